Source: an optimization exercise on an open RTL-to-GDS flow (aim: small area, a short achievable clock period and few clock cycles). Production flows keep margins and buffers that such runs may drop.
Function was checked by simulation only, so behaviour that the tests miss may differ from the original.
Runs are listed by start time; runs that overlapped did not see each other's results, and the first one shown may already differ from the original design.
Some runs may be left out. An edit can pass the tests and still lose a function that they never use.
No activity file was given, so power comes from the tool's default toggle rates.

**design/flow/run.sh**
```bash
#!/bin/bash
# synth_recipe.tcl (not shown) runs the flow's synth.tcl, then flattens the netlist and writes it again
# the make line also repeats each setting of config.mk as NAME=value (left out here)
make -C /OpenROAD-flow-scripts/flow DESIGN_CONFIG=/design/flow/config.mk WORK_HOME=/design/flow/orfs CLKGATE_MAP_FILE= SYNTH_SCRIPT=/design/flow/synth_recipe.tcl finish
```
**design/flow/constraint.sdc**
```tcl
create_clock -name core_clock -period 15.0 [get_ports {clk}]
set_input_delay 3.0000 -clock core_clock [delete_from_list [all_inputs] [get_ports {clk}]]
set_output_delay 3.0000 -clock core_clock [all_outputs]
set_load 0.01 [all_outputs]
```
**design/flow/design.v**
```verilog
`timescale 1ns / 1ps
module div_int(
	 input clk,
	 input rst,
	 input start,
    input [63:0] dnd,
    input [31:0] der,
    output [31:0] quo,
    output [31:0] rem,
    output err,
    output done
    );
reg [127:0] PA;
reg [127:0] res;
reg [5:0] cnt;
reg [63:0] B;
reg errf;
reg signND, signER;
reg run;
reg donef;
assign quo = res[31:0];
assign rem = res[95:64];
assign err = errf;
assign done = donef;
always @(posedge clk) begin
	if (rst) begin
		cnt = 6'b0;
		run = 1'b0;
		donef = 1'b0;
	end
	else begin
	donef = 1'b0;
	if (start) begin
		B[31:0] = der;
		B[63:32] = {der[31],der[31],der[31],der[31],der[31],der[31],der[31],der[31],der[31],der[31],der[31],der[31],der[31],der[31],der[31],der[31],
								der[31],der[31],der[31],der[31],der[31],der[31],der[31],der[31],der[31],der[31],der[31],der[31],der[31],der[31],der[31],der[31]};
		PA = {64'b0, dnd};
		if (B[63] == 1) begin
			signER = 1;
			B = {~B[63], ~B[62], ~B[61], ~B[60], ~B[59], ~B[58], ~B[57], ~B[56], ~B[55], ~B[54], ~B[53], ~B[52], ~B[51], ~B[50], ~B[49], ~B[48],
					 ~B[47], ~B[46], ~B[45], ~B[44], ~B[43], ~B[42], ~B[41], ~B[40], ~B[39], ~B[38], ~B[37], ~B[36], ~B[35], ~B[34], ~B[33], ~B[32],
					 ~B[31], ~B[30], ~B[29], ~B[28], ~B[27], ~B[26], ~B[25], ~B[24], ~B[23], ~B[22], ~B[21], ~B[20], ~B[19], ~B[18], ~B[17], ~B[16],
					 ~B[15], ~B[14], ~B[13], ~B[12], ~B[11], ~B[10], ~B[9], ~B[8], ~B[7], ~B[6], ~B[5], ~B[4], ~B[3], ~B[2], ~B[1], ~B[0]} + 1;
		end
		else begin
			signER = 0;
		end
		if (PA[63] == 1) begin
			signND = 1;
			PA = {~PA[63], ~PA[62], ~PA[61], ~PA[60], ~PA[59], ~PA[58], ~PA[57], ~PA[56], ~PA[55], ~PA[54], ~PA[53], ~PA[52], ~PA[51], ~PA[50], ~PA[49], ~PA[48],
						~PA[47], ~PA[46], ~PA[45], ~PA[44], ~PA[43], ~PA[42], ~PA[41], ~PA[40], ~PA[39], ~PA[38], ~PA[37], ~PA[36], ~PA[35], ~PA[34], ~PA[33], ~PA[32],
						~PA[31], ~PA[30], ~PA[29], ~PA[28], ~PA[27], ~PA[26], ~PA[25], ~PA[24], ~PA[23], ~PA[22], ~PA[21], ~PA[20], ~PA[19], ~PA[18], ~PA[17], ~PA[16],
						~PA[15], ~PA[14], ~PA[13], ~PA[12], ~PA[11], ~PA[10], ~PA[9], ~PA[8], ~PA[7], ~PA[6], ~PA[5], ~PA[4], ~PA[3], ~PA[2], ~PA[1], ~PA[0]} + 1;
		end
		else begin
			signND = 0;
		end
		errf = 0;
		if (B == 0) begin
			errf = 1;
		end
		cnt = 6'b0;
		run = 1'b1;
	end
	if (run) begin
	PA = PA << 1;
	if (PA[127] == 1) begin
		PA[127:64] = PA[127:64] + B;
	end
	else begin
		PA[127:64] = PA[127:64] - B;
	end
	if (PA[127] == 1) begin
		PA[0] = 0;
	end
	else begin
		PA[0] = 1;
	end
	cnt = cnt + 1;
	if (cnt == 0) begin
		if (PA[127] == 1) begin
			PA[127:64] = PA[127:64] + B;
		end
		res = PA;
		if (signER == 1) begin
			if (signND == 1) begin
				res[127:64] = -res[127:64];
			end
			else begin
				res[63:0] = -res[63:0];
			end
		end
		else begin
			if (signND == 1) begin
				res[63:0] = -res[63:0];
				res[127:64] = -res[127:64];
			end
			else begin
			end
		end
		run = 1'b0;
		donef = 1'b1;
	end
	end
	end
end
endmodule
`timescale 1ns / 1ps
module div_int_u(
	 input clk,
	 input rst,
	 input start,
    input [63:0] dnd,
    input [31:0] der,
    output [31:0] quo,
    output [31:0] rem,
    output err,
    output done
    );
reg [127:0] PA;
reg [127:0] res;
reg [5:0] cnt;
reg [63:0] B;
reg errf;
reg run;
reg donef;
assign quo = res[31:0];
assign rem = res[95:64];
assign err = errf;
assign done = donef;
always @(posedge clk) begin
	if (rst) begin
		cnt = 6'b0;
		run = 1'b0;
		donef = 1'b0;
	end
	else begin
	donef = 1'b0;
	if (start) begin
		B = {32'b0, der};
		PA = {64'b0, dnd};
		errf = 0;
		if (B == 0) begin
			errf = 1;
		end
		cnt = 6'b0;
		run = 1'b1;
	end
	if (run) begin
	PA = PA << 1;
	if (PA[127] == 1) begin
		PA[127:64] = PA[127:64] + B;
	end
	else begin
		PA[127:64] = PA[127:64] - B;
	end
	if (PA[127] == 1) begin
		PA[0] = 0;
	end
	else begin
		PA[0] = 1;
	end
	cnt = cnt + 1;
	if (cnt == 0) begin
		if (PA[127] == 1) begin
			PA[127:64] = PA[127:64] + B;
		end
		res = PA;
		run = 1'b0;
		donef = 1'b1;
	end
	end
	end
end
endmodule
`timescale 1ns / 1ps
module mul_int(
		input clk,
		input rst,
		input start,
		input wire [31:0]a,
		input wire [31:0]b,
		output wire [63:0]c,
		output wire done
		);
	reg [4:0] cnt;
	reg [63:0] tmp;
	reg [63:0] ans;
	reg [31:0] ra;
	reg [31:0] rb;
	reg [32:0] sum;
	reg run;
	reg donef;
	always @(posedge clk) begin
		if (rst) begin
			cnt = 5'b0;
			run = 1'b0;
			donef = 1'b0;
		end
		else begin
			donef = 1'b0;
			if (start) begin
				ra = a;
				rb = b;
				tmp = 64'b0;
				cnt = 5'b0;
				run = 1'b1;
			end
			if (run) begin
				if (ra[cnt] == 1'b1)
					sum = {1'b0, rb[31:0]} + {1'b0, tmp[63:32]};
				else
					sum = {1'b0, tmp[63:32]};
				tmp = {sum, tmp[31:1]};		 
				cnt = cnt + 5'b1;
				if (cnt == 5'b0) begin
					ans = tmp;
					run = 1'b0;
					donef = 1'b1;
				end
			end
		end
	end
	assign c = ans;
	assign done = donef;
endmodule
`timescale 1ns / 1ps
module div_float(
    input clk,
    input rst,
    input start,
    input [31:0] dnd,
    input [31:0] der,
    output [31:0] quo,
	 output err,
    output done
    );
reg errf;
reg [5:0] cnt;
reg [5:0] sft;
reg [7:0] e;
reg [127:0] PA;
reg [63:0] B;
reg [31:0] res;
reg [31:0] D;
reg [31:0] R;
reg run;
reg donef;
assign err = errf;
assign quo = res;
assign done = donef;
always @(posedge clk) begin
	if (rst) begin
		cnt = 6'b0;
		sft = 6'b0;
		run = 1'b0;
		donef = 1'b0;
	end
	else begin
	donef = 1'b0;
	if (start) begin
		D = dnd;
		R = der;
		PA = 0;
		PA[63:40] = {1'b1, dnd[22:0]};
		B = 0;
		B[23:0] = {1'b1, der[22:0]};
		e = dnd[30:23] - der[30:23] + 127;
		cnt = 6'b0;
		run = 1'b1;
	end
	if (run) begin
	PA = PA << 1;
	if (PA[127] == 1) begin
		PA[127:64] = PA[127:64] + B;
	end
	else begin
		PA[127:64] = PA[127:64] - B;
	end
	if (PA[127] == 1) begin
		PA[0] = 0;
	end
	else begin
		PA[0] = 1;
	end
	cnt = cnt + 1;
	if (cnt == 0) begin
		if (PA[63] == 1) begin
			sft = 0;
		end
		else if (PA[62] == 1) begin
			sft = 1;
		end
		else if (PA[61] == 1) begin
			sft = 2;
		end
		else if (PA[60] == 1) begin
			sft = 3;
		end
		else if (PA[59] == 1) begin
			sft = 4;
		end
		else if (PA[58] == 1) begin
			sft = 5;
		end
		else if (PA[57] == 1) begin
			sft = 6;
		end
		else if (PA[56] == 1) begin
			sft = 7;
		end
		else if (PA[55] == 1) begin
			sft = 8;
		end
		else if (PA[54] == 1) begin
			sft = 9;
		end
		else if (PA[53] == 1) begin
			sft = 10;
		end
		else if (PA[52] == 1) begin
			sft = 11;
		end
		else if (PA[51] == 1) begin
			sft = 12;
		end
		else if (PA[50] == 1) begin
			sft = 13;
		end
		else if (PA[49] == 1) begin
			sft = 14;
		end
		else if (PA[48] == 1) begin
			sft = 15;
		end
		else if (PA[47] == 1) begin
			sft = 16;
		end
		else if (PA[46] == 1) begin
			sft = 17;
		end
		else if (PA[45] == 1) begin
			sft = 18;
		end
		else if (PA[44] == 1) begin
			sft = 19;
		end
		else if (PA[43] == 1) begin
			sft = 20;
		end
		else if (PA[42] == 1) begin
			sft = 21;
		end
		else if (PA[41] == 1) begin
			sft = 22;
		end
		else if (PA[40] == 1) begin
			sft = 23;
		end
		else if (PA[39] == 1) begin
			sft = 24;
		end
		else if (PA[38] == 1) begin
			sft = 25;
		end
		else if (PA[37] == 1) begin
			sft = 26;
		end
		else if (PA[36] == 1) begin
			sft = 27;
		end
		else if (PA[35] == 1) begin
			sft = 28;
		end
		else if (PA[34] == 1) begin
			sft = 29;
		end
		else if (PA[33] == 1) begin
			sft = 30;
		end
		else if (PA[32] == 1) begin
			sft = 31;
		end
		else if (PA[31] == 1) begin
			sft = 32;
		end
		else if (PA[30] == 1) begin
			sft = 33;
		end
		else if (PA[29] == 1) begin
			sft = 34;
		end
		else if (PA[28] == 1) begin
			sft = 35;
		end
		else if (PA[27] == 1) begin
			sft = 36;
		end
		else if (PA[26] == 1) begin
			sft = 37;
		end
		else if (PA[25] == 1) begin
			sft = 38;
		end
		else if (PA[24] == 1) begin
			sft = 39;
		end
		else if (PA[23] == 1) begin
			sft = 40;
		end
		e = e - (sft+1) - 40 + 64;
		PA = PA << (sft+1);
		errf = 0;
		if (R == 0)
			errf = 1;
		if ((D[30] == R[30]) && (D[30] != e[7]))
			errf = 1;
		if ((D[30:23] == 8'b11111111) && (D[22:0] != 0))
			errf = 1;
		if ((R[30:23] == 8'b11111111) && (R[22:0] != 0))
			errf = 1;
		if (((D[30:23] == 8'b11111111) && (D[22:0] == 0)) && ((R[30:23] == 8'b11111111) && (R[22:0] == 0)))
			errf = 1;
		if ((D[30:23] == 8'b11111111) && (D[22:0] == 0)) begin
			res = D;
		end
		else if ((R[30:23] == 8'b11111111) && (R[22:0] == 0)) begin
			res = 32'b0;
		end
		else begin
			res[31] = D[31] ^ R[31];
			res[30:23] = e;
			res[22:0] = PA[63:41];
		end
		run = 1'b0;
		donef = 1'b1;
	end
	end
	end
end
endmodule
`timescale 1ns / 1ps
module calc_unit(
	input clk,
	input rst,
	input start,
	input [1:0] op,
	input [63:0] a,
	input [31:0] b,
	output busy,
	output done,
	output reg [63:0] result,
	output reg err
	);
wire [63:0] muluir;
wire [31:0] diviq, divir, divfr, divuq, divur;
wire err_di, err_du, err_df;
wire [3:0] dn;
reg running;
reg [1:0] op_r;
assign done = |dn;
assign busy = running & ~done;
wire go = start & ~busy;
always @(posedge clk) begin
	if (rst) begin
		running <= 1'b0;
		op_r <= 2'b0;
	end
	else if (go) begin
		running <= 1'b1;
		op_r <= op;
	end
	else if (done) begin
		running <= 1'b0;
	end
end
div_int divint0(clk, rst, go & (op == 2'd0), a, b, diviq, divir, err_di, dn[0]);
div_int_u divintu0(clk, rst, go & (op == 2'd1), a, b, divuq, divur, err_du, dn[1]);
mul_int mulint1(clk, rst, go & (op == 2'd2), a[31:0], b, muluir, dn[2]);
div_float divflt0(clk, rst, go & (op == 2'd3), a[31:0], b, divfr, err_df, dn[3]);
always @* begin
	case (op_r)
		2'd0: begin
			err = err_di;
			result = {diviq, divir};
		end
		2'd1: begin
			err = err_du;
			result = {divuq, divur};
		end
		2'd2: begin
			err = 1'b0;
			result = muluir;
		end
		default: begin
			err = err_df;
			result = {32'b0, divfr};
		end
	endcase
end
endmodule
```
**design/flow/config.mk**
```make
export PLATFORM = sky130hd
export DESIGN_NAME = calc_unit
export DESIGN_NICKNAME = calc_unit
export VERILOG_FILES = /design/flow/design.v
export SDC_FILE = /design/flow/constraint.sdc
export NUM_CORES = 4
export LEC_CHECK = 0
export CAP_MARGIN = 20
export CORE_MARGIN = 2
export CORE_UTILIZATION = 40
export PLACE_DENSITY = 0.6
export SLEW_MARGIN = 20
```
==> tab_implementation.tex, run 1 <==
\begin{tabular}{lr}
\hline
Metric & Value \\
\hline
\multicolumn{2}{l}{\textbf{Floorplanning}} \\
Die height & approximately 470 um \\
Floorplan row count & roughly 170 \\
Std-Cell Core Area & 0.212 mm2 \\
Initial core utilization & 0.403 \\
Die boundary width & between 400 and 500 um \\
Count of pins on the block boundary & approximately 170 \\
Die Footprint & 0.217 mm2 \\
\multicolumn{2}{l}{\textbf{Yosys}} \\
Portion of synthesized cell area occupied by the leading cell type & 0.352 \\
Count of flip-flops with a built-in enable after synthesis & approximately 1000 \\
Leading post-synthesis cells by cell area & edfxtp\_1 (35\%), nand2\_1 (6.0\%), ha\_1 (5.6\%) \\
Cell area after synthesis & between 0.08 and 0.09 mm2 \\
FFs w/ async S/R, synth & 0 \\
Seq/Total Area, Yosys & 0.361 \\
Flop and latch count out of synthesis & between 1000 and 1500 \\
Number of warnings reported in the yosys synthesis log & 5 \\
Mapped Avg Cell Area & 8.77 um2 \\
Post-synthesis cell type with the largest combined area & edfxtp\_1 \\
Post-Syn Nets & 10200 \\
Top\_reg\_cell synth & edfxtp\_1 \\
Number of different library cells in the post-synthesis netlist & 105 \\
Post-Syn Instances & $\sim$9700 \\
\multicolumn{2}{l}{\textbf{Finish}} \\
Layout cell share with drive strength beyond 1 & 0.0802 \\
Final-stage net count & just over 10000 \\
Fillcell total & between 20000 and 25000 \\
FF+latch area & between 0.03 and 0.04 mm2 \\
Post-route design area & about 0.095 mm2 \\
Area used by multi-input combinational logic & roughly 0.05 mm2 \\
Area grow syn2layout & 11.3\% \\
Fraction of the core area covered by cells at the end of the flow & 0.448 \\
\multicolumn{2}{l}{\textbf{Clock tree}} \\
Post-CTS Repair Setup Buffers & 0 \\
Bufs on Longest Clock Path & 3 \\
Cell at the root of the clock tree & clkbuf\_16 \\
Level count of the clock H-tree & 4 \\
CTS-repair resized insts & 0 \\
Post-CTS Hold Buffers & 0 \\
Insertion delay of the later-clocked pin in the worst-skew pair & 0.86 ns \\
Num CTS Buffers & roughly 140 \\
Sink Count & between 1000 and 1500 \\
Clock transition at the registers of the reported paths & 0.06 ns \\
TritonCTS clock tree & built \\
\multicolumn{2}{l}{\textbf{Route}} \\
Final antenna-violating net count & 0 \\
Aggregate routed wire length & about 340000 um \\
Drt first pass iters & 8 \\
Detailed-route via count & 78800 \\
Number of DRC markers after the initial detailed-route iteration & slightly above 9000 \\
Average routed wire per standard cell & 26.8 um \\
DRC viols & 0 \\
Vias per cell & $\sim$6.2 \\
\multicolumn{2}{l}{\textbf{Power}} \\
Combinational share of power & 0.552 \\
Int Pwr & between 8 and 9 mW \\
Largest vdd supply drop & 0.131 mV \\
Net switching fraction of the power & 0.446 \\
Power density normalized to cell area & between 150 and 200 mW/mm2 \\
Switching component of the power & 7.14 mW \\
Static Leak & approximately 37 nW \\
Clock group share of total power & 0.215 \\
Proportion of power drawn by flip-flops and latches & 0.233 \\
\multicolumn{2}{l}{\textbf{Critical path}} \\
Sum of buffers and inverters on the critical path & 5 \\
Category of the worst setup path launch point & primary input \\
Crit path kind & in2reg \\
Critical path data arrival time & $\sim$15 ns \\
Kind of end point of the critical path & register \\
Largest fanout on the critical path & 5 \\
Worst Path Required & $\sim$16 ns \\
Highest cell delay on the worst timing path & a little under 0.7 ns \\
Largest delay contributor family on the critical path & simple AND/OR/NAND/NOR gates \\
Critical-path top delay cell & clkdlybuf4s50\_1 \\
\multicolumn{2}{l}{\textbf{Placed design}} \\
Post-detail-place hpwl & approximately 250000 um \\
Gp weighted congestion & 1.02 \\
Pre-CTS worst setup slack & around 0.29 ns \\
Placement Cell Area & $\sim$0.090 mm2 \\
Number of port buffers & between 150 and 200 \\
\multicolumn{2}{l}{\textbf{STA}} \\
Fmax achieved & 0.0699 GHz \\
Actual slew at the worst max-slew pin & approximately 1.2 ns \\
Count of final max-slew check failures & 0 \\
Post-route clock skew & about 0.076 ns \\
Worst slew slack as a fraction of its limit & 0.169 \\
Endpoints failing hold & 0 \\
Worst path setup slack after routing & roughly 0.7 ns \\
RSZ-0062 raised after global routing & no \\
Setup Viol. Count Final & 0 \\
Post-route minimum period & $\sim$14 ns \\
Final critical-path share of the clock period & 0.954 \\
\multicolumn{2}{l}{\textbf{Run status}} \\
Status & no timing/DRC/antenna violations \\
\multicolumn{2}{l}{\textbf{Worst hold path}} \\
Hold Crit Class & reg2reg \\
\multicolumn{2}{l}{\textbf{GRT}} \\
Maximum number of pins on one net before global-route repair & 149 \\
Initial antenna violation count & 39 \\
Vias in the first global route & 74500 \\
Overall global routing resource usage & 0.302 \\
Wire length of the first global-routing pass & slightly below 500000 um \\
Total overflow reported by the global router & 0 \\
\multicolumn{2}{l}{\textbf{Run}} \\
Number of maximum-capacitance violations & 0 \\
\hline
\end{tabular}
==> tightest hold or removal path: stages, from the launching register on <==
cell and delay (ns):
dfxtp_1 0.31, nand2_1 0.05, a21oi_1 0.05
==> power by group through the flow <==
stage          combinational [mW]  clock (mW)  sequential (mW)
3_3_place_gp                 8.51           0             3.78
6_report                     8.83        3.44             3.73
4_1_cts                      8.63        3.49             3.73
3_5_place_dp                 8.57           0             3.79
5_1_grt                      9.54        3.59             3.76
2_1_floorplan                6.23           0             3.78
==> layout make-up <==
| cell class | instances | area share |
|---|---|---|
| inverters | 298 | 0.0118 |
| clock inverters | 79 | 0.0106 |
| clock buffers | 172 | 0.0380 |
| well taps | 2821 | 0.0371 |
| flip-flops and latches | 1041 | 0.325 |
| repair buffers | 389 | 0.0358 |
| multi-input cells | 7826 | 0.541 |
| diodes | 31 | 0.000816 |
==> path summary, 6_finish.rpt <==
| path | start | slack, ns | cells past startpoint | end |
|---|---|---|---|---|
| worst min register to register | divflt0.sft[3] | 0.46 | 2 | divflt0.sft[3] |
| worst max-delay path | a[9] | 0.69 | 43 | divint0.PA[126] |
| worst max register to register | divintu0.donef | 3.77 | 29 | divflt0.PA[44] |
| worst min-delay path | divflt0.sft[3] | 0.46 | 2 | divflt0.sft[3] |
==> layout by cell type, fill, tap and decap left out, types with 83 or more instances in the layout <==
master / count
xnor2_1: 438
ha_1: 382
o21a_1: 85
edfxtp_1: 1001
mux2i_1: 423
a21o_1: 244
o31ai_1: 95
buf_4: 214
nand3_1: 150
mux2_2: 157
and3_1: 83
nand2_1: 1367
and2_1: 375
nor2_1: 760
xor2_1: 195
inv_1: 286
a211oi_1: 87
clkdlybuf4s50_1: 164
clkbuf_16: 137
o21ai_0: 635
nor3_1: 177
a31oi_1: 158
a21oi_1: 727
==> layer usage <==
metal,wire (um),GRT usage,up-vias
met2,149000,0.463,3919
met4,24000,0.195,6
met1,137000,0.392,38200
li1,-,-,35700
met5,36,0,-
met3,29800,0.0527,884
==> cell usage after synthesis, types with 23 or more instances <==
master,instances
o21a_1,85
nand2_1,1371
or3_1,77
o22ai_1,58
ha_1,382
edfxtp_1,1001
nand2b_1,68
a31oi_1,158
nor4_1,66
o2111ai_1,24
o41ai_1,27
nand3_1,150
o21bai_1,62
xnor2_1,442
o211ai_1,68
a21oi_1,728
nor2b_1,56
nor3_1,179
o31ai_1,96
or4_1,38
o21ai_1,30
buf_2,66
a211oi_1,87
a21o_1,244
a221oi_1,47
inv_1,290
or2_2,38
buf_1,83
nand4_1,62
a22oi_1,66
o21ai_0,636
dfxtp_1,40
a31o_2,23
xor2_1,195
nor2_1,773
a22o_1,23
and2_1,375
and3_1,84
mux2_2,157
o221ai_1,25
clkbuf_1,417
mux4_2,58
mux2i_1,424
==> flip-flops by register name, indices dropped and copies added (netlist names), 64 cells and up <==
name	flops
mulint1.ans	64
divintu0.B	64
divint0.PA	127
divint0.res	64
divflt0.B	64
divint0.B	64
divintu0.PA	127
divintu0.res	64
divflt0.PA	127
==> stage by stage <==
step	std cells	power [mW]	hold WS, ns	TNS [ns]
floorplan	9735	10.0	0.433	-207.94
global placement	12400	12.3	0.445	0
detailed placement	12400	12.4	0.450	0
CTS	12600	15.9	0.459	0
global route	12600	16.9	0.486	0
finish	12700	16.0	0.456	0
==> cells by family (layout without fill, tap and decap cells) <==
group	Yosys count	in the layout	share of synthesized area
buffers and inverters	868	938	0.0393
muxes	642	642	0.0862
AOI/OAI and AO/OA	2715	2715	0.202
DFF	1041	1041	0.361
xor gates and xnor gates	638	638	0.0655
other	0	31	0
and+or+nand+nor	3441	3441	0.188
adders and majority gates	390	390	0.0579
Testbench counts, summed over its fixed seeds: cycles 179,744.
==> run 2, diff against run 1 <==
==> design/flow/design.v (replaced) <==
`timescale 1ns / 1ps
module calc_unit(
	input clk,
	input rst,
	input start,
	input [1:0] op,
	input [63:0] a,
	input [31:0] b,
	output busy,
	output done,
	output [63:0] result,
	output err
	);
localparam S_PRE = 2'd1, S_RUN = 2'd2, S_POST = 2'd3;
reg busy_r, done_r;
reg [1:0] st;
reg [1:0] opr;
reg [31:0] R;
reg [63:0] N;
reg [31:0] D;
reg [6:0] cnt;
reg sa, sb;
reg [8:0] fb;
reg n63;
reg errr;
assign busy = busy_r;
assign done = done_r;
assign err = errr;
assign result = (opr == 2'd2) ? {R, N[31:0]} : {N[31:0], R};
wire is_mul = (opr == 2'd2);
wire dz = (D == 32'd0);
wire [33:0] bdiv = {2'b11, D ^ {32{~sb}}};
wire cdiv = ~sb;
wire [33:0] x1 = is_mul ? {2'b00, R} : {1'b0, R, N[63]};
wire [33:0] y1 = is_mul ? {2'b00, D & {32{N[0]}}} : bdiv;
wire [34:0] s1 = {x1, 1'b1} + {y1, is_mul ? 1'b0 : cdiv};
wire [33:0] t1 = s1[34:1];
wire q1 = ~t1[33];
wire [31:0] r1 = q1 ? t1[31:0] : x1[31:0];
wire [33:0] x2 = is_mul ? {2'b00, t1[32:1]} : {1'b0, r1, N[62]};
wire [33:0] y2 = is_mul ? {2'b00, D & {32{N[1]}}} : bdiv;
wire [34:0] s2 = {x2, 1'b1} + {y2, is_mul ? 1'b0 : cdiv};
wire [33:0] t2 = s2[34:1];
wire q2 = ~t2[33];
wire [31:0] r2 = q2 ? t2[31:0] : x2[31:0];
wire [33:0] xs = {2'b00, R[23:0], N[63:56]};
wire [34:0] ss = {xs, 1'b1} + {bdiv, cdiv};
wire skip8 = ~is_mul & (R[31:24] == 8'd0) & ss[34] & (cnt >= 7'd8);
wire skip32 = ~opr[1] & cnt[6] & (N[63:32] == 32'd0) & ~dz;
wire last_dz = dz & (cnt == 7'd2);    
wire [6:0] cnt_nx = skip32 ? cnt - 7'd32 : (skip8 ? cnt - 7'd8 : cnt - 7'd2);
wire run_end = (cnt_nx == 7'd0);
wire need_post = (opr == 2'd3) | ((opr == 2'd0) & (sa | sb));
wire [63:0] nN = -N;
wire [31:0] nR = -R;
wire a31 = N[57];
wire [7:0] ae = N[56:49];
wire [22:0] am = N[48:26];
wire b31 = fb[8];
wire [7:0] be = fb[7:0];
wire [22:0] bm = D[22:0];
wire ge = N[25];
wire [22:0] mant = ge ? N[24:2] : N[23:1];
wire [7:0] fe = ae - be + 8'd127 - {7'd0, ~ge};
wire a_inf = (ae == 8'hff) & (am == 23'd0);
wire a_nan = (ae == 8'hff) & (am != 23'd0);
wire b_inf = (be == 8'hff) & (bm == 23'd0);
wire b_nan = (be == 8'hff) & (bm != 23'd0);
wire b_zero = ~b31 & (be == 8'd0) & (bm == 23'd0);
wire ferr = b_zero | ((ae[7] == be[7]) & (ae[7] != fe[7])) | a_nan | b_nan | (a_inf & b_inf);
wire [31:0] f = a_inf ? {a31, 8'hff, 23'd0} : (b_inf ? 32'd0 : {a31 ^ b31, fe, mant});
always @(posedge clk) begin
	if (rst) begin
		busy_r <= 1'b0;
		done_r <= 1'b0;
		st <= S_RUN;
	end
	else begin
		done_r <= 1'b0;
		if (!busy_r) begin
			if (start) begin
				busy_r <= 1'b1;
				st <= ((op == 2'd0) & a[63]) ? S_PRE : S_RUN;
			end
		end
		else begin
			case (st)
				S_PRE: st <= S_RUN;
				S_RUN: if (run_end) begin
					if (need_post) st <= S_POST;
					else begin
						busy_r <= 1'b0;
						done_r <= 1'b1;
					end
				end
				default: begin
					busy_r <= 1'b0;
					done_r <= 1'b1;
				end
			endcase
		end
	end
end
always @(posedge clk) begin
	if (!busy_r) begin
		opr <= op;
		D <= (op == 2'd3) ? {8'd0, 1'b1, b[22:0]} : b;
		fb <= b[31:23];
		R <= (op == 2'd3) ? {9'd0, 1'b1, a[22:1]} : 32'd0;
		N <= (op == 2'd3) ? {a[0], 31'd0, a[31:0]} : a;
		cnt <= (op == 2'd3) ? 7'd26 : ((op == 2'd2) ? 7'd32 : 7'd64);
		sa <= (op == 2'd0) & a[63];
		sb <= (op == 2'd0) & b[31];
	end
	else begin
		errr <= (opr == 2'd3) ? ferr : (~opr[1] & dz);
		case (st)
			S_PRE: N <= nN;
			S_RUN: begin
				cnt <= cnt_nx;
				if (cnt[6]) n63 <= N[63];
				if (is_mul) begin
					R <= t2[32:1];
					N[31:0] <= {t2[0], t1[0], N[31:2]};
				end
				else if (skip32)
					N <= {N[31:0], 32'd0};
				else if (skip8) begin
					R <= {R[23:0], N[63:56]};
					N <= {N[55:0], 8'd0};
				end
				else begin
					R <= r2;
					N <= {N[61:0], q1, (last_dz & n63) ? 1'b0 : q2};
				end
			end
			default: begin
				if (opr == 2'd3) begin
					R <= f;
					N[31:0] <= 32'd0;
				end
				else begin
					if (sa) R <= nR;
					if (sa ^ sb) N[31:0] <= nN[31:0];
				end
			end
		endcase
	end
end
endmodule
==> tab_implementation.tex, run 2 <==
\begin{tabular}{lr}
\hline
Metric & Value \\
\hline
\multicolumn{2}{l}{\textbf{Placed design}} \\
Placed cells & 3117 \\
Gp weighted congestion & $\sim$1.0 \\
Pre-CTS worst setup slack & 6.15 ns \\
Post-detail-place hpwl & slightly above 70000 um \\
Number of port buffers & 167 \\
\multicolumn{2}{l}{\textbf{Floorplanning}} \\
Die Footprint & 0.0492 mm2 \\
Count of pins on the block boundary & about 170 \\
Initial core utilization & 0.406 \\
Die height & 222 um \\
Std-Cell Core Area & approximately 0.047 mm2 \\
Die boundary width & approximately 220 um \\
Floorplan row count & 79 \\
\multicolumn{2}{l}{\textbf{Clock tree}} \\
Num CTS Buffers & 17 \\
Level count of the clock H-tree & 4 \\
Post-CTS Repair Setup Buffers & 0 \\
TritonCTS clock tree & built \\
Sink Count & 153 \\
Bufs on Longest Clock Path & 2 \\
Cell at the root of the clock tree & clkbuf\_16 \\
CTS-repair resized insts & 0 \\
Clock transition at the registers of the reported paths & approximately 0.07 ns \\
Insertion delay of the later-clocked pin in the worst-skew pair & 0.51 ns \\
Post-CTS Hold Buffers & 0 \\
\multicolumn{2}{l}{\textbf{STA}} \\
Post-route minimum period & 9.21 ns \\
Actual slew at the worst max-slew pin & about 1.2 ns \\
Worst slew slack as a fraction of its limit & 0.229 \\
Final critical-path share of the clock period & 0.614 \\
Worst path setup slack after routing & a little under 6 ns \\
Setup Viol. Count Final & 0 \\
Total Negative Setup Slacks & 0 ns \\
Post-route clock skew & 0.0255 ns \\
RSZ-0062 raised after global routing & no \\
Endpoints failing hold & 0 \\
Fmax achieved & $\sim$0.11 GHz \\
Count of final max-slew check failures & 0 \\
\multicolumn{2}{l}{\textbf{GRT}} \\
Total overflow reported by the global router & 0 \\
Maximum number of pins on one net before global-route repair & about 80 \\
Vias in the first global route & 19500 \\
Initial antenna violation count & 0 \\
Overall global routing resource usage & 0.369 \\
Wire length of the first global-routing pass & approximately 130000 um \\
\multicolumn{2}{l}{\textbf{Yosys}} \\
Count of flip-flops with a built-in enable after synthesis & approximately 150 \\
Top\_reg\_cell synth & edfxtp\_1 \\
Combinational family with the most area after synthesis & compound AO/OA/AOI/OAI gates \\
Post-synthesis share of cell area spent on full adders, half adders and majority gates & 0.0862 \\
Leading post-synthesis cells by cell area & edfxtp\_1 (24\%), nand2\_1 (9.9\%), ha\_1 (8.3\%) \\
Most common library cells after synthesis & nand2\_1 (501), o21ai\_0 (177), nor2\_1 (172) \\
FFs w/ async S/R, synth & 0 \\
Post-synthesis xor/xnor area fraction & 0.0842 \\
Number of different library cells in the post-synthesis netlist & between 100 and 150 \\
Flop and latch count out of synthesis & between 150 and 200 \\
Post-Syn Instances & 2491 \\
Most frequent cell after synthesis & nand2\_1 \\
Portion of synthesized cell area occupied by the leading cell type & 0.236 \\
Mux cell area share after synthesis & 0.0530 \\
Post-synthesis cell type with the largest combined area & edfxtp\_1 \\
Mapped Avg Cell Area & between 7 and 8 um2 \\
Number of warnings reported in the yosys synthesis log & 1 \\
Synth Area in Simple Gates & 0.235 \\
Compound-gate portion of the synthesized area & 0.248 \\
Seq/Total Area, Yosys & 0.240 \\
Cell area after synthesis & 0.0190 mm2 \\
Post-Syn Nets & roughly 2700 \\
\multicolumn{2}{l}{\textbf{Finish}} \\
Number of flip-flops under the largest register name & 64 \\
Final-stage net count & 2760 \\
Commonest non-fill, non-tap cell in the layout & nand2\_1 \\
Register bank with the most flops & N \\
Area grow syn2layout & 13.5\% \\
Layout cell share with drive strength beyond 1 & 0.0495 \\
Number of inserted diodes & 0 \\
Final Non-Filler Cells & around 3200 \\
Most frequent cells in the layout & nand2\_1 (501), o21ai\_0 (177), nor2\_1 (171), clkdlybuf4s50\_1 (167), edfxtp\_1 (149) \\
\multicolumn{2}{l}{\textbf{Critical path}} \\
Category of the worst setup path launch point & register \\
Number of cells on the worst reg-to-reg path & 26 \\
Kind of end point of the critical path & register \\
Worst reg2reg startpoint & opr[1] \\
Largest fanout on the critical path & 49 \\
R2R Path End & R[31] \\
Critical path data arrival time & roughly 9.5 ns \\
Slack of the worst reg-to-reg path & between 5 and 6 ns \\
Crit path kind & reg2reg \\
Worst Path Required & roughly 15 ns \\
\multicolumn{2}{l}{\textbf{Power}} \\
Switching component of the power & 2.33 mW \\
Clock group share of total power & 0.110 \\
Combinational share of power & 0.679 \\
Int Pwr & 1.88 mW \\
Net switching fraction of the power & 0.553 \\
Static Leak & $\sim$8.6 nW \\
Power density normalized to cell area & roughly 200 mW/mm2 \\
Proportion of power drawn by flip-flops and latches & 0.211 \\
Largest vdd supply drop & approximately 0.097 mV \\
\multicolumn{2}{l}{\textbf{Route}} \\
Detailed-route via count & $\sim$21000 \\
Aggregate routed wire length & slightly above 90000 um \\
Number of DRC markers after the initial detailed-route iteration & roughly 3100 \\
Final antenna-violating net count & 0 \\
Average routed wire per standard cell & $\sim$29 um \\
Vias per cell & $\sim$6.6 \\
Drt first pass iters & 6 \\
DRC viols & 0 \\
\multicolumn{2}{l}{\textbf{Worst hold path}} \\
Number of cells on the worst hold path & 2 \\
Hold Crit Class & reg2reg \\
Startpoint of the lowest-slack hold path & st[0] \\
Capture endpoint of the worst hold path & st[0] \\
\multicolumn{2}{l}{\textbf{Run status}} \\
Status & no timing/DRC/antenna violations \\
\multicolumn{2}{l}{\textbf{Run}} \\
Number of maximum-capacitance violations & 0 \\
\hline
\end{tabular}
[run 2: cell count changes after synthesis, moves of 312 or more]
cell / delta
and2_1: -348
nor2_1: -601
mux2i_1: -334
xnor2_1: -312
a21oi_1: -584
edfxtp_1: -852
o21ai_0: -459
nand2_1: -870
[run 2: power groups by stage]
stage                     sequential [mW]  combinational, mW  clock [mW]
after detailed placement            0.884               2.76           0
final                               0.891               2.86       0.462
after global placement              0.886               2.77           0
after global routing                0.895               3.03       0.477
after floorplan                     0.670               1.93           0
after CTS                           0.876               2.78       0.462
[run 2: metrics by stage]
step | hold slack [ns] | utilization | instance area (um2) | power [mW]
2_1_floorplan | 0.463 | - | 19000 | 2.60
3_3_place_gp | 0.493 | 0.448 | 21000 | 3.66
3_5_place_dp | 0.515 | 0.448 | 21000 | 3.64
4_1_cts | 0.526 | 0.461 | 21500 | 4.12
5_1_grt | 0.550 | 0.461 | 21600 | 4.41
6_report | 0.530 | 0.461 | 21600 | 4.21
[run 2: critical path, cell delays in order (launching register included)]
cell,delay [ns]
edfxtp_1,0.62
nor2b_4,1.01
buf_4,0.63
nand2_1,0.15
nand2_1,0.18
ha_1,0.35
nand2_1,0.24
o21ai_0,0.15
a21o_1,0.19
a221oi_1,0.44
o22ai_1,0.23
nor2_4,0.56
nand2_1,0.33
mux2i_1,0.35
a21oi_1,0.12
ha_1,0.30
a221o_1,0.39
or3_1,0.32
a211oi_1,0.18
nor3_1,0.09
buf_4,0.18
a311oi_1,0.39
o21a_1,0.28
o211ai_1,0.20
nor2_2,0.54
nor3_1,0.09
or3_1,0.39
[run 2: worst max-delay path by stage]
stage | slack [ns] | endpoint | from | cells after the start
after global placement | 6.30 | R[31] | opr[1] | 26
final | 5.79 | R[31] | opr[1] | 26
after floorplan | 7.81 | R[31] | opr[0] | 31
after detailed placement | 6.15 | R[31] | opr[1] | 26
after global routing | 5.34 | R[31] | opr[1] | 26
after CTS | 6.11 | R[31] | opr[1] | 26
[run 2: logic make-up (layout without fill, tap and decap cells)]
kind of cell | count (synthesis) | count (layout)
muxes | 99 | 99
xor gates and xnor gates | 180 | 180
and+or+nand+nor | 972 | 972
AOI/OAI and AO/OA | 712 | 712
buffers and inverters | 246 | 298
adders and majority gates | 129 | 129
DFF | 153 | 153
[run 2: layout make-up]
type | instances | area, um2
Fill cell | 4799 | 25200
Multi-Input combinational cell | 2092 | 13500
Sequential cell | 153 | 4560
Timing Repair Buffer | 204 | 1970
Tap cell | 607 | 759
Clock buffer | 18 | 429
Inverter | 62 | 234
Clock inverter | 14 | 148
[run 2: per-layer routing]
layer  GRT usage  wire (um)
met2       0.565      40600
met5           0          0
met4       0.218       5990
met1       0.476      37300
met3      0.0849       8980
Testbench counts for the RTL of run 2, summed over its fixed seeds: cycles 51,910.
==> run 3, diff against run 2 <==
==> design/flow/design.v (replaced) <==
`timescale 1ns / 1ps
module calc_unit(
	input clk,
	input rst,
	input start,
	input [1:0] op,
	input [63:0] a,
	input [31:0] b,
	output busy,
	output done,
	output [63:0] result,
	output err
	);
localparam S_PRE = 2'd1, S_RUN = 2'd2, S_POST = 2'd3;
reg busy_r, done_r;
reg [1:0] st;
reg [1:0] opr;
reg [31:0] R;
reg [63:0] N;
reg [31:0] D;      
reg bx;            
reg bc;            
reg [6:0] cnt;     
reg sa, sb;        
reg [8:0] fb;      
reg n63;
reg errr;
wire is_mul = (opr == 2'd2);
assign busy = busy_r;
assign done = done_r;
assign err = errr;
genvar gi;
wire [31:0] plo;
generate for (gi = 0; gi < 32; gi = gi + 1) begin : g_rev
	assign plo[gi] = N[31 - gi];
end endgenerate
assign result = is_mul ? {R[29:0], N[63:62], plo} : {N[31:0], R};
wire dz = bc & (D == 32'hffffffff);    
wire [35:0] x = {2'b00, R, N[63:62]};
wire [35:0] B1 = {{4{bx}}, D};
wire [35:0] B2 = {{3{bx}}, D, bc};
wire [35:0] u1 = x + B1 + {35'd0, bc};
wire [35:0] u2 = x + B2 + {35'd0, bc};
wire [35:0] cs_s = x ^ B1 ^ B2;
wire [35:0] cs_c = (x & B1) | (x & B2) | (B1 & B2);
wire [35:0] u3 = cs_s + {cs_c[34:0], bc} + {35'd0, bc};
wire g1 = ~u1[35], g2 = ~u2[35], g3 = ~u3[35];
wire qh = g2;
wire ql = g2 ? g3 : g1;
wire [31:0] rdiv = g2 ? (g3 ? u3[31:0] : u2[31:0]) : (g1 ? u1[31:0] : x[31:0]);
wire [35:0] umul = N[60] ? (N[61] ? u3 : u2) : (N[61] ? u1 : x);
wire [35:0] xs = {4'd0, R[23:0], N[63:56]};
wire [35:0] us = xs + B1 + {35'd0, bc};
wire skip8 = ~is_mul & (R[31:24] == 8'd0) & us[35] & (cnt >= 7'd8);
wire skip32 = ~opr[1] & cnt[6] & (N[63:32] == 32'd0) & ~dz;
wire last_dz = dz & (cnt == 7'd2) & n63;   
wire [6:0] cnt_nx = skip32 ? cnt - 7'd32 : (skip8 ? cnt - 7'd8 : cnt - 7'd2);
wire run_end = (cnt_nx == 7'd0);
wire need_post = (opr == 2'd3) | sa | sb;
wire post = (st == S_POST);
wire [32:0] neg_lo = {1'b0, ~N[31:0]} + 33'd1;
wire [31:0] neg_hi = ~(post ? R : N[63:32]) + {31'd0, post | neg_lo[32]};
wire a31 = N[57];
wire [7:0] ae = N[56:49];
wire [22:0] am = N[48:26];
wire b31 = fb[8];
wire [7:0] be = fb[7:0];
wire bm_zero = (D[22:0] == 23'h7fffff);
wire ge = N[25];
wire [22:0] mant = ge ? N[24:2] : N[23:1];
wire [7:0] fe = ae - be + 8'd127 - {7'd0, ~ge};
wire a_inf = (ae == 8'hff) & (am == 23'd0);
wire a_nan = (ae == 8'hff) & (am != 23'd0);
wire b_inf = (be == 8'hff) & bm_zero;
wire b_nan = (be == 8'hff) & ~bm_zero;
wire b_zero = ~b31 & (be == 8'd0) & bm_zero;
wire ferr = b_zero | ((ae[7] == be[7]) & (ae[7] != fe[7])) | a_nan | b_nan | (a_inf & b_inf);
wire [31:0] f = a_inf ? {a31, 8'hff, 23'd0} : (b_inf ? 32'd0 : {a31 ^ b31, fe, mant});
always @(posedge clk) begin
	if (rst) begin
		busy_r <= 1'b0;
		done_r <= 1'b0;
		st <= S_RUN;
	end
	else begin
		done_r <= 1'b0;
		if (!busy_r) begin
			if (start) begin
				busy_r <= 1'b1;
				st <= ((op == 2'd0) & a[63]) ? S_PRE : S_RUN;
			end
		end
		else begin
			case (st)
				S_PRE: st <= S_RUN;
				S_RUN: if (run_end) begin
					if (need_post) st <= S_POST;
					else begin
						busy_r <= 1'b0;
						done_r <= 1'b1;
					end
				end
				default: begin
					busy_r <= 1'b0;
					done_r <= 1'b1;
				end
			endcase
		end
	end
end
wire ld_add = (op == 2'd2) | ((op == 2'd0) & b[31]);
integer i;
always @(posedge clk) begin
	if (!busy_r) begin
		opr <= op;
		D <= ((op == 2'd3) ? {8'd0, 1'b1, b[22:0]} : b) ^ {32{~ld_add}};
		bx <= (op != 2'd2);
		bc <= ~ld_add;
		fb <= b[31:23];
		R <= (op == 2'd3) ? {9'd0, 1'b1, a[22:1]} : 32'd0;
		case (op)
			2'd3: N <= {a[0], 31'd0, a[31:0]};
			2'd2: begin
				N[63:62] <= 2'b00;
				for (i = 0; i < 32; i = i + 1) N[61 - i] <= a[i];
				N[29:0] <= a[29:0];
			end
			default: N <= a;
		endcase
		cnt <= (op == 2'd3) ? 7'd26 : ((op == 2'd2) ? 7'd32 : 7'd64);
		sa <= (op == 2'd0) & a[63];
		sb <= (op == 2'd0) & b[31];
	end
	else begin
		errr <= (opr == 2'd3) ? ferr : (~opr[1] & dz);
		case (st)
			S_PRE: N <= {neg_hi, neg_lo[31:0]};
			S_RUN: begin
				cnt <= cnt_nx;
				if (cnt[6]) n63 <= N[63];
				if (is_mul) begin
					R <= umul[35:4];
					N <= {umul[3:2], N[59:0], umul[0], umul[1]};
				end
				else if (skip32)
					N <= {N[31:0], 32'd0};
				else if (skip8) begin
					R <= {R[23:0], N[63:56]};
					N <= {N[55:0], 8'd0};
				end
				else begin
					R <= rdiv;
					N <= {N[61:0], qh, ql & ~last_dz};
				end
			end
			default: begin
				if (opr == 2'd3) begin
					R <= f;
					N[31:0] <= 32'd0;
				end
				else begin
					if (sa) R <= neg_hi;
					if (sa ^ sb) N[31:0] <= neg_lo[31:0];
				end
			end
		endcase
	end
end
endmodule
==> tab_implementation.tex, run 3 <==
\begin{tabular}{lr}
\hline
Metric & Value \\
\hline
\multicolumn{2}{l}{\textbf{Critical path}} \\
Critical-path top delay cell & clkdlybuf4s50\_1 \\
Critical path data arrival time & around 2.9 ns \\
Sum of buffers and inverters on the critical path & 2 \\
Highest cell delay on the worst timing path & between 0.6 and 0.7 ns \\
Category of the worst setup path launch point & register \\
Cells traversed along the worst timing path & nor2b\_4 -> buf\_4 -> nand2\_1 -> o21ai\_0 -> clkdlybuf4s50\_1 \\
Largest fanout on the critical path & a little over 70 \\
Largest delay contributor family on the critical path & buffers and inverters \\
Crit path kind & reg2out \\
Worst Path Required & between 10 and 15 ns \\
Kind of end point of the critical path & output pin \\
\multicolumn{2}{l}{\textbf{Placed design}} \\
Placement Cell Area & about 0.024 mm2 \\
Gp weighted congestion & roughly 1 \\
Pre-CTS worst setup slack & between 8 and 9 ns \\
Post-detail-place hpwl & 76200 um \\
Number of port buffers & between 150 and 200 \\
Placed cells & 3370 \\
\multicolumn{2}{l}{\textbf{Floorplanning}} \\
Initial core utilization & 0.403 \\
Floorplan row count & 84 \\
Std-Cell Core Area & about 0.052 mm2 \\
Die boundary width & about 230 um \\
Die Footprint & $\sim$0.055 mm2 \\
Count of pins on the block boundary & 168 \\
Die height & approximately 230 um \\
\multicolumn{2}{l}{\textbf{Yosys}} \\
FFs w/ async S/R, synth & 0 \\
Leading post-synthesis cells by cell area & edfxtp\_1 (21\%), ha\_1 (10\%), nand2\_1 (7.1\%) \\
Top\_reg\_cell synth & edfxtp\_1 \\
Flop and latch count out of synthesis & between 150 and 200 \\
Post-synthesis cell type with the largest combined area & edfxtp\_1 \\
Cell area after synthesis & approximately 0.021 mm2 \\
Post-Syn Nets & between 2000 and 3000 \\
Number of different library cells in the post-synthesis netlist & between 80 and 90 \\
Number of warnings reported in the yosys synthesis log & 1 \\
Most frequent cell after synthesis & nand2\_1 \\
Post-Syn Instances & around 2600 \\
Most common library cells after synthesis & nand2\_1 (400), a21oi\_1 (227), nor2\_1 (191) \\
Portion of synthesized cell area occupied by the leading cell type & 0.214 \\
Mapped Avg Cell Area & $\sim$8.0 um2 \\
Seq/Total Area, Yosys & 0.218 \\
Count of flip-flops with a built-in enable after synthesis & 151 \\
\multicolumn{2}{l}{\textbf{Power}} \\
Int Pwr & 2.51 mW \\
Combinational share of power & 0.746 \\
Switching component of the power & about 3.1 mW \\
Net switching fraction of the power & 0.556 \\
Largest vdd supply drop & 0.122 mV \\
Total power consumption of the routed design & roughly 5.7 mW \\
Static Leak & a little under 10 nW \\
Proportion of power drawn by flip-flops and latches & 0.174 \\
Power density normalized to cell area & roughly 240 mW/mm2 \\
Clock group share of total power & 0.080 \\
\multicolumn{2}{l}{\textbf{GRT}} \\
Total overflow reported by the global router & 0 \\
Wire length of the first global-routing pass & between 100000 and 150000 um \\
Overall global routing resource usage & 0.363 \\
Initial antenna violation count & 1 \\
Vias in the first global route & 21400 \\
Maximum number of pins on one net before global-route repair & between 70 and 80 \\
\multicolumn{2}{l}{\textbf{Finish}} \\
Layout cell share with drive strength beyond 1 & 0.0671 \\
Post-route design area & between 0.02 and 0.025 mm2 \\
FF+latch area & 0.00462 mm2 \\
Final Non-Filler Cells & $\sim$3400 \\
Fraction of the core area covered by cells at the end of the flow & 0.459 \\
Final-stage net count & $\sim$3000 \\
Most frequent cells in the layout & nand2\_1 (400), a21oi\_1 (227), nor2\_1 (188), ha\_1 (170), clkdlybuf4s50\_1 (167) \\
Fillcell total & about 5000 \\
Commonest non-fill, non-tap cell in the layout & nand2\_1 \\
Register bank with the most flops & N \\
Area grow syn2layout & 13.8\% \\
Number of flip-flops under the largest register name & 64 \\
Area used by multi-input combinational logic & 0.0156 mm2 \\
Number of inserted diodes & 0 \\
\multicolumn{2}{l}{\textbf{Run}} \\
Number of maximum-capacitance violations & 0 \\
\multicolumn{2}{l}{\textbf{STA}} \\
Post-route minimum period & a little under 6 ns \\
Post-route clock skew & approximately 0.023 ns \\
Count of final max-slew check failures & 0 \\
Final critical-path share of the clock period & 0.390 \\
Setup Viol. Count Final & 0 \\
Worst-case hold slack & approximately 0.61 ns \\
Endpoints failing hold & 0 \\
Actual slew at the worst max-slew pin & approximately 1.1 ns \\
Worst path setup slack after routing & around 9.1 ns \\
Fmax achieved & $\sim$0.17 GHz \\
RSZ-0062 raised after global routing & no \\
Worst slew slack as a fraction of its limit & 0.256 \\
Total Negative Setup Slacks & 0 ns \\
\multicolumn{2}{l}{\textbf{Clock tree}} \\
Level count of the clock H-tree & 4 \\
Clock transition at the registers of the reported paths & about 0.090 ns \\
Bufs on Longest Clock Path & 2 \\
Insertion delay of the later-clocked pin in the worst-skew pair & $\sim$0.52 ns \\
Post-CTS Repair Setup Buffers & 0 \\
Post-CTS Hold Buffers & 0 \\
Num CTS Buffers & 17 \\
Sink Count & between 150 and 200 \\
TritonCTS clock tree & built \\
CTS-repair resized insts & 0 \\
Cell at the root of the clock tree & clkbuf\_16 \\
\multicolumn{2}{l}{\textbf{Route}} \\
Vias per cell & about 6.7 \\
Number of DRC markers after the initial detailed-route iteration & between 2000 and 3000 \\
Drt first pass iters & 8 \\
Aggregate routed wire length & between 100000 and 150000 um \\
DRC viols & 0 \\
Detailed-route via count & 22800 \\
Final antenna-violating net count & 0 \\
Average routed wire per standard cell & between 20 and 30 um \\
\multicolumn{2}{l}{\textbf{Run status}} \\
Status & no timing/DRC/antenna violations \\
\multicolumn{2}{l}{\textbf{Worst hold path}} \\
Hold Crit Class & reg2reg \\
\hline
\end{tabular}
## run 3: worst register-to-register path: cells and delay by family, from the launching register on
kind / cells / cell delay, ns
compound gates: 5 / 1.72
fa+ha+maj: 2 / 0.90
buf+inv: 1 / 0.52
flops: 1 / 0.91
mux: 2 / 0.72
simple gates: 3 / 0.81
## run 3: cells by family after synthesis
group,synth area share
and+or+nand+nor,0.190
AOI/OAI and AO/OA,0.242
buffers and inverters,0.0465
adders and majority gates,0.136
xor gates and xnor gates,0.0803
DFF,0.218
muxes,0.0870
## run 3: worst paths after layout
| kind | from | end | slack [ns] | cells past startpoint |
|---|---|---|---|---|
| min reg2reg | st[0] | st[0] | 0.61 | 2 |
| min | st[0] | st[0] | 0.61 | 2 |
| max | opr[1] | result[32] | 9.14 | 5 |
| max reg2reg | R[1] | N[0] | 9.25 | 13 |
## run 3: area by class of cell
cell class,count,area share
timing repair buffer,219,0.0857
clock inverter,15,0.00525
clock buffer,17,0.0177
inverter,89,0.0139
multi-input combinational,2219,0.650
sequential,155,0.192
tap,688,0.0358
## run 3: power by group through the flow
stage               sequential [mW]  clock [mW]  combinational, mW
floorplan                     0.772           0               2.84
CTS                           0.967       0.453               4.11
global placement              0.978           0               4.05
global route                  0.988       0.464               4.52
detailed placement            0.973           0               4.08
finish                        0.986       0.453               4.22
## run 3: routing by layer
| metal | part of all wire | GRT usage | wire length [um] | vias up |
|---|---|---|---|---|
| met4 | 0.060 | 0.200 | 6040 | 0 |
| met5 | 0 | 0 | 0 | - |
| met3 | 0.10 | 0.0618 | 10100 | 315 |
| met2 | 0.45 | 0.575 | 45000 | 1517 |
| met1 | 0.39 | 0.470 | 39800 | 11000 |
| li1 | - | - | - | 9927 |
Testbench counts for the RTL of run 3, summed over its fixed seeds: cycles 51,910.
==> run 4, diff against run 3 <==
==> design/flow/design.v (replaced) <==
`timescale 1ns / 1ps
module calc_unit(
	input clk,
	input rst,
	input start,
	input [1:0] op,
	input [63:0] a,
	input [31:0] b,
	output busy,
	output done,
	output [63:0] result,
	output err
	);
localparam S_PRE = 2'd1, S_RUN = 2'd2, S_POST = 2'd3;
reg busy_r, done_r;
reg [1:0] st;
reg [1:0] opr;
reg [31:0] R;
reg [63:0] N;
reg [31:0] D;      
reg bc;            
reg [6:0] cnt;     
reg sa, sb;        
reg [8:0] fb;      
reg n63;
reg errr;
wire is_mul = (opr == 2'd2);
wire is_flt = (opr == 2'd3);
assign busy = busy_r;
assign done = done_r;
assign err = errr;
assign result = {N[31:0], R};
wire dz = bc & (D == 32'hffffffff);    
wire bx = ~is_mul;
wire [35:0] x = {2'b00, R, N[63:62]};
wire [35:0] B1 = {{4{bx}}, D};
wire [35:0] B2 = {{3{bx}}, D, bc};
wire [35:0] u1 = x + B1 + {35'd0, bc};
wire [35:0] u2 = x + B2 + {35'd0, bc};
wire [35:0] cs_s = x ^ B1 ^ B2;
wire [35:0] cs_c = (x & B1) | (x & B2) | (B1 & B2);
wire [35:0] u3 = cs_s + {cs_c[34:0], bc} + {35'd0, bc};
wire g1 = ~u1[35], g2 = ~u2[35], g3 = ~u3[35];
wire qh = g2;
wire ql = g2 ? g3 : g1;
wire [31:0] rdiv = g2 ? (g3 ? u3[31:0] : u2[31:0]) : (g1 ? u1[31:0] : x[31:0]);
wire [35:0] umul = N[60] ? (N[61] ? u3 : u2) : (N[61] ? u1 : x);
wire [31:0] plo;
genvar gi;
generate for (gi = 0; gi < 30; gi = gi + 1) begin : g_rev
	assign plo[gi] = N[29 - gi];
end endgenerate
assign plo[31:30] = {umul[1], umul[0]};
wire [35:0] xs = {4'd0, R[23:0], N[63:56]};
wire [35:0] us = xs + B1 + {35'd0, bc};
wire skip8 = ~opr[1] & (R[31:24] == 8'd0) & us[35] & (cnt >= 7'd8);
wire last = (cnt == 7'd2);
wire last_dz = dz & last & n63;    
wire [6:0] cnt_nx = skip8 ? cnt - 7'd8 : cnt - 7'd2;
wire run_end = (cnt_nx == 7'd0);
wire need_post = sa | sb;
wire [63:0] negN = -N;
wire [31:0] negR = -R;
wire [63:0] nabs = sa ? negN : N;
wire skip32 = (sa ? ((N[63:32] == 32'hffffffff) & (N[31:0] != 32'd0)) : (N[63:32] == 32'd0)) & (D != 32'd0);
wire a31 = N[55];
wire [7:0] ae = N[54:47];
wire [22:0] am = N[46:24];
wire b31 = fb[8];
wire [7:0] be = fb[7:0];
wire bm_zero = (D[22:0] == 23'h7fffff);
wire ge = N[23];
wire [22:0] mant = ge ? N[22:0] : {N[21:0], qh};
wire [7:0] fe = ae - be + 8'd127 - {7'd0, ~ge};
wire a_inf = (ae == 8'hff) & (am == 23'd0);
wire a_nan = (ae == 8'hff) & (am != 23'd0);
wire b_inf = (be == 8'hff) & bm_zero;
wire b_nan = (be == 8'hff) & ~bm_zero;
wire b_zero = ~b31 & (be == 8'd0) & bm_zero;
wire ferr = b_zero | ((ae[7] == be[7]) & (ae[7] != fe[7])) | a_nan | b_nan | (a_inf & b_inf);
wire [31:0] f = a_inf ? {a31, 8'hff, 23'd0} : (b_inf ? 32'd0 : {a31 ^ b31, fe, mant});
always @(posedge clk) begin
	if (rst) begin
		busy_r <= 1'b0;
		done_r <= 1'b0;
		st <= S_RUN;
	end
	else begin
		done_r <= 1'b0;
		if (!busy_r) begin
			if (start) begin
				busy_r <= 1'b1;
				st <= S_PRE;
			end
		end
		else begin
			case (st)
				S_PRE: st <= S_RUN;
				S_RUN: if (run_end) begin
					if (need_post) st <= S_POST;
					else begin
						busy_r <= 1'b0;
						done_r <= 1'b1;
					end
				end
				default: begin
					busy_r <= 1'b0;
					done_r <= 1'b1;
				end
			endcase
		end
	end
end
integer i;
always @(posedge clk) begin
	if (!busy_r) begin
		opr <= op;
		D <= b;
		bc <= (op != 2'd2) & ~((op == 2'd0) & b[31]);
		fb <= b[31:23];
		R <= 32'd0;
		N <= a;
		cnt <= op[1] ? (op[0] ? 7'd26 : 7'd32) : 7'd64;
		sa <= (op == 2'd0) & a[63];
		sb <= (op == 2'd0) & b[31];
	end
	else begin
		errr <= is_flt ? ferr : (~opr[1] & dz);
		case (st)
			S_PRE: begin
				if (is_flt) begin
					D <= {8'hff, 1'b0, ~D[22:0]};
					R <= {9'd0, 1'b1, N[22:1]};
					N <= {N[0], 31'd0, N[31:0]};
				end
				else if (is_mul) begin
					N[63:62] <= 2'b00;
					for (i = 0; i < 32; i = i + 1) N[61 - i] <= N[i];
				end
				else begin
					if (bc) D <= ~D;
					n63 <= nabs[63];
					if (skip32) begin
						N <= {nabs[31:0], 32'd0};
						cnt <= 7'd32;
					end
					else
						N <= nabs;
				end
			end
			S_RUN: begin
				cnt <= cnt_nx;
				if (is_mul) begin
					if (last) begin
						R <= plo;
						N[31:0] <= umul[33:2];
					end
					else begin
						R <= umul[35:4];
						N <= {umul[3:2], N[59:0], umul[0], umul[1]};
					end
				end
				else if (is_flt & last) begin
					R <= f;
					N[31:0] <= 32'd0;
				end
				else if (skip8) begin
					R <= {R[23:0], N[63:56]};
					N <= {N[55:0], 8'd0};
				end
				else begin
					R <= rdiv;
					N <= {N[61:0], qh, ql & ~last_dz};
				end
			end
			default: begin
				if (sa) R <= negR;
				if (sa ^ sb) N[31:0] <= negN[31:0];
			end
		endcase
	end
end
endmodule
==> design/flow/flow/run.sh (new file) <==
#!/bin/bash
# The standard layout (standard.sh: standard synthesis, then ORFS floorplan
# to finish), with the timing repair steps asked to leave 10.5 ns of setup slack
# at the design's own clock period and constraints, so that they size and buffer
# the critical paths instead of stopping once the 15 ns clock is met.
set -euo pipefail
bash standard.sh synth > synth.log 2>&1
bash standard.sh SETUP_SLACK_MARGIN=10.5 finish > layout.log 2>&1
==> design/flow/standard.sh (new file) <==
#!/bin/bash
# synth_recipe.tcl (not shown) runs the flow's synth.tcl, then flattens the netlist and writes it again
# the make line also repeats each setting of config.mk as NAME=value (left out here)
make -C /OpenROAD-flow-scripts/flow DESIGN_CONFIG=/design/flow/config.mk WORK_HOME=/design/flow/orfs CLKGATE_MAP_FILE= SYNTH_SCRIPT=/design/flow/synth_recipe.tcl "${@:-finish}"
removed: design/flow/run.sh
==> tab_implementation.tex, run 4 <==
\begin{tabular}{lr}
\hline
Metric & Value \\
\hline
\multicolumn{2}{l}{\textbf{Critical path}} \\
Highest cell delay on the worst timing path & $\sim$0.66 ns \\
Number of cells on the worst reg-to-reg path & 11 \\
Sum of buffers and inverters on the critical path & 1 \\
Crit path kind & reg2reg \\
Critical-path top delay cell & edfxtp\_1 \\
Kind of end point of the critical path & register \\
Critical path data arrival time & 4.80 ns \\
R2R Path End & N[16] \\
Category of the worst setup path launch point & register \\
Largest delay contributor family on the critical path & compound AO/OA/AOI/OAI gates \\
Worst Path Required & between 15 and 20 ns \\
Slack of the worst reg-to-reg path & between 10 and 15 ns \\
Largest fanout on the critical path & 47 \\
Most frequent cell on the critical path & nand4\_1 \\
Cells traversed along the worst timing path & ha\_1 -> nand4\_1 -> o211ai\_1 -> nand4\_1 -> o22ai\_2 -> or2\_4 -> buf\_8 -> a21oi\_4 -> o221a\_2 -> a221oi\_1 -> nor2\_1 \\
Worst reg2reg startpoint & D[29] \\
\multicolumn{2}{l}{\textbf{Yosys}} \\
Number of warnings reported in the yosys synthesis log & 1 \\
Count of flip-flops with a built-in enable after synthesis & between 100 and 150 \\
Most common library cells after synthesis & nand2\_1 (358), a21oi\_1 (296), o21ai\_0 (237) \\
Post-synthesis cell type with the largest combined area & edfxtp\_1 \\
Post-Syn Nets & approximately 3500 \\
FFs w/ async S/R, synth & 0 \\
Top\_reg\_cell synth & edfxtp\_1 \\
Leading post-synthesis cells by cell area & edfxtp\_1 (15\%), ha\_1 (8.8\%), a21oi\_1 (6.3\%) \\
Post-Syn Instances & 3149 \\
Flop and latch count out of synthesis & between 150 and 200 \\
Portion of synthesized cell area occupied by the leading cell type & 0.150 \\
Cell area after synthesis & 0.0236 mm2 \\
Number of different library cells in the post-synthesis netlist & 91 \\
Seq/Total Area, Yosys & 0.180 \\
Mapped Avg Cell Area & 7.51 um2 \\
Most frequent cell after synthesis & nand2\_1 \\
\multicolumn{2}{l}{\textbf{STA}} \\
Final critical-path share of the clock period & 0.302 \\
Post-route clock skew & around 0.021 ns \\
Post-route minimum period & between 4 and 5 ns \\
Total Negative Setup Slacks & 0 ns \\
Fmax achieved & 0.221 GHz \\
RSZ-0062 raised after global routing & yes \\
Setup Viol. Count Final & 0 \\
Worst path setup slack after routing & about 10 ns \\
Worst slew slack as a fraction of its limit & 0.185 \\
Endpoints failing hold & 0 \\
Count of final max-slew check failures & 0 \\
Actual slew at the worst max-slew pin & 1.22 ns \\
\multicolumn{2}{l}{\textbf{Finish}} \\
Number of flip-flops under the largest register name & 64 \\
Most frequent cells in the layout & nand2\_1 (350), a21oi\_1 (288), o21ai\_0 (227), nor2\_1 (215), buf\_4 (198) \\
Register bank with the most flops & N \\
Area grow syn2layout & 20.2\% \\
Commonest non-fill, non-tap cell in the layout & nand2\_1 \\
Fraction of the core area covered by cells at the end of the flow & 0.484 \\
Layout cell share with drive strength beyond 1 & 0.138 \\
Final-stage net count & $\sim$3600 \\
\multicolumn{2}{l}{\textbf{GRT}} \\
Maximum number of pins on one net before global-route repair & 73 \\
Vias in the first global route & about 27000 \\
Overall global routing resource usage & 0.457 \\
Initial antenna violation count & 10 \\
Wire length of the first global-routing pass & approximately 200000 um \\
Total overflow reported by the global router & 0 \\
\multicolumn{2}{l}{\textbf{Power}} \\
Proportion of power drawn by flip-flops and latches & 0.155 \\
Largest vdd supply drop & between 0.1 and 0.15 mV \\
Static Leak & $\sim$11 nW \\
Combinational share of power & 0.729 \\
Net switching fraction of the power & 0.569 \\
Int Pwr & 1.84 mW \\
Switching component of the power & $\sim$2.4 mW \\
Power density normalized to cell area & 150 mW/mm2 \\
Clock group share of total power & 0.117 \\
\multicolumn{2}{l}{\textbf{Clock tree}} \\
Cell at the root of the clock tree & clkbuf\_16 \\
Post-CTS Hold Buffers & 0 \\
Sink Count & about 150 \\
Level count of the clock H-tree & 4 \\
Bufs on Longest Clock Path & 2 \\
Insertion delay of the later-clocked pin in the worst-skew pair & between 0.5 and 0.6 ns \\
TritonCTS clock tree & built \\
Num CTS Buffers & 17 \\
Clock transition at the registers of the reported paths & approximately 0.09 ns \\
\multicolumn{2}{l}{\textbf{Placed design}} \\
Post-detail-place hpwl & between 100000 and 150000 um \\
Gp weighted congestion & 1.04 \\
Number of port buffers & around 170 \\
Pre-CTS worst setup slack & 9.54 ns \\
\multicolumn{2}{l}{\textbf{Floorplanning}} \\
Die height & 247 um \\
Count of pins on the block boundary & roughly 170 \\
Die Footprint & 0.0610 mm2 \\
Initial core utilization & 0.403 \\
Die boundary width & 247 um \\
Std-Cell Core Area & $\sim$0.059 mm2 \\
Floorplan row count & $\sim$90 \\
\multicolumn{2}{l}{\textbf{Worst hold path}} \\
Startpoint of the lowest-slack hold path & st[1] \\
Hold Crit Class & reg2reg \\
Number of cells on the worst hold path & 3 \\
Capture endpoint of the worst hold path & st[1] \\
\multicolumn{2}{l}{\textbf{Route}} \\
Detailed-route via count & 29200 \\
Aggregate routed wire length & 143000 um \\
Vias per cell & $\sim$7.1 \\
Number of DRC markers after the initial detailed-route iteration & between 4000 and 5000 \\
Average routed wire per standard cell & roughly 35 um \\
Drt first pass iters & 9 \\
Final antenna-violating net count & 0 \\
DRC viols & 0 \\
\multicolumn{2}{l}{\textbf{Run status}} \\
Status & no timing/DRC/antenna violations \\
\multicolumn{2}{l}{\textbf{Run}} \\
Number of maximum-capacitance violations & 0 \\
\hline
\end{tabular}
==> run 4: cell types whose count changed after synthesis, moves of 34 or more <==
cell and change:
a31oi_1 +39, a21oi_1 +69, buf_4 +34, o21ai_0 +82, nand2_1 -42, nor3_1 +46
==> run 4: final cells by class <==
class                           instances  area (um2)
Clock inverter                         15         211
Multi-Input combinational cell       2646       18300
Clock buffer                           17         425
Fill cell                            5889       30300
Tap cell                              773         967
Inverter                               94         359
Antenna cell                            2        5.00
Timing Repair Buffer                  401        3760
Sequential cell                       154        4380
==> run 4: worst max path at each step <==
stage | from | to | cells past startpoint
4_1_cts | D[21] | R[25] | 12
3_3_place_gp | D[3] | R[0] | 12
3_5_place_dp | opr[1] | R[0] | 16
6_report | D[29] | N[16] | 11
2_1_floorplan | opr[0] | R[9] | 20
5_1_grt | N[62] | R[14] | 16
==> run 4: routing by layer <==
metal  up-vias  share of wire  track usage
met3       705           0.13        0.152
met5         -         0.0015            0
met2      2311           0.42        0.681
met1     13900           0.36        0.547
met4        20          0.091        0.334
li1      12300              -            -
==> run 4: worst register-to-register path: cells and delay by family (launching register included) <==
family	cells	cell delay, ns
simple gates	4	1.09
fa+ha+maj	1	0.45
compound gates	5	1.64
buf+inv	1	0.43
flops	1	0.66
==> run 4: timing repair <==
| action | in CTS | in global routing |
|---|---|---|
| pin swaps | 10 | 14 |
| endpoints found under the setup margin | 153 | 89 |
| resized for setup | 197 | 57 |
| cloned | 6 | 0 |
| setup buffers | 109 | 37 |
==> run 4: logic make-up after synthesis <==
| logic type | after synthesis | synth area share |
|---|---|---|
| simple gates | 1068 | 0.219 |
| buf+inv | 353 | 0.0654 |
| mux | 90 | 0.0453 |
| compound gates | 1116 | 0.310 |
| fa+ha+maj | 204 | 0.120 |
| xor+xnor | 164 | 0.0608 |
| flops | 154 | 0.180 |
==> run 4: stage by stage <==
step	instance area [um2]	std cells	hold WS [ns]	power [mW]
floorplan	23600	3149	0.510	2.37
global placement	25800	3914	0.581	3.35
detailed placement	25800	3916	0.602	3.36
CTS	27900	4063	0.628	4.05
global route	28400	4100	0.662	4.40
finish	28400	4102	0.640	4.27
==> run 4: power groups by stage <==
stage,Combinational (mW),Sequential (mW),Clock [mW]
2_1_floorplan,1.72,0.645,0
3_3_place_gp,2.61,0.743,0
3_5_place_dp,2.62,0.745,0
4_1_cts,2.89,0.665,0.499
5_1_grt,3.22,0.667,0.512
6_report,3.11,0.661,0.498
Testbench counts for the RTL of run 4, summed over its fixed seeds: cycles 53,344.
==> run 5, diff against run 4 <==
--- a/design/flow/design.v
+++ b/design/flow/design.v
@@ -12,6 +12,7 @@
 	output err
 	);
 localparam S_PRE = 2'd1, S_RUN = 2'd2, S_POST = 2'd3;
+localparam SKIP = 14;
 reg busy_r, done_r;
 reg [1:0] st;
 reg [1:0] opr;
@@ -25,6 +26,7 @@
 reg n63;
 reg errr;
 wire is_mul = (opr == 2'd2);
+wire ld_sub = (op != 2'd2) & ~((op == 2'd0) & b[31]);    
 wire is_flt = (opr == 2'd3);
 assign busy = busy_r;
 assign done = done_r;
@@ -44,25 +46,18 @@
 wire qh = g2;
 wire ql = g2 ? g3 : g1;
 wire [31:0] rdiv = g2 ? (g3 ? u3[31:0] : u2[31:0]) : (g1 ? u1[31:0] : x[31:0]);
-wire [35:0] umul = N[60] ? (N[61] ? u3 : u2) : (N[61] ? u1 : x);
-wire [31:0] plo;
-genvar gi;
-generate for (gi = 0; gi < 30; gi = gi + 1) begin : g_rev
-	assign plo[gi] = N[29 - gi];
-end endgenerate
-assign plo[31:30] = {umul[1], umul[0]};
-wire [35:0] xs = {4'd0, R[23:0], N[63:56]};
+wire [35:0] umul = N[1] ? (N[0] ? u3 : u2) : (N[0] ? u1 : x);
+wire [35:0] xs = {4'd0, R[31-SKIP:0], N[63:64-SKIP]};
 wire [35:0] us = xs + B1 + {35'd0, bc};
-wire skip8 = ~opr[1] & (R[31:24] == 8'd0) & us[35] & (cnt >= 7'd8);
+wire skipj = ~opr[1] & (R[31:32-SKIP] == {SKIP{1'b0}}) & us[35] & (cnt >= SKIP);
+wire skip32 = ~opr[1] & cnt[6] & (N[63:32] == 32'd0) & ~dz;
 wire last = (cnt == 7'd2);
 wire last_dz = dz & last & n63;    
-wire [6:0] cnt_nx = skip8 ? cnt - 7'd8 : cnt - 7'd2;
+wire [6:0] cnt_nx = skip32 ? cnt - 7'd32 : (skipj ? cnt - SKIP : cnt - 7'd2);
 wire run_end = (cnt_nx == 7'd0);
 wire need_post = sa | sb;
 wire [63:0] negN = -N;
 wire [31:0] negR = -R;
-wire [63:0] nabs = sa ? negN : N;
-wire skip32 = (sa ? ((N[63:32] == 32'hffffffff) & (N[31:0] != 32'd0)) : (N[63:32] == 32'd0)) & (D != 32'd0);
 wire a31 = N[55];
 wire [7:0] ae = N[54:47];
 wire [22:0] am = N[46:24];
@@ -90,7 +85,7 @@
 		if (!busy_r) begin
 			if (start) begin
 				busy_r <= 1'b1;
-				st <= S_PRE;
+				st <= ((op == 2'd3) | (op == 2'd0) & a[63]) ? S_PRE : S_RUN;
 			end
 		end
 		else begin
@@ -111,15 +106,14 @@
 		end
 	end
 end
-integer i;
 always @(posedge clk) begin
 	if (!busy_r) begin
 		opr <= op;
-		D <= b;
-		bc <= (op != 2'd2) & ~((op == 2'd0) & b[31]);
+		D <= ((op == 2'd3) ? {8'd0, 1'b1, b[22:0]} : b) ^ {32{ld_sub}};
+		bc <= ld_sub;
 		fb <= b[31:23];
 		R <= 32'd0;
-		N <= a;
+		N <= {a[63:62] & {2{op != 2'd2}}, a[61:0]};
 		cnt <= op[1] ? (op[0] ? 7'd26 : 7'd32) : 7'd64;
 		sa <= (op == 2'd0) & a[63];
 		sb <= (op == 2'd0) & b[31];
@@ -129,44 +123,35 @@
 		case (st)
 			S_PRE: begin
 				if (is_flt) begin
-					D <= {8'hff, 1'b0, ~D[22:0]};
 					R <= {9'd0, 1'b1, N[22:1]};
 					N <= {N[0], 31'd0, N[31:0]};
 				end
-				else if (is_mul) begin
-					N[63:62] <= 2'b00;
-					for (i = 0; i < 32; i = i + 1) N[61 - i] <= N[i];
-				end
-				else begin
-					if (bc) D <= ~D;
-					n63 <= nabs[63];
-					if (skip32) begin
-						N <= {nabs[31:0], 32'd0};
-						cnt <= 7'd32;
-					end
-					else
-						N <= nabs;
-				end
+				else
+					N <= negN;
 			end
 			S_RUN: begin
 				cnt <= cnt_nx;
+				if (cnt[6]) n63 <= N[63];
 				if (is_mul) begin
 					if (last) begin
-						R <= plo;
+						R <= {umul[1:0], N[31:2]};
 						N[31:0] <= umul[33:2];
 					end
 					else begin
 						R <= umul[35:4];
-						N <= {umul[3:2], N[59:0], umul[0], umul[1]};
+						N[63:62] <= umul[3:2];
+						N[31:0] <= {umul[1:0], N[31:2]};
 					end
 				end
 				else if (is_flt & last) begin
 					R <= f;
 					N[31:0] <= 32'd0;
 				end
-				else if (skip8) begin
-					R <= {R[23:0], N[63:56]};
-					N <= {N[55:0], 8'd0};
+				else if (skip32)
+					N <= {N[31:0], 32'd0};
+				else if (skipj) begin
+					R <= {R[31-SKIP:0], N[63:64-SKIP]};
+					N <= {N[63-SKIP:0], {SKIP{1'b0}}};
 				end
 				else begin
 					R <= rdiv;
==> design/flow/flow/run.sh (replaced) <==
#!/bin/bash
# The standard layout (standard.sh: standard synthesis, then ORFS floorplan
# to finish), at the design's own clock period and constraints, with two changes
# in how it is made:
#  - the timing repair steps are asked to leave 10.5 ns of setup slack, so that they
#    size and buffer the critical paths instead of stopping once 15 ns is met;
#  - every port still gets its buffer, but a buf_4 rather than the delay cell
#    buffer_ports picks by default.
set -euo pipefail
bash standard.sh synth > synth.log 2>&1
bash standard.sh SETUP_SLACK_MARGIN=10.5 "BUFFER_PORTS_ARGS=-buffer_cell sky130_fd_sc_hd__buf_4" finish > layout.log 2>&1
==> tab_implementation.tex, run 5 <==
\begin{tabular}{lr}
\hline
Metric & Value \\
\hline
\multicolumn{2}{l}{\textbf{STA}} \\
Endpoints failing hold & 0 \\
Post-route clock skew & between 0.02 and 0.025 ns \\
Actual slew at the worst max-slew pin & $\sim$1.1 ns \\
Setup Viol. Count Final & 0 \\
Count of final max-slew check failures & 0 \\
Post-route minimum period & about 4.5 ns \\
RSZ-0062 raised after global routing & yes \\
Fmax achieved & $\sim$0.22 GHz \\
Final critical-path share of the clock period & 0.301 \\
Worst path setup slack after routing & 10.48 ns \\
Total Negative Setup Slacks & 0 ns \\
Worst slew slack as a fraction of its limit & 0.254 \\
\multicolumn{2}{l}{\textbf{Power}} \\
Switching component of the power & between 2 and 3 mW \\
Int Pwr & $\sim$2.2 mW \\
Static Leak & slightly above 10 nW \\
Combinational share of power & 0.745 \\
Largest vdd supply drop & between 0.1 and 0.15 mV \\
Total power consumption of the routed design & between 5 and 6 mW \\
Proportion of power drawn by flip-flops and latches & 0.155 \\
Power density normalized to cell area & just over 200 mW/mm2 \\
Net switching fraction of the power & 0.563 \\
Clock group share of total power & 0.099 \\
\multicolumn{2}{l}{\textbf{Critical path}} \\
Sum of buffers and inverters on the critical path & 1 \\
Worst Path Required & about 12 ns \\
Cells traversed along the worst timing path & buf\_4 \\
Critical path data arrival time & 1.52 ns \\
Startpoint of the worst setup timing path & R[27] \\
Worst reg2reg startpoint & D[5] \\
Largest fanout on the critical path & 10 \\
Category of the worst setup path launch point & register \\
Critical-path top delay cell & dfxtp\_1 \\
Kind of end point of the critical path & output pin \\
Highest cell delay on the worst timing path & about 0.75 ns \\
Crit path kind & reg2out \\
Largest delay contributor family on the critical path & flip-flops \\
\multicolumn{2}{l}{\textbf{Floorplanning}} \\
Std-Cell Core Area & about 0.053 mm2 \\
Die Footprint & roughly 0.056 mm2 \\
Die boundary width & between 200 and 250 um \\
Initial core utilization & 0.403 \\
Die height & $\sim$240 um \\
Floorplan row count & 85 \\
Count of pins on the block boundary & $\sim$170 \\
\multicolumn{2}{l}{\textbf{Route}} \\
Vias per cell & $\sim$6.8 \\
Drt first pass iters & 8 \\
DRC viols & 0 \\
Detailed-route via count & approximately 24000 \\
Aggregate routed wire length & 108000 um \\
Final antenna-violating net count & 0 \\
Average routed wire per standard cell & 29.9 um \\
Number of DRC markers after the initial detailed-route iteration & 3067 \\
\multicolumn{2}{l}{\textbf{Yosys}} \\
Top\_reg\_cell synth & edfxtp\_1 \\
Flop and latch count out of synthesis & between 150 and 200 \\
Number of warnings reported in the yosys synthesis log & 1 \\
Post-Syn Instances & $\sim$2800 \\
Leading post-synthesis cells by cell area & edfxtp\_1 (16\%), ha\_1 (9.6\%), a21oi\_1 (6.6\%) \\
Post-synthesis cell type with the largest combined area & edfxtp\_1 \\
Mapped Avg Cell Area & about 7.8 um2 \\
Portion of synthesized cell area occupied by the leading cell type & 0.164 \\
Most frequent cell after synthesis & nand2\_1 \\
FFs w/ async S/R, synth & 0 \\
Seq/Total Area, Yosys & 0.198 \\
Most common library cells after synthesis & nand2\_1 (331), a21oi\_1 (284), nor2\_1 (214) \\
Count of flip-flops with a built-in enable after synthesis & 118 \\
Post-Syn Nets & slightly above 3000 \\
Cell area after synthesis & about 0.022 mm2 \\
Number of different library cells in the post-synthesis netlist & 87 \\
\multicolumn{2}{l}{\textbf{Finish}} \\
Final-stage net count & 3189 \\
Layout cell share with drive strength beyond 1 & 0.165 \\
Register bank with the most flops & N \\
Number of flip-flops under the largest register name & 64 \\
Area grow syn2layout & 16.2\% \\
Commonest non-fill, non-tap cell in the layout & nand2\_1 \\
Fraction of the core area covered by cells at the end of the flow & 0.468 \\
Most frequent cells in the layout & nand2\_1 (329), buf\_4 (291), a21oi\_1 (278), nor2\_1 (211), o21ai\_0 (171) \\
\multicolumn{2}{l}{\textbf{GRT}} \\
Total overflow reported by the global router & 0 \\
Initial antenna violation count & 5 \\
Wire length of the first global-routing pass & approximately 150000 um \\
Vias in the first global route & 22600 \\
Overall global routing resource usage & 0.374 \\
Maximum number of pins on one net before global-route repair & between 50 and 60 \\
\multicolumn{2}{l}{\textbf{Clock tree}} \\
Cell at the root of the clock tree & clkbuf\_16 \\
Sink Count & 154 \\
Post-CTS Hold Buffers & 0 \\
Bufs on Longest Clock Path & 2 \\
Insertion delay of the later-clocked pin in the worst-skew pair & 0.52 ns \\
Clock transition at the registers of the reported paths & around 0.080 ns \\
Level count of the clock H-tree & 4 \\
Num CTS Buffers & 17 \\
TritonCTS clock tree & built \\
\multicolumn{2}{l}{\textbf{Run status}} \\
Status & no timing/DRC/antenna violations \\
\multicolumn{2}{l}{\textbf{Placed design}} \\
Post-detail-place hpwl & between 70000 and 80000 um \\
Number of port buffers & about 170 \\
Pre-CTS worst setup slack & $\sim$9.5 ns \\
Gp weighted congestion & roughly 1.1 \\
\multicolumn{2}{l}{\textbf{Worst hold path}} \\
Hold Crit Class & reg2reg \\
Startpoint of the lowest-slack hold path & st[0] \\
\multicolumn{2}{l}{\textbf{Run}} \\
Number of maximum-capacitance violations & 0 \\
\hline
\end{tabular}
==> run 5: cell types whose count changed in the layout (fill, tap and decap cells not counted), sizes merged, moves of 34 or more <==
cell           change
buf               +70
o21ai             -71
nor3              -49
xor2              +34
dlygate4sd2       -35
clkdlybuf4s50    -129
==> run 5: layout make-up <==
type,count,area (um2)
timing repair buffer,306,2480
tap,696,871
fill,5344,28500
clock buffer,17,425
clock inverter,15,211
sequential,154,4290
antenna,4,10.0
inverter,84,329
multi-input combinational,2322,16400
==> run 5: power by group through the flow <==
stage | registers, mW | clock network, mW | logic (mW)
after floorplan | 0.712 | 0 | 2.30
after global placement | 0.867 | 0 | 3.31
after CTS | 0.798 | 0.512 | 3.54
final | 0.797 | 0.509 | 3.82
after global routing | 0.802 | 0.527 | 4.01
after detailed placement | 0.869 | 0 | 3.32
==> run 5: logic make-up after synthesis <==
group,after synthesis,synth area share
mux,111,0.0650
compound gates,907,0.268
buf+inv,303,0.0604
flops,154,0.198
xor+xnor,201,0.0817
fa+ha+maj,203,0.131
simple gates,900,0.196
==> run 5: through the flow <==
stage	area [um2]	hold WS (ns)	instances
after floorplan	21500	0.516	2779
final	25000	0.583	3598
after global routing	25000	0.611	3594
after detailed placement	23200	0.569	3483
after global placement	23200	0.555	3483
after CTS	24500	0.576	3560
==> run 5: what timing repair did <==
item | CTS | global route
setup endpoints to repair | 103 | 62
pin swaps | 6 | 12
gates resized for setup | 58 | 61
buffers inserted | 42 | 33
gates cloned | 3 | 1
endpoints found under the hold margin | 0 | 0
==> run 5: layer usage <==
metal	part of all wire	global-route usage	wire length (um)
met4	0.061	0.192	6560
met5	0.00027	0	29
met2	0.42	0.556	45100
met1	0.40	0.504	42900
met3	0.12	0.0867	13100
==> run 5: worst paths after layout <==
check | endpoint | slack (ns) | depth (start not counted)
hold reg to reg | st[0] | 0.58 | 2
setup reg to reg | N[29] | 10.52 | 13
hold / removal | st[0] | 0.58 | 2
setup / recovery | result[27] | 10.48 | 1
Testbench counts for the RTL of run 5, summed over its fixed seeds: cycles 50,842.
==> run 6, diff against run 5 <==
==> design/flow/flow/run.sh (replaced) <==
#!/bin/bash
# The standard layout (standard.sh: standard synthesis, then ORFS floorplan
# to finish), at the design's own clock period and constraints, with two changes
# in how it is made:
#  - the timing repair steps are asked to leave 10.5 ns of setup slack, so that they
#    size and buffer the critical paths instead of stopping once 15 ns is met;
#  - every port still gets its buffer, but a buf_1 rather than the delay cell
#    buffer_ports picks by default (the repair steps may resize it).
set -euo pipefail
bash standard.sh synth > synth.log 2>&1
bash standard.sh SETUP_SLACK_MARGIN=10.5 "BUFFER_PORTS_ARGS=-buffer_cell sky130_fd_sc_hd__buf_1" finish > layout.log 2>&1
--- a/design/flow/config.mk
+++ b/design/flow/config.mk
@@ -7,6 +7,6 @@
 export LEC_CHECK = 0
 export CAP_MARGIN = 20
 export CORE_MARGIN = 2
-export CORE_UTILIZATION = 40
-export PLACE_DENSITY = 0.6
+export CORE_UTILIZATION = 60
+export PLACE_DENSITY = 0.75
 export SLEW_MARGIN = 20
==> tab_implementation.tex, run 6 <==
\begin{tabular}{lr}
\hline
Metric & Value \\
\hline
\multicolumn{2}{l}{\textbf{Placed design}} \\
Post-detail-place hpwl & between 70000 and 80000 um \\
Gp weighted congestion & about 1.1 \\
Number of port buffers & roughly 170 \\
Placed cells & 3243 \\
\multicolumn{2}{l}{\textbf{GRT}} \\
Wire length of the first global-routing pass & about 150000 um \\
Total overflow reported by the global router & 0 \\
Overall global routing resource usage & 0.515 \\
Vias in the first global route & 23000 \\
Maximum number of pins on one net before global-route repair & 58 \\
Initial antenna violation count & 7 \\
\multicolumn{2}{l}{\textbf{Yosys}} \\
FFs w/ async S/R, synth & 0 \\
Most frequent cell after synthesis & nand2\_1 \\
Count of flip-flops with a built-in enable after synthesis & roughly 120 \\
Post-synthesis cell type with the largest combined area & edfxtp\_1 \\
Flop and latch count out of synthesis & $\sim$150 \\
Post-Syn Instances & 2779 \\
Most common library cells after synthesis & nand2\_1 (331), a21oi\_1 (284), nor2\_1 (214) \\
Seq/Total Area, Yosys & 0.198 \\
Leading post-synthesis cells by cell area & edfxtp\_1 (16\%), ha\_1 (9.6\%), a21oi\_1 (6.6\%) \\
Top\_reg\_cell synth & edfxtp\_1 \\
Portion of synthesized cell area occupied by the leading cell type & 0.164 \\
Number of different library cells in the post-synthesis netlist & 87 \\
Post-Syn Nets & roughly 3100 \\
Number of warnings reported in the yosys synthesis log & 1 \\
Cell area after synthesis & 0.0215 mm2 \\
Mapped Avg Cell Area & a little under 8 um2 \\
\multicolumn{2}{l}{\textbf{Critical path}} \\
Crit path kind & reg2reg \\
Category of the worst setup path launch point & register \\
Critical path data arrival time & 5.05 ns \\
Kind of end point of the critical path & register \\
Worst Path Required & between 15 and 20 ns \\
Largest fanout on the critical path & 14 \\
\multicolumn{2}{l}{\textbf{STA}} \\
Worst-case hold slack & 0.597 ns \\
Post-route minimum period & around 4.7 ns \\
Total Negative Setup Slacks & 0 ns \\
Actual slew at the worst max-slew pin & between 1 and 1.5 ns \\
RSZ-0062 raised after global routing & yes \\
Fmax achieved & between 0.2 and 0.25 GHz \\
Final critical-path share of the clock period & 0.311 \\
Endpoints failing hold & 0 \\
Post-route clock skew & about 0.012 ns \\
Count of final max-slew check failures & 0 \\
Setup Viol. Count Final & 0 \\
Worst slew slack as a fraction of its limit & 0.272 \\
\multicolumn{2}{l}{\textbf{Route}} \\
Detailed-route via count & 25400 \\
Number of DRC markers after the initial detailed-route iteration & between 4000 and 5000 \\
Aggregate routed wire length & about 100000 um \\
Final antenna-violating net count & 0 \\
DRC viols & 0 \\
Vias per cell & between 7 and 8 \\
Drt first pass iters & 7 \\
Average routed wire per standard cell & between 30 and 40 um \\
\multicolumn{2}{l}{\textbf{Clock tree}} \\
Insertion delay of the later-clocked pin in the worst-skew pair & $\sim$0.47 ns \\
TritonCTS clock tree & built \\
Cell at the root of the clock tree & clkbuf\_16 \\
Level count of the clock H-tree & 4 \\
Num CTS Buffers & 17 \\
Sink Count & between 150 and 200 \\
Bufs on Longest Clock Path & 2 \\
Clock transition at the registers of the reported paths & roughly 0.07 ns \\
Post-CTS Hold Buffers & 0 \\
\multicolumn{2}{l}{\textbf{Power}} \\
Largest vdd supply drop & around 0.15 mV \\
Power density normalized to cell area & between 200 and 250 mW/mm2 \\
Total power consumption of the routed design & 5.08 mW \\
Static Leak & between 9 and 10 nW \\
\multicolumn{2}{l}{\textbf{Run}} \\
Number of maximum-capacitance violations & 0 \\
\multicolumn{2}{l}{\textbf{Floorplanning}} \\
Die height & 193 um \\
Initial core utilization & 0.607 \\
Die boundary width & 193 um \\
Die Footprint & roughly 0.037 mm2 \\
Floorplan row count & between 60 and 70 \\
Std-Cell Core Area & 0.0355 mm2 \\
Count of pins on the block boundary & 168 \\
\multicolumn{2}{l}{\textbf{Finish}} \\
Register bank with the most flops & N \\
Layout cell share with drive strength beyond 1 & 0.0964 \\
Area grow syn2layout & 10.6\% \\
Final Non-Filler Cells & 3347 \\
Fraction of the core area covered by cells at the end of the flow & 0.672 \\
Final-stage net count & $\sim$3200 \\
Commonest non-fill, non-tap cell in the layout & nand2\_1 \\
Number of flip-flops under the largest register name & between 60 and 70 \\
Most frequent cells in the layout & nand2\_1 (328), a21oi\_1 (279), nor2\_1 (213), o21ai\_0 (171), buf\_1 (167) \\
\multicolumn{2}{l}{\textbf{Worst hold path}} \\
Hold Crit Class & reg2reg \\
\multicolumn{2}{l}{\textbf{Run status}} \\
Status & no timing/DRC/antenna violations \\
\hline
\end{tabular}
==> run 6: repair_timing <==
action | CTS | global route
gates cloned | 0 | 2
buffers inserted | 31 | 36
gates resized for setup | 47 | 46
pin swaps | 2 | 15
setup endpoints to repair | 70 | 66
==> run 6: per-layer routing <==
metal | wire (um) | global-route usage | vias to the layer above | part of all wire
li1 | - | - | 10500 | -
met5 | 76 | 0 | - | 0.00075
met1 | 35200 | 0.653 | 11700 | 0.35
met3 | 18000 | 0.218 | 595 | 0.18
met4 | 7910 | 0.309 | 10 | 0.078
met2 | 40300 | 0.724 | 2516 | 0.40
==> run 6: critical path, stage by stage (launching register included) <==
cell and delay [ns]:
edfxtp_1 0.55, buf_4 0.21, ha_1 0.34, o211ai_1 0.14, a21oi_1 0.48, o2111ai_2 0.22, nand4_1 0.28, a31o_2 0.26
a21oi_4 0.07, buf_12 0.15, xnor2_2 0.59, buf_4 0.37, mux2i_1 0.42, o221ai_1 0.23, a31oi_1 0.26
==> run 6: area by class of cell <==
type / count / area, um2
multi-input cells: 2322 / 16400
fillers: 3051 / 11700
flip-flops and latches: 154 / 4280
repair buffers: 291 / 1670
well taps: 461 / 577
clock buffers: 21 / 450
inverters: 84 / 328
clock inverters: 11 / 146
diodes: 3 / 7.51
==> run 6: logic make-up (layout without fill, tap and decap cells) <==
group / after synthesis / in the layout / share of synthesized area
xor gates and xnor gates: 201 / 201 / 0.0817
and+or+nand+nor: 900 / 900 / 0.196
buffers and inverters: 303 / 407 / 0.0604
muxes: 111 / 111 / 0.0650
adders and majority gates: 203 / 203 / 0.131
DFF: 154 / 154 / 0.198
AOI/OAI and AO/OA: 907 / 907 / 0.268
other: 0 / 3 / 0
==> run 6: per-stage QoR <==
step / setup slack [ns] / area, um2
4_1_cts: 10.49 / 23300
3_5_place_dp: 9.48 / 22200
5_1_grt: 10.40 / 23800
6_report: 10.33 / 23800
2_1_floorplan: 10.50 / 21500
3_3_place_gp: 9.55 / 22200
==> run 6: path summary, 6_finish.rpt <==
kind	start	endpoint	slack, ns	cells after the start
setup / recovery	D[1]	R[6]	10.33	14
hold / removal	st[0]	st[0]	0.60	2
setup reg to reg	D[1]	R[6]	10.33	14
hold reg to reg	st[0]	st[0]	0.60	2
==> run 6: power by group <==
part	internal (mW)	total [mW]	leakage [nW]	switching (mW)
clock	0.266	0.479	0.277	0.212
combinational	1.33	3.75	7.54	2.43
sequential	0.575	0.850	1.52	0.275
==> run 7, diff against run 6 <==
--- a/design/flow/design.v
+++ b/design/flow/design.v
@@ -25,7 +25,8 @@
 reg [8:0] fb;      
 reg n63;
 reg errr;
-wire is_mul = (opr == 2'd2);
+reg is_mul;         
+reg bx;
 wire ld_sub = (op != 2'd2) & ~((op == 2'd0) & b[31]);    
 wire is_flt = (opr == 2'd3);
 assign busy = busy_r;
@@ -33,23 +34,27 @@
 assign err = errr;
 assign result = {N[31:0], R};
 wire dz = bc & (D == 32'hffffffff);    
-wire bx = ~is_mul;
-wire [35:0] x = {2'b00, R, N[63:62]};
-wire [35:0] B1 = {{4{bx}}, D};
-wire [35:0] B2 = {{3{bx}}, D, bc};
-wire [35:0] u1 = x + B1 + {35'd0, bc};
-wire [35:0] u2 = x + B2 + {35'd0, bc};
-wire [35:0] cs_s = x ^ B1 ^ B2;
-wire [35:0] cs_c = (x & B1) | (x & B2) | (B1 & B2);
-wire [35:0] u3 = cs_s + {cs_c[34:0], bc} + {35'd0, bc};
-wire g1 = ~u1[35], g2 = ~u2[35], g3 = ~u3[35];
+wire [34:0] x = {1'b0, R, N[63:62]};
+wire [34:0] B1 = {{3{bx}}, D};
+wire [34:0] B2 = {{2{bx}}, D, bc};
+wire [34:0] u1 = x + B1 + {34'd0, bc};
+wire [34:0] u2 = x + B2 + {34'd0, bc};
+wire [34:0] cs_s = x ^ B1 ^ B2;
+wire [34:0] cs_c = (x & B1) | (x & B2) | (B1 & B2);
+wire [34:0] u3 = cs_s + {cs_c[33:0], bc} + {34'd0, bc};
+wire g1 = ~u1[34], g2 = ~u2[34], g3 = ~u3[34];
 wire qh = g2;
 wire ql = g2 ? g3 : g1;
-wire [31:0] rdiv = g2 ? (g3 ? u3[31:0] : u2[31:0]) : (g1 ? u1[31:0] : x[31:0]);
-wire [35:0] umul = N[1] ? (N[0] ? u3 : u2) : (N[0] ? u1 : x);
-wire [35:0] xs = {4'd0, R[31-SKIP:0], N[63:64-SKIP]};
-wire [35:0] us = xs + B1 + {35'd0, bc};
-wire skipj = ~opr[1] & (R[31:32-SKIP] == {SKIP{1'b0}}) & us[35] & (cnt >= SKIP);
+wire s3 = is_mul ? (N[1] & N[0]) : g3;
+wire s2 = is_mul ? (N[1] & ~N[0]) : (g2 & ~g3);
+wire s1 = is_mul ? (~N[1] & N[0]) : (g1 & ~g2);
+wire s0 = is_mul ? ~(N[1] | N[0]) : ~g1;
+wire [34:0] usel = ({35{s3}} & u3) | ({35{s2}} & u2) | ({35{s1}} & u1) | ({35{s0}} & x);
+wire [31:0] rdiv = usel[31:0];
+wire [35:0] umul = {1'b0, usel};
+wire [32:0] xs = {1'b0, R[31-SKIP:0], N[63:64-SKIP]};
+wire [32:0] us = xs + B1[32:0] + {32'd0, bc};
+wire skipj = ~opr[1] & (R[31:32-SKIP] == {SKIP{1'b0}}) & us[32] & (cnt >= SKIP);
 wire skip32 = ~opr[1] & cnt[6] & (N[63:32] == 32'd0) & ~dz;
 wire last = (cnt == 7'd2);
 wire last_dz = dz & last & n63;    
@@ -111,6 +116,8 @@
 		opr <= op;
 		D <= ((op == 2'd3) ? {8'd0, 1'b1, b[22:0]} : b) ^ {32{ld_sub}};
 		bc <= ld_sub;
+		is_mul <= (op == 2'd2);
+		bx <= (op != 2'd2);
 		fb <= b[31:23];
 		R <= 32'd0;
 		N <= {a[63:62] & {2{op != 2'd2}}, a[61:0]};
==> design/flow/flow/run.sh (replaced) <==
#!/bin/bash
# The standard layout (standard.sh: standard synthesis, then ORFS floorplan
# to finish), at the design's own clock period and constraints, with two changes
# in how it is made:
#  - the timing repair steps are asked to leave 10.5 ns of setup slack, so that they
#    size and buffer the critical paths instead of stopping once 15 ns is met;
#  - every port still gets its buffer, but a buf_4 rather than the delay cell
#    buffer_ports picks by default.
set -euo pipefail
bash standard.sh synth > synth.log 2>&1
bash standard.sh SETUP_SLACK_MARGIN=10.5 "BUFFER_PORTS_ARGS=-buffer_cell sky130_fd_sc_hd__buf_4" finish > layout.log 2>&1
--- a/design/flow/config.mk
+++ b/design/flow/config.mk
@@ -7,6 +7,6 @@
 export LEC_CHECK = 0
 export CAP_MARGIN = 20
 export CORE_MARGIN = 2
-export CORE_UTILIZATION = 60
-export PLACE_DENSITY = 0.75
+export CORE_UTILIZATION = 40
+export PLACE_DENSITY = 0.6
 export SLEW_MARGIN = 20
==> tab_implementation.tex, run 7 <==
\begin{tabular}{lr}
\hline
Metric & Value \\
\hline
\multicolumn{2}{l}{\textbf{Floorplanning}} \\
Die Footprint & $\sim$0.053 mm2 \\
Std-Cell Core Area & about 0.050 mm2 \\
Initial core utilization & 0.405 \\
Count of pins on the block boundary & 168 \\
Floorplan row count & 82 \\
Die boundary width & 229 um \\
Die height & between 200 and 250 um \\
\multicolumn{2}{l}{\textbf{Critical path}} \\
Kind of end point of the critical path & register \\
Number of cells on the worst reg-to-reg path & 16 \\
Largest fanout on the critical path & 7 \\
Crit path kind & reg2reg \\
R2R Path End & N[13] \\
Critical path data arrival time & 4.86 ns \\
Slack of the worst reg-to-reg path & a little over 10 ns \\
Worst reg2reg startpoint & D[1] \\
Worst Path Required & around 15 ns \\
Category of the worst setup path launch point & register \\
\multicolumn{2}{l}{\textbf{Worst hold path}} \\
Startpoint of the lowest-slack hold path & st[0] \\
Capture endpoint of the worst hold path & st[0] \\
Hold Crit Class & reg2reg \\
Number of cells on the worst hold path & 2 \\
\multicolumn{2}{l}{\textbf{Clock tree}} \\
TritonCTS clock tree & built \\
Num CTS Buffers & 17 \\
Clock transition at the registers of the reported paths & 0.07 ns \\
Sink Count & between 150 and 200 \\
Insertion delay of the later-clocked pin in the worst-skew pair & around 0.5 ns \\
Cell at the root of the clock tree & clkbuf\_16 \\
Level count of the clock H-tree & 4 \\
Bufs on Longest Clock Path & 2 \\
\multicolumn{2}{l}{\textbf{Finish}} \\
Number of flip-flops under the largest register name & 64 \\
Commonest non-fill, non-tap cell in the layout & buf\_4 \\
Register bank with the most flops & N \\
Area grow syn2layout & 25.1\% \\
Layout cell share with drive strength beyond 1 & 0.234 \\
Post-route design area & around 0.025 mm2 \\
Most frequent cells in the layout & buf\_4 (386), nand2\_1 (291), nor2\_1 (226), a21oi\_1 (198), o21ai\_0 (163) \\
Final-stage net count & roughly 3200 \\
\multicolumn{2}{l}{\textbf{GRT}} \\
Overall global routing resource usage & 0.374 \\
Maximum number of pins on one net before global-route repair & roughly 80 \\
Wire length of the first global-routing pass & $\sim$150000 um \\
Total overflow reported by the global router & 0 \\
Global route hottest layer & met2 \\
Vias in the first global route & 22000 \\
GR Util met2 & 0.575 \\
GR met3 Demand/Resource & 0.0946 \\
Global Route met1 Usage & 0.478 \\
Initial antenna violation count & 5 \\
\multicolumn{2}{l}{\textbf{Power}} \\
Power density normalized to cell area & roughly 180 mW/mm2 \\
Total power consumption of the routed design & approximately 4.6 mW \\
Static Leak & between 10 and 15 nW \\
Largest vdd supply drop & 0.0956 mV \\
\multicolumn{2}{l}{\textbf{Placed design}} \\
Gp weighted congestion & between 1 and 1.5 \\
Number of port buffers & roughly 170 \\
Placement Cell Area & approximately 0.022 mm2 \\
Post-detail-place hpwl & 73000 um \\
\multicolumn{2}{l}{\textbf{STA}} \\
Fmax achieved & roughly 0.22 GHz \\
Post-route minimum period & $\sim$4.6 ns \\
Worst slew slack as a fraction of its limit & 0.246 \\
Worst-case hold slack & between 0.5 and 0.6 ns \\
Endpoints failing hold & 0 \\
Final critical-path share of the clock period & 0.307 \\
Actual slew at the worst max-slew pin & between 1 and 1.5 ns \\
Count of final max-slew check failures & 0 \\
Post-route clock skew & roughly 0.015 ns \\
Total Negative Setup Slacks & 0 ns \\
RSZ-0062 raised after global routing & yes \\
Setup Viol. Count Final & 0 \\
\multicolumn{2}{l}{\textbf{Yosys}} \\
Post-Syn Nets & 2912 \\
FFs w/ async S/R, synth & 0 \\
Most common library cells after synthesis & nand2\_1 (296), nor2\_1 (233), a21oi\_1 (215) \\
Number of warnings reported in the yosys synthesis log & 1 \\
Portion of synthesized cell area occupied by the leading cell type & 0.177 \\
Mapped Avg Cell Area & around 7.8 um2 \\
Cell area after synthesis & between 0.02 and 0.025 mm2 \\
Count of flip-flops with a built-in enable after synthesis & 120 \\
Post-synthesis cell type with the largest combined area & edfxtp\_1 \\
Top\_reg\_cell synth & edfxtp\_1 \\
Seq/Total Area, Yosys & 0.213 \\
Number of different library cells in the post-synthesis netlist & slightly below 100 \\
Flop and latch count out of synthesis & 156 \\
Leading post-synthesis cells by cell area & edfxtp\_1 (18\%), ha\_1 (10\%), nand2\_1 (5.5\%) \\
Most frequent cell after synthesis & nand2\_1 \\
Post-Syn Instances & 2607 \\
\multicolumn{2}{l}{\textbf{Route}} \\
Aggregate routed wire length & approximately 100000 um \\
Vias per cell & between 6 and 7 \\
Number of DRC markers after the initial detailed-route iteration & 3124 \\
Drt first pass iters & 9 \\
Average routed wire per standard cell & approximately 29 um \\
Final antenna-violating net count & 0 \\
Detailed-route via count & approximately 24000 \\
DRC viols & 0 \\
\multicolumn{2}{l}{\textbf{Run}} \\
Number of maximum-capacitance violations & 0 \\
\multicolumn{2}{l}{\textbf{Run status}} \\
Status & no timing/DRC/antenna violations \\
\hline
\end{tabular}
[run 7: cells by family (layout without fill, tap and decap cells)]
family	after synthesis	after routing	synth area share
AO/OA/AOI/OAI	877	877	0.283
XOR/XNOR	195	195	0.0840
adder cells (fa/ha/maj)	204	204	0.139
buffers and inverters	265	521	0.0562
flip-flops	156	156	0.213
multiplexers	40	41	0.0204
other	0	3	0
AND/OR/NAND/NOR	870	871	0.204
[run 7: area by class of cell]
cell class	count	area (um2)
inverters	70	269
repair buffers	419	3350
multi-input cells	2188	16100
clock buffers	28	553
diodes	3	7.51
clock inverters	4	25.0
flip-flops and latches	156	4350
well taps	672	841
fillers	4918	24700
[run 7: layer usage]
layer	share of wire	wire (um)
met2	0.44	45000
met4	0.060	6190
met1	0.38	39300
met5	0.00013	13
met3	0.12	12300
[run 7: how the worst max path moves through the flow]
stage	startpoint	end	slack, ns	cells after the start
after floorplan	D[0]	N[7]	10.55	15
after global placement	N[62]	R[3]	9.23	15
after detailed placement	N[63]	R[3]	9.11	15
after CTS	D[4]	N[31]	10.42	15
after global routing	D[1]	N[6]	10.26	16
final	D[1]	N[13]	10.39	16
[run 7: critical path, stage by stage, from the launching register on]
cell	delay, ns
edfxtp_1	0.50
fa_1	0.56
fa_2	0.36
a21o_1	0.20
a221oi_4	0.28
o31a_1	0.30
o32ai_2	0.14
o21ai_2	0.14
buf_6	0.16
mux2i_4	0.30
nor2_4	0.11
buf_12	0.17
a222oi_1	0.44
o21a_4	0.24
nand2_4	0.06
a221oi_4	0.31
nor2_1	0.07
[run 7: per-stage QoR]
stage / setup slack [ns] / std cells / util
after CTS: 10.42 / 3462 / 0.479
after global placement: 9.23 / 3317 / 0.440
after floorplan: 10.55 / 2607 / -
after global routing: 10.26 / 3538 / 0.507
final: 10.39 / 3540 / 0.507
after detailed placement: 9.11 / 3317 / 0.440
[run 7: where the power goes]
part,leakage [nW],internal (mW),switching [mW]
combinational,8.74,1.38,2.07
sequential,1.55,0.562,0.150
clock,0.290,0.251,0.199
total,10.6,2.19,2.42
[run 7: timing repair]
action	CTS	global route
gates cloned	3	2
pin swaps	32	84
setup endpoints to repair	116	95
gates resized for setup	126	173
setup buffers	110	73
hold buffers	0	0
Testbench counts for the RTL of run 7, summed over its fixed seeds: cycles 50,842.
==> run 8, diff against run 7 <==
==> design/flow/flow/run.sh (replaced) <==
#!/bin/bash
# The standard layout (standard.sh: standard synthesis, then ORFS floorplan
# to finish), at the design's own clock period and constraints, with these changes
# in how it is made:
#  - the timing repair steps are asked to leave setup slack beyond what the 15 ns
#    clock needs, so that they size and buffer the critical paths: 10.5 ns up to
#    and including clock tree synthesis, 10.2 ns after global routing (where the
#    repair otherwise spends much area for little gain);
#  - every port still gets its buffer, but a buf_1 rather than the delay cell
#    buffer_ports picks by default (the repair steps may resize it).
# Each step's output goes to its own log file here; ORFS's own logs are under orfs/logs.
set -euo pipefail
PORTS="BUFFER_PORTS_ARGS=-buffer_cell sky130_fd_sc_hd__buf_1"
bash standard.sh synth > synth.log 2>&1
bash standard.sh SETUP_SLACK_MARGIN=10.5 "$PORTS" cts > layout_to_cts.log 2>&1
bash standard.sh SETUP_SLACK_MARGIN=10.2 "$PORTS" finish > layout_to_finish.log 2>&1
--- a/design/flow/config.mk
+++ b/design/flow/config.mk
@@ -7,6 +7,6 @@
 export LEC_CHECK = 0
 export CAP_MARGIN = 20
 export CORE_MARGIN = 2
-export CORE_UTILIZATION = 40
-export PLACE_DENSITY = 0.6
+export CORE_UTILIZATION = 60
+export PLACE_DENSITY = 0.75
 export SLEW_MARGIN = 20
==> tab_implementation.tex, run 8 <==
\begin{tabular}{lr}
\hline
Metric & Value \\
\hline
\multicolumn{2}{l}{\textbf{Clock tree}} \\
Cell at the root of the clock tree & clkbuf\_16 \\
Level count of the clock H-tree & 4 \\
Clock transition at the registers of the reported paths & 0.07 ns \\
Sink Count & approximately 160 \\
Num CTS Buffers & 17 \\
Insertion delay of the later-clocked pin in the worst-skew pair & 0.47 ns \\
Bufs on Longest Clock Path & 2 \\
TritonCTS clock tree & built \\
\multicolumn{2}{l}{\textbf{Power}} \\
Power density normalized to cell area & around 180 mW/mm2 \\
Largest vdd supply drop & $\sim$0.12 mV \\
Static Leak & a little over 9 nW \\
\multicolumn{2}{l}{\textbf{Critical path}} \\
R2R Path End & R[22] \\
Kind of end point of the critical path & register \\
Largest delay contributor family on the critical path & compound AO/OA/AOI/OAI gates \\
Number of cells on the worst reg-to-reg path & 16 \\
Worst Path Required & 15.35 ns \\
Cells traversed along the worst timing path & buf\_4 -> buf\_4 -> ha\_1 -> a21o\_1 -> a21oi\_1 -> nor2b\_1 -> o311ai\_1 -> a21oi\_1 -> o41ai\_2 -> a21oi\_4 -> buf\_8 -> and2\_1 -> or4b\_1 -> o32ai\_1 -> nor2\_1 -> a311o\_1 \\
Critical-path top delay cell & o311ai\_1 \\
Category of the worst setup path launch point & register \\
Instance count on the critical path & 16 \\
Highest cell delay on the worst timing path & approximately 0.66 ns \\
Slack of the worst reg-to-reg path & 10.16 ns \\
Critical path data arrival time & around 5.2 ns \\
Crit path kind & reg2reg \\
Startpoint of the worst setup timing path & D[26] \\
Worst reg2reg startpoint & D[26] \\
Sum of buffers and inverters on the critical path & 3 \\
Capturing instance or port of the critical path & R[22] \\
Largest fanout on the critical path & 22 \\
\multicolumn{2}{l}{\textbf{Yosys}} \\
Most common library cells after synthesis & nand2\_1 (296), nor2\_1 (233), a21oi\_1 (215) \\
Portion of synthesized cell area occupied by the leading cell type & 0.177 \\
FFs w/ async S/R, synth & 0 \\
Leading post-synthesis cells by cell area & edfxtp\_1 (18\%), ha\_1 (10\%), nand2\_1 (5.5\%) \\
Mapped Avg Cell Area & between 7 and 8 um2 \\
Post-Syn Instances & approximately 2600 \\
Number of different library cells in the post-synthesis netlist & 97 \\
Most frequent cell after synthesis & nand2\_1 \\
Post-synthesis cell type with the largest combined area & edfxtp\_1 \\
Top\_reg\_cell synth & edfxtp\_1 \\
Number of warnings reported in the yosys synthesis log & 1 \\
Seq/Total Area, Yosys & 0.213 \\
Count of flip-flops with a built-in enable after synthesis & 120 \\
Post-Syn Nets & 2912 \\
Flop and latch count out of synthesis & between 150 and 200 \\
Cell area after synthesis & just over 0.02 mm2 \\
\multicolumn{2}{l}{\textbf{GRT}} \\
Vias in the first global route & approximately 23000 \\
Wire length of the first global-routing pass & approximately 140000 um \\
Initial antenna violation count & 4 \\
Overall global routing resource usage & 0.530 \\
Total overflow reported by the global router & 0 \\
Maximum number of pins on one net before global-route repair & 70 \\
\multicolumn{2}{l}{\textbf{Floorplanning}} \\
Die boundary width & 188 um \\
Initial core utilization & 0.608 \\
Die Footprint & $\sim$0.035 mm2 \\
Die height & between 150 and 200 um \\
Floorplan row count & 67 \\
Count of pins on the block boundary & 168 \\
Std-Cell Core Area & approximately 0.033 mm2 \\
\multicolumn{2}{l}{\textbf{STA}} \\
Count of final max-slew check failures & 0 \\
Post-route clock skew & approximately 0.016 ns \\
Worst slew slack as a fraction of its limit & 0.114 \\
Endpoints failing hold & 0 \\
RSZ-0062 raised after global routing & yes \\
Actual slew at the worst max-slew pin & around 1.3 ns \\
Total Negative Setup Slacks & 0 ns \\
Post-route minimum period & slightly below 5 ns \\
Fmax achieved & 0.207 GHz \\
Setup Viol. Count Final & 0 \\
Final critical-path share of the clock period & 0.323 \\
\multicolumn{2}{l}{\textbf{Route}} \\
Number of DRC markers after the initial detailed-route iteration & roughly 4400 \\
DRC viols & 0 \\
Average routed wire per standard cell & 30.1 um \\
Final antenna-violating net count & 0 \\
Detailed-route via count & approximately 24000 \\
Aggregate routed wire length & just under 100000 um \\
Vias per cell & 7.55 \\
Drt first pass iters & 13 \\
\multicolumn{2}{l}{\textbf{Finish}} \\
Fraction of the core area covered by cells at the end of the flow & 0.684 \\
Layout cell share with drive strength beyond 1 & 0.111 \\
Final-stage net count & about 3100 \\
Final Non-Filler Cells & $\sim$3200 \\
Area grow syn2layout & 12.5\% \\
Register bank with the most flops & N \\
Number of flip-flops under the largest register name & between 60 and 70 \\
Commonest non-fill, non-tap cell in the layout & nand2\_1 \\
Post-route design area & approximately 0.023 mm2 \\
Most frequent cells in the layout & nand2\_1 (295), nor2\_1 (229), a21oi\_1 (210), o21ai\_0 (186), buf\_1 (167) \\
\multicolumn{2}{l}{\textbf{Worst hold path}} \\
Number of cells on the worst hold path & 2 \\
Hold Crit Class & reg2reg \\
\multicolumn{2}{l}{\textbf{Placed design}} \\
Gp weighted congestion & roughly 1.1 \\
Post-detail-place hpwl & 65700 um \\
Placed cells & between 3000 and 4000 \\
Number of port buffers & about 170 \\
Placement Cell Area & between 0.02 and 0.025 mm2 \\
\multicolumn{2}{l}{\textbf{Run status}} \\
Status & no timing/DRC/antenna violations \\
\multicolumn{2}{l}{\textbf{Run}} \\
Number of maximum-capacitance violations & 0 \\
\hline
\end{tabular}
run 8: repair_timing:
action | in CTS | in global routing
pin swaps | 17 | 4
setup buffers | 81 | 15
gates cloned | 2 | 1
resized for setup | 96 | 17
hold buffers | 0 | 0
endpoints found under the setup margin | 100 | 31
run 8: routing by layer:
| metal | vias to the layer above | part of all wire | track usage |
|---|---|---|---|
| li1 | 10000 | - | - |
| met1 | 11000 | 0.34 | 0.647 |
| met2 | 2438 | 0.40 | 0.748 |
| met3 | 713 | 0.17 | 0.225 |
| met4 | 8 | 0.094 | 0.372 |
| met5 | - | 0.0011 | 0.00962 |
run 8: worst min-delay path by stage:
| stage | end | start | slack (ns) |
|---|---|---|---|
| detailed placement | st[0] | st[0] | 0.50 |
| global placement | st[0] | st[0] | 0.49 |
| global route | st[0] | st[0] | 0.58 |
| floorplan | st[0] | st[0] | 0.47 |
| finish | st[0] | st[0] | 0.57 |
| CTS | st[0] | st[0] | 0.54 |
run 8: where the power goes:
group	switching (mW)	internal [mW]
clock	0.209	0.259
combinational	1.83	1.09
sequential	0.233	0.563
total	2.27	1.92
run 8: worst register-to-register path, cell delays in order, from the launching register on:
cell and delay, ns:
edfxtp_1 0.47, buf_4 0.23, buf_4 0.16, ha_1 0.38, a21o_1 0.21, a21oi_1 0.20
nor2b_1 0.07, o311ai_1 0.66, a21oi_1 0.23, o41ai_2 0.46, a21oi_4 0.13, buf_8 0.21
and2_1 0.26, or4b_1 0.48, o32ai_1 0.15, nor2_1 0.08, a311o_1 0.34
run 8: final cells by class:
cell class,count,area [um2]
Clock buffer,18,429
Sequential cell,156,4350
Tap cell,448,561
Fill cell,2735,10600
Multi-Input combinational cell,2187,15200
Timing Repair Buffer,319,1920
Inverter,70,264
Clock inverter,12,148
Antenna cell,1,2.50
run 8: metrics by stage:
step	hold slack (ns)	power, mW	setup WS, ns
final	0.569	4.18	10.16
after global placement	0.491	3.23	9.44
after CTS	0.537	3.94	10.49
after floorplan	0.467	2.44	10.55
after detailed placement	0.502	3.27	9.33
after global routing	0.582	4.32	10.09
run 8: cell families after synthesis:
family	count (synthesis)	share of synthesized area
buf+inv	265	0.0562
compound gates	877	0.283
mux	40	0.0204
fa+ha+maj	204	0.139
xor+xnor	195	0.0840
simple gates	870	0.204
flops	156	0.213

port drivers added, routing unchanged:
How much do the figures lean on ideal ports? The routed layouts below were timed once more, with nothing changed but the port constraints.
Step 1 assumes that a clkbuf_16 drives the clock port and a buf_2 every other input.
Step 2 adds t to the input delays and takes it off the output delays; t is the mean of the earliest and latest rising clock arrival at the registers after step 1. Input paths then give back, and output paths get back, about the clock's delay inside the block.
a / b / c = ideal ports / drivers / drivers and shift; a / b = the first two.
run	t, ns	setup WS [ns]	latest minus earliest clock arrival (ns)	worst register clock-pin slew, ns	pins driven straight from the clock port
run 1	0.917	0.694 / 0.731 / -0.187	0.077 / 0.077	0.07 / 0.07	1
run 2	0.558	5.791 / 5.791 / 5.791	0.025 / 0.025	0.08 / 0.08	1
run 3	0.569	9.144 / 9.081 / 8.750	0.023 / 0.023	0.09 / 0.09	1
run 4	0.587	10.471 / 10.422 / 10.471	0.021 / 0.021	0.09 / 0.09	1
run 5	0.577	10.483 / 10.417 / 10.520	0.021 / 0.021	0.08 / 0.08	1
run 6	0.526	10.329 / 10.329 / 10.322	0.012 / 0.012	0.07 / 0.07	1
run 7	0.551	10.393 / 10.393 / 10.150	0.015 / 0.016	0.08 / 0.08	1
run 8	0.523	10.161 / 10.161 / 9.905	0.017 / 0.016	0.08 / 0.08	1
With both steps, setup timing fails in run 1, where it was met with ideal ports. For run 1, which loses most, drivers alone change the setup slack by +0.037 ns; drivers and shift together by -0.881 ns.
